This design comes from an exercise in tuning for small area on the open sky130 flow, not from production work. In this exercise RTL edits were held to simulation tests only and were not proved equivalent to the original. Runs are listed by start time; runs that overlapped did not see each other's results, and the first one shown may already differ from the original design. The series may have gaps, and a smaller design here may also do less where the tests do not look. Power is estimated from default activity; no workload was simulated.

## design/flow/config.mk

```make
export PLATFORM = sky130hd
export DESIGN_NAME = Register
export DESIGN_NICKNAME = Register
export VERILOG_FILES = /design/flow/design.v
export SDC_FILE = /design/flow/constraint.sdc
export NUM_CORES = 4
export LEC_CHECK = 0
export CAP_MARGIN = 20
export CORE_MARGIN = 2
export CORE_UTILIZATION = 40
export SLEW_MARGIN = 20
export SYNTH_HIERARCHICAL = 1
```

## design/flow/constraint.sdc

```tcl
create_clock -name core_clock -period 5.0 [get_ports {Clock}]
set_input_delay 1.0000 -clock core_clock [delete_from_list [all_inputs] [get_ports {Clock}]]
set_output_delay 1.0000 -clock core_clock [all_outputs]
set_load 0.01 [all_outputs]
```

## design/flow/design.v

```verilog
module Decoder(Selector, WriAdd, WriEn, Clock);
input [4:0] WriAdd;
input WriEn, Clock;
output [31:0] Selector;
reg       En;
reg [4:0] Add;
always @(posedge Clock)
begin
	En  <= WriEn;
	Add <= WriAdd;
end
assign Selector = {31'b0, En} << Add;
endmodule
module CompArchReg(R, DataI, Clock, EnWri);
input Clock, EnWri;
input [31:0] DataI;
output reg [31:0] R;
always @(posedge Clock)
	if (EnWri)
		R <= DataI;
endmodule
module Multiplex(R, ReadAdd, Output, Clock);
input [1023:0] R;
input [4:0] ReadAdd;
input Clock;
output reg [31:0] Output;
wire [31:0] Sel = 32'b1 << ReadAdd;
wire [31:0] Out;
genvar b, i;
generate
for (b = 0; b < 32; b = b + 1) begin : g_bit
	wire [31:0] col;
	for (i = 0; i < 32; i = i + 1) begin : g_col
		assign col[i] = R[32*i + b];
	end
	MuxBit mb (col, Sel, Out[b]);
end
endgenerate
always @(posedge Clock)
	Output <= Out;
endmodule
module MuxBit(D, Sel, O);
input [31:0] D, Sel;
output O;
wire [10:0] n;
genvar g;
generate
for (g = 0; g < 10; g = g + 1) begin : g_grp
	AndOr3 ao (D[3*g +: 3], Sel[3*g +: 3], n[g]);
end
endgenerate
assign n[10] = ~(D[30] & Sel[30] | D[31] & Sel[31]);
assign O = ~&n;
endmodule
module AndOr3(D, S, N);
input [2:0] D, S;
output N;
assign N = ~(D[0] & S[0] | D[1] & S[1] | D[2] & S[2]);
endmodule
module Register(Clock, Reset, EnWri, WriAdd, DataI, ReadA, ReadB, DataA, DataB);
input Clock, Reset, EnWri;
input [31:0] DataI;
input [4:0] WriAdd, ReadA, ReadB;
output [31:0] DataA, DataB;
wire [31:0] Selector;
wire [1023:0] Rall;
Decoder Dec (Selector, WriAdd, EnWri, Clock);
wire [31:0] DataW = DataI & {32{~Reset}};
genvar i;
generate
for (i = 0; i < 32; i = i + 1) begin : g_reg
	CompArchReg Reg (Rall[32*i +: 32], DataW, Clock, Selector[i] | Reset);
end
endgenerate
Multiplex MulA (Rall, ReadA, DataA, Clock);
Multiplex MulB (Rall, ReadB, DataB, Clock);
endmodule
```

## design/flow/run.sh

```bash
#!/bin/bash
# synth_recipe.tcl (not shown) runs the flow's synth.tcl, then flattens the netlist and writes it again
# the make line also repeats each setting of config.mk as NAME=value (left out here)
make -C /OpenROAD-flow-scripts/flow DESIGN_CONFIG=/design/flow/config.mk WORK_HOME=/design/flow/orfs CLKGATE_MAP_FILE= SYNTH_SCRIPT=/design/flow/synth_recipe.tcl finish
```

==> impl_summary.log, run 1 <==
INFO  metric timing.critical_path.required = 5.57 ns
INFO  metric p_int = 15.9 mW
INFO  metric slew_viol_final = 0
INFO  metric pwr_cell_area = 416 nW/um^2
INFO  metric holdCritPathClass = reg -> reg
INFO  metric route.detailed.vias_per_inst = 7.35
INFO  metric r2r-start = Dec.En
INFO  metric design.die.area = 108000 sq um
INFO  metric synth.largest_area_cell = sky130_fd_sc_hd__edfxtp_1
INFO  metric area_growth = 18.6%
INFO  metric clk_root_buffer_cell = sky130_fd_sc_hd__clkbuf_16
INFO  metric postRouteAntennaNets = 0
INFO  metric max-slew-margin-rel = 17.8%
INFO  metric synthesis.instances = 2266
INFO  metric number_of_global_route_vias_before_repair = 29.1k
INFO  metric synthesis.yosys.warnings = 9
INFO  metric path_max_fanout = 18
INFO  metric fillerInstances = 8527
INFO  metric rsz0062_at_grt = false
INFO  metric timing.clock.skew = 0.0286 ns
INFO  metric post_route_cells_drive_above_1_share = 18.1%
INFO  metric relative_contribution_of_the_clock_network_to_total_power = 39.8%
INFO  metric run_status = finished clean
INFO  metric hold_path.startpoint = g_reg[31].Reg.R[1]
INFO  metric track_usage = 28.1%
INFO  metric critPathLaunchType = primary input
INFO  metric cts_htree_levels = 3
INFO  metric place_congestion = 0.936
INFO  metric synth.distinct_cells = 25
INFO  metric crit_path_end_kind = flip-flop
INFO  metric whs = 0.596 ns
INFO  metric ff_to_ff_path_depth = 4
INFO  metric remaining_drc_errors = 0
INFO  metric seq_area_frac_synth = 76.5%
INFO  metric initial_core_util = 40.5%
INFO  metric fin_crit = 3.67 ns
INFO  metric post_cts_buffers = 0
INFO  metric tritoncts_clock_tree = yes
INFO  metric timing_worst_slew_pin_value = 1.23 ns
INFO  metric antenna_cells = 0
INFO  metric maxCapViolations = 0
INFO  metric pwr-share-seq = 53.4%
INFO  metric peak_ir_drop_on_the_vdd_network = 0.267 mV
INFO  metric r2r_setup_slack = 2.32 ns
INFO  metric hold_buffers = 0
INFO  metric number_of_hold_slack_violations_in_the_final_timing_report = 0
INFO  metric power.combinational.fraction = 6.8%
INFO  metric ctsLongestPathBuffers = 3
INFO  metric synth_top_area_share = 73.2%
INFO  metric ys_async_sr_fraction = 0%
INFO  metric fin_nets = 2654
INFO  metric timing.rr.end = g_reg[6].Reg.R[15]
INFO  metric critPathKind = in -> reg
INFO  metric die-height = 328 microns
INFO  metric drt_pass_1_iters = 14
INFO  metric setup-violations-final = 0
INFO  metric switching_share = 23.2%
INFO  metric fmax = 0.273 GHz
INFO  metric clock_buffers_created_by_tritoncts = 106
INFO  metric clock_latency = 0.69 ns
INFO  metric placementRows = 118
INFO  metric timing.final.crit_share = 73.4%
INFO  metric clk_pin_slew_worst_paths = 0.06 ns
INFO  metric initialDrtViolationCount = 8186
INFO  metric cell_area_after_synthesis = 42000 sq um
INFO  metric cts-resized-gates = 0
INFO  metric timing.hold.worst_endpoint = MulB.Output[1]
INFO  metric vias = 30.0k
INFO  metric leak = 17.0 nW
INFO  metric design.portCount = 114
INFO  metric post_synth.cell_area_avg = 18.5 sq um
INFO  metric flop_and_latch_count_out_of_synthesis = 1094
INFO  metric dieWidth = 328 microns
INFO  metric wl_per_cell = 38.2 microns
INFO  metric globalRoute.totalOverflow = 0
INFO  metric first_pass_grt_wire_length = 216000 microns
INFO  metric arrival = 4.24 ns
INFO  metric synth-edff-count = 1024
INFO  metric setup_tns = 0 ns
INFO  metric dp_hpwl = 93200 microns
INFO  metric p_sw = 4.80 mW
INFO  metric antenna_found_initial = 0
INFO  metric place.port_buffers = 113
INFO  metric synth.area.top_cells = sky130_fd_sc_hd__edfxtp_1, sky130_fd_sc_hd__a222oi_1, sky130_fd_sc_hd__dfxtp_1
INFO  metric total_routed_wirelength = 156000 microns
INFO  metric grt_start_max_net_pins = 50
INFO  metric ys.flop_type = sky130_fd_sc_hd__edfxtp_1
INFO  metric numClockSinks = 1094
INFO  metric whs_path_depth = 2
INFO  metric core_area = 104000 sq um
INFO  metric final_util = 48.0%
==> power groups by stage <==
stage	sequential, mW	combinational, mW	clock [mW]
6_report	11.1	1.41	8.26
5_1_grt	11.1	1.44	8.66
4_1_cts	11.0	1.38	8.29
3_5_place_dp	11.2	1.37	0
3_3_place_gp	11.2	1.35	0
2_1_floorplan	11.1	0.556	0
==> metrics by stage <==
step | worst slack (ns) | instance area (sq um) | total power [mW] | cells
floorplan | 2.02 | 42000 | 11.7 | 2266
global placement | 0.851 | 46200 | 12.5 | 3876
CTS | 1.44 | 49800 | 20.7 | 4077
detailed placement | 0.727 | 46200 | 12.6 | 3876
finish | 1.33 | 49800 | 20.7 | 4077
global route | 1.42 | 49800 | 21.2 | 4077
==> worst max-delay path by stage <==
stage          cells past startpoint     start              to
4_1_cts                            7  ReadA[4]  MulA.Output[4]
5_1_grt                            7  ReadA[4]  MulA.Output[4]
2_1_floorplan                      5  ReadA[1]  MulA.Output[0]
3_3_place_gp                       7  ReadA[4]  MulA.Output[4]
6_report                           7  ReadA[4]  MulA.Output[4]
3_5_place_dp                       7  ReadA[4]  MulA.Output[4]
==> per-module statistics from Yosys, one instance, submodules excluded <==
module,flops+latches,cells inside,times used,cell area [sq um]
Decoder,6,53,1,350
AndOr3,0,1,640,10.0
Register,0,71,1,467
CompArchReg,32,32,32,961
MuxBit,0,5,64,36.3
Multiplex,32,79,2,855
==> critical path: stages <==
cell and delay (ns):
sky130_fd_sc_hd__clkdlybuf4s50_1 0.55, sky130_fd_sc_hd__nand2b_1 0.63, sky130_fd_sc_hd__nor2_4 0.33, sky130_fd_sc_hd__buf_4 0.27
sky130_fd_sc_hd__a222oi_1 0.29, sky130_fd_sc_hd__nand4_1 0.49, sky130_fd_sc_hd__or4_4 0.63
==> registers in the layout (all words and copies together) (netlist names) <==
signal,cells
g.Reg.R,1024
MulB.Output,32
MulA.Output,32
Dec.Add,5
Dec.En,1
==> placed cells by master, fill, tap and decap left out, types with 2 or more instances in the layout <==
cell | Yosys | routed
sky130_fd_sc_hd__dfxtp_1 | 70 | 70
sky130_fd_sc_hd__clkbuf_16 | 0 | 109
sky130_fd_sc_hd__nand2_1 | 67 | 67
sky130_fd_sc_hd__or4_4 | 64 | 64
sky130_fd_sc_hd__or3b_1 | 6 | 6
sky130_fd_sc_hd__nor2_1 | 96 | 32
sky130_fd_sc_hd__buf_4 | 0 | 133
sky130_fd_sc_hd__nand4bb_1 | 3 | 3
sky130_fd_sc_hd__clkinv_1 | 0 | 17
sky130_fd_sc_hd__clkinv_2 | 0 | 17
sky130_fd_sc_hd__and2b_2 | 8 | 9
sky130_fd_sc_hd__nand2b_1 | 6 | 6
sky130_fd_sc_hd__nand4b_1 | 3 | 3
sky130_fd_sc_hd__clkdlybuf4s50_1 | 0 | 112
sky130_fd_sc_hd__clkinvlp_4 | 0 | 3
sky130_fd_sc_hd__a222oi_1 | 640 | 640
sky130_fd_sc_hd__nand3b_1 | 6 | 6
sky130_fd_sc_hd__nand3_1 | 2 | 2
sky130_fd_sc_hd__a22o_1 | 64 | 64
sky130_fd_sc_hd__nor2_2 | 0 | 35
sky130_fd_sc_hd__nand4_1 | 129 | 129
sky130_fd_sc_hd__bufinv_16 | 0 | 11
sky130_fd_sc_hd__nor2_4 | 0 | 29
sky130_fd_sc_hd__inv_6 | 0 | 3
sky130_fd_sc_hd__edfxtp_1 | 1024 | 1024
sky130_fd_sc_hd__or3_1 | 2 | 2
sky130_fd_sc_hd__clkinv_4 | 0 | 2
sky130_fd_sc_hd__nor2b_4 | 0 | 15
sky130_fd_sc_hd__or2_2 | 3 | 35
sky130_fd_sc_hd__clkbuf_8 | 0 | 13
sky130_fd_sc_hd__nor2b_2 | 0 | 7
sky130_fd_sc_hd__clkbuf_1 | 9 | 23
sky130_fd_sc_hd__clkinv_8 | 0 | 2
==> cell usage after synthesis, types with 3 or more instances <==
library cell                   n
sky130_fd_sc_hd__a222oi_1    640
sky130_fd_sc_hd__a22o_1       64
sky130_fd_sc_hd__and2b_2       8
sky130_fd_sc_hd__buf_2         5
sky130_fd_sc_hd__clkbuf_1      9
sky130_fd_sc_hd__dfxtp_1      70
sky130_fd_sc_hd__edfxtp_1   1024
sky130_fd_sc_hd__nand2_1      67
sky130_fd_sc_hd__nand2b_1      6
sky130_fd_sc_hd__nand3b_1      6
sky130_fd_sc_hd__nand4_1     129
sky130_fd_sc_hd__nand4b_1      3
sky130_fd_sc_hd__nand4bb_1     3
sky130_fd_sc_hd__nor2_1       96
sky130_fd_sc_hd__nor2b_1      22
sky130_fd_sc_hd__or2_1        32
sky130_fd_sc_hd__or2_2         3
sky130_fd_sc_hd__or3b_1        6
sky130_fd_sc_hd__or4_4        64
==> cells by family after synthesis <==
| logic type | count (synthesis) | synth area share, % |
|---|---|---|
| flip-flops | 1094 | 76.5 |
| AO/OA/AOI/OAI | 704 | 16.6 |
| AND/OR/NAND/NOR | 452 | 6.69 |
| buffers and inverters | 16 | 0.185 |
==> area by class of cell <==
| class | instances | area, sq um | area share [%] |
|---|---|---|---|
| Clock buffer | 145 | 2990 | 6.01 |
| Clock inverter | 56 | 598 | 1.20 |
| Multi-Input combinational cell | 1156 | 10200 | 20.5 |
| Sequential cell | 1094 | 32200 | 64.5 |
| Tap cell | 1380 | 1730 | 3.47 |
| Timing Repair Buffer | 246 | 2140 | 4.29 |
==> metal layers <==
metal / global-route usage (%) / share of wire (%) / vias to the layer above
met2: 42.3 / 44 / 2758
met5: 0 / 0 / -
met3: 6.38 / 15 / 404
li1: - / - / 11700
met1: 38.5 / 36 / 15100
met4: 13.7 / 5.5 / 0
==> run 2, diff against run 1 <==
==> design/flow/design.v (replaced) <==
module Decoder(Selector, WriAdd, WriEn, Reset, Clock);
input [4:0] WriAdd;
input WriEn, Reset, Clock;
output [31:0] Selector;
reg       En;
reg [4:0] Add;
always @(posedge Clock)
begin
	En  <= WriEn;
	Add <= WriAdd;
end
wire [7:0] Hi = ({7'b0, En} << Add[4:2]) | {8{Reset}};
wire [3:0] Lo = ({3'b0, 1'b1} << Add[1:0]) | {4{Reset}};
OneHot Oh (Hi, Lo, Selector);
endmodule
module OneHot(Hi, Lo, Sel);
input [7:0] Hi;
input [3:0] Lo;
output [31:0] Sel;
genvar j, k;
generate
for (j = 0; j < 8; j = j + 1) begin : g_hi
	for (k = 0; k < 4; k = k + 1) begin : g_lo
		wire n;
		Nand2 a (Hi[j], Lo[k], n);
		Inv d (n, Sel[4*j + k]);
	end
end
endgenerate
endmodule
module Nand2(A, B, Y);
input A, B;
output Y;
assign Y = ~(A & B);
endmodule
module Inv(A, Y);
input A;
output Y;
assign Y = ~A;
endmodule
module CompArchReg(R, DataI, Clock, EnWri);
input Clock, EnWri;
input [31:0] DataI;
output reg [31:0] R;
always @(posedge Clock)
	if (EnWri)
		R <= DataI;
endmodule
module Multiplex(Rn, ReadAdd, Output, Clock);
input [1023:0] Rn;
input [4:0] ReadAdd;
input Clock;
output reg [31:0] Output;
wire [7:0] Hi = {7'b0, 1'b1} << ReadAdd[4:2];
wire [3:0] Lo = {3'b0, 1'b1} << ReadAdd[1:0];
wire [31:0] Sel;
wire [31:0] Out;
OneHot Oh (Hi, Lo, Sel);
genvar b, i;
generate
for (b = 0; b < 32; b = b + 1) begin : g_bit
	wire [31:0] col;
	for (i = 0; i < 32; i = i + 1) begin : g_col
		assign col[i] = Rn[32*i + b];
	end
	MuxBit mb (col, Sel, Out[b]);
end
endgenerate
always @(posedge Clock)
	Output <= Out;
endmodule
module MuxBit(Dn, Sel, O);
input [31:0] Dn, Sel;
output O;
wire [10:0] n;
wire [2:0] m;
genvar g;
generate
for (g = 0; g < 10; g = g + 1) begin : g_grp
	AndOr3 ao (Dn[3*g +: 3], Sel[3*g +: 3], n[g]);
end
endgenerate
AndOr2 ao10 (Dn[31:30], Sel[31:30], n[10]);
Nand4 c0 (n[3:0], m[0]);
Nand4 c1 (n[7:4], m[1]);
Nand3 c2 (n[10:8], m[2]);
Nor3 c3 (m, O);
endmodule
module AndOr3(D, S, N);
input [2:0] D, S;
output N;
assign N = ~(D[0] & S[0] | D[1] & S[1] | D[2] & S[2]);
endmodule
module AndOr2(D, S, N);
input [1:0] D, S;
output N;
assign N = ~(D[0] & S[0] | D[1] & S[1]);
endmodule
module Nand4(A, Y);
input [3:0] A;
output Y;
assign Y = ~&A;
endmodule
module Nand3(A, Y);
input [2:0] A;
output Y;
assign Y = ~&A;
endmodule
module Nor3(A, Y);
input [2:0] A;
output Y;
assign Y = ~|A;
endmodule
module Register(Clock, Reset, EnWri, WriAdd, DataI, ReadA, ReadB, DataA, DataB);
input Clock, Reset, EnWri;
input [31:0] DataI;
input [4:0] WriAdd, ReadA, ReadB;
output [31:0] DataA, DataB;
wire [31:0] Selector;
wire [1023:0] Rn;
Decoder Dec (Selector, WriAdd, EnWri, Reset, Clock);
wire ResetN = ~Reset;
wire [31:0] DataN;
Nand2Vec Wd (DataI, ResetN, DataN);
genvar i;
generate
for (i = 0; i < 32; i = i + 1) begin : g_reg
	CompArchReg Reg (Rn[32*i +: 32], DataN, Clock, Selector[i]);
end
endgenerate
Multiplex MulA (Rn, ReadA, DataA, Clock);
Multiplex MulB (Rn, ReadB, DataB, Clock);
endmodule
module Nand2Vec(A, B, Y);
input [31:0] A;
input B;
output [31:0] Y;
assign Y = ~(A & {32{B}});
endmodule
==> design/flow/flow/run.sh (new file) <==
#!/bin/bash
# Standard ORFS layout, changed in three places:
#  - synthesis buffers are removed at floorplan and port buffers are the
#    smallest buffer;
#  - after global placement, flow/size.tcl sizes the gates to their loads
#    (instead of leaving it all to repair_design's buffering);
#  - clock tree synthesis uses clkbuf_8 with larger sink clusters and no
#    dummy loads.
set -euo pipefail
export REMOVE_ABC_BUFFERS=1
export BUFFER_PORTS_ARGS="-buffer_cell sky130_fd_sc_hd__buf_1"
export CTS_ARGS="-sink_clustering_enable -repair_clock_nets -dont_use_dummy_load -buf_list {sky130_fd_sc_hd__clkbuf_8} -sink_clustering_size 18 -sink_clustering_max_diameter 60"
export RESULTS=$PWD/orfs/results/sky130hd/Register/base
bash standard.sh $RESULTS/3_3_place_gp.odb > standard_place.log 2>&1
openroad -no_init -exit flow/size.tcl > size.log 2>&1
bash standard.sh > standard_finish.log 2>&1
==> design/flow/flow/size.tcl (new file) <==
# Gate sizing after global placement: every combinational cell to the
# smallest of its family, then drivers up until their nets' slew is in range.
set P $::env(FLOW_HOME)/platforms/sky130hd
set R $::env(RESULTS)
read_liberty $P/lib/sky130_fd_sc_hd__tt_025C_1v80.lib
read_db $R/3_3_place_gp.odb
read_sdc $R/2_floorplan.sdc
source $P/setRC.tcl
source [file dirname [info script]]/size_lib.tcl
estimate_parasitics -placement
report_design_area
size_pass 1.1
report_design_area
estimate_parasitics -placement
report_check_types -max_slew -max_capacitance -violators
write_db $R/3_3_place_gp.odb
==> design/flow/flow/size_lib.tcl (new file) <==
# Resize combinational cells: first everything to the smallest cell of its
# family, then drivers up only as far as their nets' slew needs.
proc size_pass {target} {
  set lib [lindex [get_libs *] 0]
  set fam [dict create]
  foreach lc [get_lib_cells */*] {
    set n [get_name $lc]
    if {[regexp {^(sky130_fd_sc_hd__[a-z0-9]+)_([0-9]+)$} $n -> base sz]} {
      if {[string match "*lpflow*" $n] || [string match "*probe*" $n]} continue
      dict lappend fam $base [list $n [get_property $lc area] $sz]
    }
  }
  foreach base [dict keys $fam] {
    dict set fam $base [lsort -real -index 1 [lsort -integer -decreasing -index 2 [dict get $fam $base]]]
  }
  set insts {}
  foreach c [get_cells *] {
    set ref [get_property $c ref_name]
    if {![regexp {^(sky130_fd_sc_hd__[a-z0-9]+)_([0-9]+)$} $ref -> base sz]} continue
    if {[regexp {^sky130_fd_sc_hd__(df|edf|sdf|dl|tap|fill|decap|conb|clkbuf|clkinv)} $ref]} continue
    lappend insts [list $c $base]
  }
  set down 0
  foreach ib $insts {
    lassign $ib c base
    set small [lindex [dict get $fam $base] 0 0]
    if {[get_property $c ref_name] ne $small} { replace_cell $c $small; incr down }
  }
  puts "downsized $down"
  for {set pass 0} {$pass < 3} {incr pass} {
    set up 0
    foreach ib $insts {
      lassign $ib c base
      set outs [get_pins -of_objects $c -filter "direction == output"]
      if {[llength $outs] == 0} continue
      set opts [dict get $fam $base]
      set ref [get_property $c ref_name]
      set i 0
      foreach o $opts { if {[lindex $o 0] eq $ref} break; incr i }
      while 1 {
        set worst 0
        foreach o $outs {
          set net [get_nets -of_objects $o]
          foreach p [get_pins -of_objects $net] {
            set s [get_property $p slew_max]
            if {$s > $worst} { set worst $s }
          }
        }
        if {$worst <= $target || $i >= [llength $opts] - 1} break
        incr i
        replace_cell $c [lindex $opts $i 0]
        incr up
      }
    }
    puts "pass $pass upsized $up"
    if {$up == 0} break
  }
}
==> design/flow/standard.sh (new file) <==
#!/bin/bash
# synth_recipe.tcl (not shown) runs the flow's synth.tcl, then flattens the netlist and writes it again
# the make line also repeats each setting of config.mk as NAME=value (left out here)
make -C /OpenROAD-flow-scripts/flow DESIGN_CONFIG=/design/flow/config.mk WORK_HOME=/design/flow/orfs CLKGATE_MAP_FILE= SYNTH_SCRIPT=/design/flow/synth_recipe.tcl "${@:-finish}"
--- a/design/flow/config.mk
+++ b/design/flow/config.mk
@@ -7,6 +7,7 @@
 export LEC_CHECK = 0
-export CAP_MARGIN = 20
+export CAP_MARGIN = 10
 export CORE_MARGIN = 2
-export CORE_UTILIZATION = 40
-export SLEW_MARGIN = 20
+export CORE_UTILIZATION = 45
+export GPL_TIMING_DRIVEN = 0
+export SLEW_MARGIN = 10
 export SYNTH_HIERARCHICAL = 1
removed: design/flow/run.sh
==> run 2 against run 1 <==
Net effect:
- highest routed layer is now met5
- register-to-register slack improved by 0.27 ns
- combinational power hardly changed
- sequential share of layout area is 7.2 points higher
- clock-buffer cell count decreased by 64
- routed wire length is 2.7% lower
- power decreased by 20%
- core utilization is 0.075 points higher
- sequential cell count did not move
==> impl_summary.log, run 2 <==
INFO  metric run_status = finished clean
INFO  metric post_route_cells_drive_above_1_share = 7.44%
INFO  metric clock_buffers_created_by_tritoncts = 81
INFO  metric timing.hold.worst_endpoint = Dec.Add[1]
INFO  metric maxCapViolations = 0
INFO  metric timing.critical_path.required = 5.53 ns
INFO  metric grt_start_max_net_pins = 33
INFO  metric crit_path_end_kind = flip-flop
INFO  metric max-slew-margin-rel = 18.6%
INFO  metric whs_path_depth = 1
INFO  metric postRouteAntennaNets = 0
INFO  metric flop_and_latch_count_out_of_synthesis = 1094
INFO  metric synth.largest_area_cell = sky130_fd_sc_hd__edfxtp_1
INFO  metric vias = 29.4k
INFO  metric synth.distinct_cells = 26
INFO  metric clk_pin_slew_worst_paths = 0.11 ns
INFO  metric synth.most_common_cell = sky130_fd_sc_hd__edfxtp_1
INFO  metric placementRows = 112
INFO  metric pwr_cell_area = 373 nW/um^2
INFO  metric final_common_cell = sky130_fd_sc_hd__edfxtp_1
INFO  metric total_power = 16.7 mW
INFO  metric place_congestion = 0.884
INFO  metric largest_reg_flops = 1024
INFO  metric tritoncts_clock_tree = yes
INFO  metric design.portCount = 114
INFO  metric clock_latency = 0.78 ns
INFO  metric holdCritPathClass = in -> reg
INFO  metric final-seq-area = 32200 sq um
INFO  metric synthesis.instances = 2324
INFO  metric ff_to_ff_path_depth = 4
INFO  metric timing.final.crit_share = 60.5%
INFO  metric leak = 13.9 nW
INFO  metric largest-register = g.Reg.R
INFO  metric dieWidth = 311 microns
INFO  metric hold_buffers = 0
INFO  metric synth.area.top_cells = sky130_fd_sc_hd__edfxtp_1, sky130_fd_sc_hd__a222oi_1, sky130_fd_sc_hd__dfxtp_1
INFO  metric fin_nets = 2566
INFO  metric die-height = 311 microns
INFO  metric wl_per_cell = 40.1 microns
INFO  metric mostFrequentLayoutCells = sky130_fd_sc_hd__edfxtp_1, sky130_fd_sc_hd__a222oi_1, sky130_fd_sc_hd__nand4_1, sky130_fd_sc_hd__nand2_1, sky130_fd_sc_hd__buf_1
INFO  metric multi_input_gate_area = 9090 sq um
INFO  metric fin_crit = 3.03 ns
INFO  metric synthesis.yosys.warnings = 9
INFO  metric fillerInstances = 7754
INFO  metric peak_ir_drop_on_the_vdd_network = 0.204 mV
INFO  metric globalRoute.totalOverflow = 0
INFO  metric remaining_drc_errors = 0
INFO  metric setup_tns = 0 ns
INFO  metric critPathKind = in -> reg
INFO  metric synth_common_cells = sky130_fd_sc_hd__edfxtp_1, sky130_fd_sc_hd__a222oi_1, sky130_fd_sc_hd__nand2_1, sky130_fd_sc_hd__nand4_1, sky130_fd_sc_hd__inv_1
INFO  metric path_max_fanout = 32
INFO  metric number_of_global_route_vias_before_repair = 29.1k
INFO  metric initialDrtViolationCount = 7896
INFO  metric worst_setup_path_startpoint = ReadB[3]
INFO  metric critPathLaunchType = primary input
INFO  metric seq_area_frac_synth = 76.0%
INFO  metric cts-resized-gates = 0
INFO  metric total_routed_wirelength = 152000 microns
INFO  metric antenna_found_initial = 10
INFO  metric track_usage = 30.2%
INFO  metric p_sw = 4.20 mW
INFO  metric arrival = 3.55 ns
INFO  metric power.combinational.fraction = 8.3%
INFO  metric dp_hpwl = 76900 microns
INFO  metric r2r_setup_slack = 2.59 ns
INFO  metric design.die.area = 96500 sq um
INFO  metric place.port_buffers = 113
INFO  metric setup-violations-final = 0
INFO  metric synth-edff-count = 1024
INFO  metric clk_root_buffer_cell = sky130_fd_sc_hd__clkbuf_8
INFO  metric hold_path.startpoint = WriAdd[1]
INFO  metric p_int = 12.5 mW
INFO  metric synth_top_area_share = 72.7%
INFO  metric drt_pass_1_iters = 13
INFO  metric timing.clock.skew = 0.0844 ns
INFO  metric post_synth.cell_area_avg = 18.2 sq um
INFO  metric timing_worst_slew_pin_value = 1.22 ns
INFO  metric ys_async_sr_fraction = 0%
INFO  metric r2r-start = Dec.Add[1]
INFO  metric slew_viol_final = 0
INFO  metric biggestRegsByFlops = g.Reg.R x1024, MulA.Output x32, MulB.Output x32
INFO  metric cell_area_after_synthesis = 42300 sq um
INFO  metric ys.flop_type = sky130_fd_sc_hd__edfxtp_1
INFO  metric area_growth = 5.88%
INFO  metric numClockSinks = 1094
INFO  metric number_of_hold_slack_violations_in_the_final_timing_report = 0
INFO  metric post_cts_buffers = 0
INFO  metric initial_core_util = 45.4%
INFO  metric pwr-share-seq = 66.3%
INFO  metric first_pass_grt_wire_length = 207000 microns
INFO  metric rsz0062_at_grt = false
INFO  metric route.detailed.vias_per_inst = 7.78
INFO  metric fmax = 0.330 GHz
INFO  metric ctsLongestPathBuffers = 3
INFO  metric timing.rr.end = g_reg[22].Reg.R[21]
INFO  metric core_area = 93200 sq um
INFO  metric switching_share = 25.2%
INFO  metric relative_contribution_of_the_clock_network_to_total_power = 25.3%
INFO  metric cts_htree_levels = 3
run 2: cell count changes in the layout (fill, tap and decap cells not counted), moves of 59 or more:
cell,delta
sky130_fd_sc_hd__a22o_1,-64
sky130_fd_sc_hd__a22oi_1,+64
sky130_fd_sc_hd__buf_1,+113
sky130_fd_sc_hd__buf_4,-133
sky130_fd_sc_hd__clkbuf_16,-109
sky130_fd_sc_hd__clkbuf_8,+68
sky130_fd_sc_hd__clkdlybuf4s50_1,-112
sky130_fd_sc_hd__inv_2,+80
sky130_fd_sc_hd__nand2_1,+59
sky130_fd_sc_hd__nand3_1,+62
sky130_fd_sc_hd__nor3_1,+66
sky130_fd_sc_hd__or4_4,-64
run 2: how the worst max path moves through the flow:
| stage | slack, ns | endpoint | depth (start not counted) |
|---|---|---|---|
| after global placement | 0.66 | MulB.Output[0] | 7 |
| after detailed placement | 1.47 | MulB.Output[1] | 7 |
| after floorplan | 2.29 | MulA.Output[0] | 6 |
| after CTS | 2.23 | MulB.Output[1] | 7 |
| after global routing | 1.95 | MulB.Output[25] | 7 |
| final | 1.97 | MulB.Output[21] | 7 |
run 2: final cells by class:
| cell class | count | area share, % |
|---|---|---|
| inverters | 100 | 0.950 |
| flip-flops and latches | 1094 | 71.8 |
| well taps | 1254 | 3.50 |
| multi-input cells | 1126 | 20.3 |
| clock buffers | 81 | 2.49 |
| repair buffers | 113 | 0.947 |
| diodes | 10 | 0.0559 |
run 2: kinds of logic (layout without fill, tap and decap cells):
logic type             after synthesis  after routing  share of synthesized area (%)
other                                0             10                              0
buffers and inverters              104            294                          0.979
AND/OR/NAND/NOR                    410            410                           5.75
AO/OA/AOI/OAI                      716            716                           17.3
flip-flops                        1094           1094                           76.0
run 2: Yosys stat by module (local to each module, per instance), a selection:
module       copies in the design  flip-flops and latches  cell area, sq um
Decoder                         1                       6               260
Nor3                           64                       0              10.0
AndOr3                        640                       0              10.0
CompArchReg                    32                      32               961
Inv                            96                       0              3.75
Nand3                          64                       0              5.00
Nand2Vec                        1                       0               154
Nand2                          96                       0              3.75
AndOr2                         64                       0              12.5
Nand4                         128                       0              6.26
Register                        1                       0              3.75
Multiplex                       2                      32               728
run 2: worst max-delay path, cell delays in order:
cell and delay (ns):
sky130_fd_sc_hd__buf_1 0.30, sky130_fd_sc_hd__and3b_1 0.27, sky130_fd_sc_hd__nand2_1 0.10, sky130_fd_sc_hd__inv_2 0.36
sky130_fd_sc_hd__a222oi_1 0.56, sky130_fd_sc_hd__nand4_1 0.29, sky130_fd_sc_hd__nor3_1 0.65
run 2: power groups by stage:
stage	Clock (mW)	Combinational (mW)	Sequential, mW
4_1_cts	4.20	1.35	11.1
2_1_floorplan	0	0.631	11.2
3_5_place_dp	0	1.35	11.3
5_1_grt	4.52	1.43	11.1
6_report	4.22	1.39	11.1
3_3_place_gp	0	1.38	11.2
run 2: metrics by stage:
stage	cell area [sq um]	setup slack [ns]	hold slack [ns]	cells	util, %
floorplan	42300	2.29	0.543	2320	-
global placement	44300	0.657	0.570	3687	47.5
global route	44800	1.95	0.329	3771	48.1
detailed placement	43700	1.47	0.574	3687	46.9
CTS	44800	2.23	0.330	3768	48.0
finish	44800	1.97	0.334	3778	48.1
run 2: metal layers:
metal	track usage, %	part of all wire, %	up-vias
met1	38.5	34	14800
met4	16.0	5.5	2
met5	0.198	0.067	-
met2	46.8	45	2652
met3	8.64	15	554
li1	-	-	11400
==> run 3, diff against run 2 <==
--- a/design/flow/design.v
+++ b/design/flow/design.v
@@ -1,5 +1,5 @@
-module Decoder(Selector, WriAdd, WriEn, Reset, Clock);
+module Decoder(Selector, SelectorN, WriAdd, WriEn, Reset, Clock);
 input [4:0] WriAdd;
 input WriEn, Reset, Clock;
-output [31:0] Selector;
+output [31:0] Selector, SelectorN;
 reg       En;
@@ -13,8 +13,8 @@
 wire [3:0] Lo = ({3'b0, 1'b1} << Add[1:0]) | {4{Reset}};
-OneHot Oh (Hi, Lo, Selector);
+OneHot Oh (Hi, Lo, Selector, SelectorN);
 endmodule
-module OneHot(Hi, Lo, Sel);
+module OneHot(Hi, Lo, Sel, SelN);
 input [7:0] Hi;
 input [3:0] Lo;
-output [31:0] Sel;
+output [31:0] Sel, SelN;
 genvar j, k;
@@ -23,5 +23,4 @@
 	for (k = 0; k < 4; k = k + 1) begin : g_lo
-		wire n;
-		Nand2 a (Hi[j], Lo[k], n);
-		Inv d (n, Sel[4*j + k]);
+		Nand2 a (Hi[j], Lo[k], SelN[4*j + k]);
+		Inv d (SelN[4*j + k], Sel[4*j + k]);
 	end
@@ -40,9 +39,26 @@
 endmodule
-module CompArchReg(R, DataI, Clock, EnWri);
-input Clock, EnWri;
+module CompArchReg(R, DataI, Clock, EnWri, EnWriN);
+input Clock, EnWri, EnWriN;
 input [31:0] DataI;
-output reg [31:0] R;
+output [31:0] R;
+wire [31:0] D;
+genvar b;
+generate
+for (b = 0; b < 32; b = b + 1) begin : g_bit
+	AndOr22 ao (R[b], EnWriN, DataI[b], EnWri, D[b]);
+end
+endgenerate
+Dff32 ff (D, R, Clock);
+endmodule
+module AndOr22(A1, A2, B1, B2, X);
+input A1, A2, B1, B2;
+output X;
+assign X = A1 & A2 | B1 & B2;
+endmodule
+module Dff32(D, Q, Clock);
+input [31:0] D;
+input Clock;
+output reg [31:0] Q;
 always @(posedge Clock)
-	if (EnWri)
-		R <= DataI;
+	Q <= D;
 endmodule
@@ -57,3 +73,3 @@
 wire [31:0] Out;
-OneHot Oh (Hi, Lo, Sel);
+OneHot Oh (Hi, Lo, Sel, );
 genvar b, i;
@@ -118,5 +134,5 @@
 output [31:0] DataA, DataB;
-wire [31:0] Selector;
+wire [31:0] Selector, SelectorN;
 wire [1023:0] Rn;
-Decoder Dec (Selector, WriAdd, EnWri, Reset, Clock);
+Decoder Dec (Selector, SelectorN, WriAdd, EnWri, Reset, Clock);
 wire ResetN = ~Reset;
@@ -127,3 +143,3 @@
 for (i = 0; i < 32; i = i + 1) begin : g_reg
-	CompArchReg Reg (Rn[32*i +: 32], DataN, Clock, Selector[i]);
+	CompArchReg Reg (Rn[32*i +: 32], DataN, Clock, Selector[i], SelectorN[i]);
 end
--- a/design/flow/flow/run.sh
+++ b/design/flow/flow/run.sh
@@ -6,3 +6,3 @@
 #    (instead of leaving it all to repair_design's buffering);
-#  - clock tree synthesis uses clkbuf_8 with larger sink clusters and no
+#  - clock tree synthesis uses clkbuf_4 with small sink clusters and no
 #    dummy loads.
@@ -11,3 +11,3 @@
 export BUFFER_PORTS_ARGS="-buffer_cell sky130_fd_sc_hd__buf_1"
-export CTS_ARGS="-sink_clustering_enable -repair_clock_nets -dont_use_dummy_load -buf_list {sky130_fd_sc_hd__clkbuf_8} -sink_clustering_size 18 -sink_clustering_max_diameter 60"
+export CTS_ARGS="-sink_clustering_enable -repair_clock_nets -dont_use_dummy_load -buf_list {sky130_fd_sc_hd__clkbuf_4} -sink_clustering_size 8 -sink_clustering_max_diameter 50"
 export RESULTS=$PWD/orfs/results/sky130hd/Register/base
==> design/flow/flow/caps.txt (new file) <==
sky130_fd_sc_hd__a2111o_1 0.175791
sky130_fd_sc_hd__a2111o_2 0.324107
sky130_fd_sc_hd__a2111o_4 0.535593
sky130_fd_sc_hd__a2111oi_0 0.021067
sky130_fd_sc_hd__a2111oi_1 0.031138
sky130_fd_sc_hd__a2111oi_2 0.056773
sky130_fd_sc_hd__a2111oi_4 0.105296
sky130_fd_sc_hd__a211o_1 0.176707
sky130_fd_sc_hd__a211o_2 0.325022
sky130_fd_sc_hd__a211o_4 0.559397
sky130_fd_sc_hd__a211oi_1 0.047617
sky130_fd_sc_hd__a211oi_2 0.088816
sky130_fd_sc_hd__a211oi_4 0.141917
sky130_fd_sc_hd__a21bo_1 0.183115
sky130_fd_sc_hd__a21bo_2 0.288401
sky130_fd_sc_hd__a21bo_4 0.475169
sky130_fd_sc_hd__a21boi_0 0.048533
sky130_fd_sc_hd__a21boi_1 0.075999
sky130_fd_sc_hd__a21boi_2 0.129099
sky130_fd_sc_hd__a21boi_4 0.215159
sky130_fd_sc_hd__a21o_1 0.177622
sky130_fd_sc_hd__a21o_2 0.309458
sky130_fd_sc_hd__a21o_4 0.568552
sky130_fd_sc_hd__a21oi_1 0.074168
sky130_fd_sc_hd__a21oi_2 0.128184
sky130_fd_sc_hd__a21oi_4 0.221568
sky130_fd_sc_hd__a221o_1 0.158396
sky130_fd_sc_hd__a221o_2 0.299387
sky130_fd_sc_hd__a221o_4 0.537424
sky130_fd_sc_hd__a221oi_1 0.054942
sky130_fd_sc_hd__a221oi_2 0.09614
sky130_fd_sc_hd__a221oi_4 0.166636
sky130_fd_sc_hd__a222oi_1 0.065928
sky130_fd_sc_hd__a22o_1 0.159312
sky130_fd_sc_hd__a22o_2 0.301218
sky130_fd_sc_hd__a22o_4 0.55665
sky130_fd_sc_hd__a22oi_1 0.088816
sky130_fd_sc_hd__a22oi_2 0.170298
sky130_fd_sc_hd__a22oi_4 0.293894
sky130_fd_sc_hd__a2bb2o_1 0.158396
sky130_fd_sc_hd__a2bb2o_2 0.300303
sky130_fd_sc_hd__a2bb2o_4 0.502634
sky130_fd_sc_hd__a2bb2oi_1 0.06959
sky130_fd_sc_hd__a2bb2oi_2 0.130015
sky130_fd_sc_hd__a2bb2oi_4 0.226145
sky130_fd_sc_hd__a311o_1 0.142832
sky130_fd_sc_hd__a311o_2 0.298472
sky130_fd_sc_hd__a311o_4 0.453196
sky130_fd_sc_hd__a311oi_1 0.043955
sky130_fd_sc_hd__a311oi_2 0.084238
sky130_fd_sc_hd__a311oi_4 0.133677
sky130_fd_sc_hd__a31o_1 0.160227
sky130_fd_sc_hd__a31o_2 0.271922
sky130_fd_sc_hd__a31o_4 0.498972
sky130_fd_sc_hd__a31oi_1 0.065928
sky130_fd_sc_hd__a31oi_2 0.118113
sky130_fd_sc_hd__a31oi_4 0.211497
sky130_fd_sc_hd__a32o_1 0.151072
sky130_fd_sc_hd__a32o_2 0.264597
sky130_fd_sc_hd__a32o_4 0.536509
sky130_fd_sc_hd__a32oi_1 0.085154
sky130_fd_sc_hd__a32oi_2 0.15565
sky130_fd_sc_hd__a32oi_4 0.25178
sky130_fd_sc_hd__a41o_1 0.16572
sky130_fd_sc_hd__a41o_2 0.325022
sky130_fd_sc_hd__a41o_4 0.560313
sky130_fd_sc_hd__a41oi_1 0.065928
sky130_fd_sc_hd__a41oi_2 0.124522
sky130_fd_sc_hd__a41oi_4 0.194102
sky130_fd_sc_hd__and2_0 0.108958
sky130_fd_sc_hd__and2_1 0.158396
sky130_fd_sc_hd__and2_2 0.303049
sky130_fd_sc_hd__and2_4 0.539255
sky130_fd_sc_hd__and2b_1 0.169383
sky130_fd_sc_hd__and2b_2 0.310374
sky130_fd_sc_hd__and2b_4 0.46876
sky130_fd_sc_hd__and3_1 0.157481
sky130_fd_sc_hd__and3_2 0.309458
sky130_fd_sc_hd__and3_4 0.532847
sky130_fd_sc_hd__and3b_1 0.157481
sky130_fd_sc_hd__and3b_2 0.309458
sky130_fd_sc_hd__and3b_4 0.46052
sky130_fd_sc_hd__and4_1 0.161143
sky130_fd_sc_hd__and4_2 0.300303
sky130_fd_sc_hd__and4_4 0.531931
sky130_fd_sc_hd__and4b_1 0.15565
sky130_fd_sc_hd__and4b_2 0.297556
sky130_fd_sc_hd__and4b_4 0.463267
sky130_fd_sc_hd__and4bb_1 0.156565
sky130_fd_sc_hd__and4bb_2 0.27009
sky130_fd_sc_hd__and4bb_4 0.461436
sky130_fd_sc_hd__buf_1 0.130015
sky130_fd_sc_hd__buf_12 5.0
sky130_fd_sc_hd__buf_16 5.0
sky130_fd_sc_hd__buf_2 0.315867
sky130_fd_sc_hd__buf_4 0.561228
sky130_fd_sc_hd__buf_6 0.785532
sky130_fd_sc_hd__buf_8 5.0
sky130_fd_sc_hd__bufbuf_16 1.49415
sky130_fd_sc_hd__bufbuf_8 0.941172
sky130_fd_sc_hd__bufinv_16 1.509714
sky130_fd_sc_hd__bufinv_8 0.942087
sky130_fd_sc_hd__clkbuf_1 0.130015
sky130_fd_sc_hd__clkbuf_16 1.531687
sky130_fd_sc_hd__clkbuf_2 0.281077
sky130_fd_sc_hd__clkbuf_4 0.517283
sky130_fd_sc_hd__clkbuf_8 0.909128
sky130_fd_sc_hd__clkdlybuf4s15_1 0.160227
sky130_fd_sc_hd__clkdlybuf4s15_2 0.280161
sky130_fd_sc_hd__clkdlybuf4s18_1 0.160227
sky130_fd_sc_hd__clkdlybuf4s18_2 0.297556
sky130_fd_sc_hd__clkdlybuf4s25_1 0.151987
sky130_fd_sc_hd__clkdlybuf4s25_2 0.298472
sky130_fd_sc_hd__clkdlybuf4s50_1 0.156565
sky130_fd_sc_hd__clkdlybuf4s50_2 0.292979
sky130_fd_sc_hd__clkinv_1 0.19044
sky130_fd_sc_hd__clkinv_16 2.348337
sky130_fd_sc_hd__clkinv_2 0.395518
sky130_fd_sc_hd__clkinv_4 0.782786
sky130_fd_sc_hd__clkinv_8 1.38154
sky130_fd_sc_hd__clkinvlp_2 0.154734
sky130_fd_sc_hd__clkinvlp_4 0.32136
sky130_fd_sc_hd__conb_1 1.9038
sky130_fd_sc_hd__dfbbn_1 0.153819
sky130_fd_sc_hd__dfbbn_2 0.288401
sky130_fd_sc_hd__dfbbp_1 0.153819
sky130_fd_sc_hd__dfrbp_1 0.16572
sky130_fd_sc_hd__dfrbp_2 0.253611
sky130_fd_sc_hd__dfrtn_1 0.174876
sky130_fd_sc_hd__dfrtp_1 0.174876
sky130_fd_sc_hd__dfrtp_2 0.322276
sky130_fd_sc_hd__dfrtp_4 0.551157
sky130_fd_sc_hd__dfsbp_1 0.166636
sky130_fd_sc_hd__dfsbp_2 0.311289
sky130_fd_sc_hd__dfstp_1 0.167551
sky130_fd_sc_hd__dfstp_2 0.311289
sky130_fd_sc_hd__dfstp_4 0.622568
sky130_fd_sc_hd__dfxbp_1 0.159312
sky130_fd_sc_hd__dfxbp_2 0.292063
sky130_fd_sc_hd__dfxtp_1 0.162058
sky130_fd_sc_hd__dfxtp_2 0.303049
sky130_fd_sc_hd__dfxtp_4 0.54658
sky130_fd_sc_hd__dlclkp_1 0.152903
sky130_fd_sc_hd__dlclkp_2 0.295725
sky130_fd_sc_hd__dlclkp_4 0.508128
sky130_fd_sc_hd__dlrbn_1 0.162058
sky130_fd_sc_hd__dlrbn_2 0.285654
sky130_fd_sc_hd__dlrbp_1 0.161143
sky130_fd_sc_hd__dlrbp_2 0.287486
sky130_fd_sc_hd__dlrtn_1 0.158396
sky130_fd_sc_hd__dlrtn_2 0.285654
sky130_fd_sc_hd__dlrtn_4 0.545664
sky130_fd_sc_hd__dlrtp_1 0.157481
sky130_fd_sc_hd__dlrtp_2 0.285654
sky130_fd_sc_hd__dlrtp_4 0.545664
sky130_fd_sc_hd__dlxbn_1 0.161143
sky130_fd_sc_hd__dlxbn_2 0.293894
sky130_fd_sc_hd__dlxbp_1 0.161143
sky130_fd_sc_hd__dlxtn_1 0.162058
sky130_fd_sc_hd__dlxtn_2 0.303965
sky130_fd_sc_hd__dlxtn_4 0.545664
sky130_fd_sc_hd__dlxtp_1 0.160227
sky130_fd_sc_hd__dlygate4sd1_1 0.159312
sky130_fd_sc_hd__dlygate4sd2_1 0.159312
sky130_fd_sc_hd__dlygate4sd3_1 0.154734
sky130_fd_sc_hd__dlymetal6s2s_1 0.157481
sky130_fd_sc_hd__dlymetal6s4s_1 0.156565
sky130_fd_sc_hd__dlymetal6s6s_1 0.160227
sky130_fd_sc_hd__ebufn_1 0.075999
sky130_fd_sc_hd__ebufn_2 0.125437
sky130_fd_sc_hd__ebufn_4 0.219736
sky130_fd_sc_hd__ebufn_8 0.380869
sky130_fd_sc_hd__edfxbp_1 0.168467
sky130_fd_sc_hd__edfxtp_1 0.171214
sky130_fd_sc_hd__einvn_0 0.050364
sky130_fd_sc_hd__einvn_1 0.074168
sky130_fd_sc_hd__einvn_2 0.128184
sky130_fd_sc_hd__einvn_4 0.244456
sky130_fd_sc_hd__einvn_8 0.411082
sky130_fd_sc_hd__einvp_1 0.076914
sky130_fd_sc_hd__einvp_2 0.135508
sky130_fd_sc_hd__einvp_4 0.236216
sky130_fd_sc_hd__einvp_8 0.403757
sky130_fd_sc_hd__fa_1 0.15565
sky130_fd_sc_hd__fa_2 0.288401
sky130_fd_sc_hd__fa_4 0.519114
sky130_fd_sc_hd__fah_1 0.161143
sky130_fd_sc_hd__fahcin_1 0.071421
sky130_fd_sc_hd__fahcon_1 0.068675
sky130_fd_sc_hd__ha_1 0.157481
sky130_fd_sc_hd__ha_2 0.295725
sky130_fd_sc_hd__ha_4 0.523691
sky130_fd_sc_hd__inv_1 0.181284
sky130_fd_sc_hd__inv_12 1.417246
sky130_fd_sc_hd__inv_16 1.681833
sky130_fd_sc_hd__inv_2 0.331431
sky130_fd_sc_hd__inv_4 0.563059
sky130_fd_sc_hd__inv_6 0.782786
sky130_fd_sc_hd__inv_8 1.035471
sky130_fd_sc_hd__lpflow_clkbufkapwr_1 0.13093
sky130_fd_sc_hd__lpflow_clkbufkapwr_16 1.742258
sky130_fd_sc_hd__lpflow_clkbufkapwr_2 0.281992
sky130_fd_sc_hd__lpflow_clkbufkapwr_4 0.52186
sky130_fd_sc_hd__lpflow_clkbufkapwr_8 0.950327
sky130_fd_sc_hd__lpflow_clkinvkapwr_1 0.191355
sky130_fd_sc_hd__lpflow_clkinvkapwr_16 2.351084
sky130_fd_sc_hd__lpflow_clkinvkapwr_2 0.395518
sky130_fd_sc_hd__lpflow_clkinvkapwr_4 0.784617
sky130_fd_sc_hd__lpflow_clkinvkapwr_8 1.42457
sky130_fd_sc_hd__lpflow_inputiso0n_1 0.158396
sky130_fd_sc_hd__lpflow_inputiso0p_1 0.169383
sky130_fd_sc_hd__lpflow_inputiso1n_1 0.169383
sky130_fd_sc_hd__lpflow_inputiso1p_1 0.164805
sky130_fd_sc_hd__lpflow_inputisolatch_1 0.162058
sky130_fd_sc_hd__lpflow_isobufsrc_1 0.082407
sky130_fd_sc_hd__lpflow_isobufsrc_16 0.576792
sky130_fd_sc_hd__lpflow_isobufsrc_2 0.142832
sky130_fd_sc_hd__lpflow_isobufsrc_4 0.254527
sky130_fd_sc_hd__lpflow_isobufsrc_8 0.420237
sky130_fd_sc_hd__lpflow_isobufsrckapwr_16 1.71937
sky130_fd_sc_hd__lpflow_lsbuf_lh_hl_isowell_tap_1 0.128184
sky130_fd_sc_hd__lpflow_lsbuf_lh_hl_isowell_tap_2 0.301218
sky130_fd_sc_hd__lpflow_lsbuf_lh_hl_isowell_tap_4 0.549326
sky130_fd_sc_hd__lpflow_lsbuf_lh_isowell_4 0.549326
sky130_fd_sc_hd__lpflow_lsbuf_lh_isowell_tap_1 0.128184
sky130_fd_sc_hd__lpflow_lsbuf_lh_isowell_tap_2 0.301218
sky130_fd_sc_hd__lpflow_lsbuf_lh_isowell_tap_4 0.549326
sky130_fd_sc_hd__macro_sparecell 1.8948
sky130_fd_sc_hd__maj3_1 0.15565
sky130_fd_sc_hd__maj3_2 0.30488
sky130_fd_sc_hd__maj3_4 0.534678
sky130_fd_sc_hd__mux2_1 0.173045
sky130_fd_sc_hd__mux2_2 0.297556
sky130_fd_sc_hd__mux2_4 0.536509
sky130_fd_sc_hd__mux2_8 0.931101
sky130_fd_sc_hd__mux2i_1 0.068675
sky130_fd_sc_hd__mux2i_2 0.108042
sky130_fd_sc_hd__mux2i_4 0.19044
sky130_fd_sc_hd__mux4_1 0.161143
sky130_fd_sc_hd__mux4_2 0.301218
sky130_fd_sc_hd__mux4_4 0.548411
sky130_fd_sc_hd__nand2_1 0.166636
sky130_fd_sc_hd__nand2_2 0.295725
sky130_fd_sc_hd__nand2_4 0.5301
sky130_fd_sc_hd__nand2_8 0.933848
sky130_fd_sc_hd__nand2b_1 0.150156
sky130_fd_sc_hd__nand2b_2 0.285654
sky130_fd_sc_hd__nand2b_4 0.52186
sky130_fd_sc_hd__nand3_1 0.146494
sky130_fd_sc_hd__nand3_2 0.26002
sky130_fd_sc_hd__nand3_4 0.469675
sky130_fd_sc_hd__nand3b_1 0.143748
sky130_fd_sc_hd__nand3b_2 0.263682
sky130_fd_sc_hd__nand3b_4 0.479746
sky130_fd_sc_hd__nand4_1 0.124522
sky130_fd_sc_hd__nand4_2 0.20051
sky130_fd_sc_hd__nand4_4 0.357981
sky130_fd_sc_hd__nand4b_1 0.124522
sky130_fd_sc_hd__nand4b_2 0.20051
sky130_fd_sc_hd__nand4b_4 0.36439
sky130_fd_sc_hd__nand4bb_1 0.123606
sky130_fd_sc_hd__nand4bb_2 0.20051
sky130_fd_sc_hd__nand4bb_4 0.35615
sky130_fd_sc_hd__nor2_1 0.08607
sky130_fd_sc_hd__nor2_2 0.141917
sky130_fd_sc_hd__nor2_4 0.25178
sky130_fd_sc_hd__nor2_8 0.433054
sky130_fd_sc_hd__nor2b_1 0.082407
sky130_fd_sc_hd__nor2b_2 0.142832
sky130_fd_sc_hd__nor2b_4 0.254527
sky130_fd_sc_hd__nor3_1 0.052195
sky130_fd_sc_hd__nor3_2 0.092478
sky130_fd_sc_hd__nor3_4 0.153819
sky130_fd_sc_hd__nor3b_1 0.049448
sky130_fd_sc_hd__nor3b_2 0.093394
sky130_fd_sc_hd__nor3b_4 0.146494
sky130_fd_sc_hd__nor4_1 0.036631
sky130_fd_sc_hd__nor4_2 0.064097
sky130_fd_sc_hd__nor4_4 0.11262
sky130_fd_sc_hd__nor4b_1 0.033884
sky130_fd_sc_hd__nor4b_2 0.065012
sky130_fd_sc_hd__nor4b_4 0.113535
sky130_fd_sc_hd__nor4bb_1 0.036631
sky130_fd_sc_hd__nor4bb_2 0.060435
sky130_fd_sc_hd__nor4bb_4 0.111704
sky130_fd_sc_hd__o2111a_1 0.161143
sky130_fd_sc_hd__o2111a_2 0.299387
sky130_fd_sc_hd__o2111a_4 0.551157
sky130_fd_sc_hd__o2111ai_1 0.071421
sky130_fd_sc_hd__o2111ai_2 0.129099
sky130_fd_sc_hd__o2111ai_4 0.215159
sky130_fd_sc_hd__o211a_1 0.183115
sky130_fd_sc_hd__o211a_2 0.268259
sky130_fd_sc_hd__o211a_4 0.509043
sky130_fd_sc_hd__o211ai_1 0.074168
sky130_fd_sc_hd__o211ai_2 0.133677
sky130_fd_sc_hd__o211ai_4 0.215159
sky130_fd_sc_hd__o21a_1 0.162974
sky130_fd_sc_hd__o21a_2 0.29481
sky130_fd_sc_hd__o21a_4 0.509959
sky130_fd_sc_hd__o21ai_0 0.050364
sky130_fd_sc_hd__o21ai_1 0.080576
sky130_fd_sc_hd__o21ai_2 0.13917
sky130_fd_sc_hd__o21ai_4 0.224314
sky130_fd_sc_hd__o21ba_1 0.156565
sky130_fd_sc_hd__o21ba_2 0.264597
sky130_fd_sc_hd__o21ba_4 0.45228
sky130_fd_sc_hd__o21bai_1 0.07783
sky130_fd_sc_hd__o21bai_2 0.140086
sky130_fd_sc_hd__o21bai_4 0.245371
sky130_fd_sc_hd__o221a_1 0.152903
sky130_fd_sc_hd__o221a_2 0.281077
sky130_fd_sc_hd__o221a_4 0.487986
sky130_fd_sc_hd__o221ai_1 0.070506
sky130_fd_sc_hd__o221ai_2 0.128184
sky130_fd_sc_hd__o221ai_4 0.216074
sky130_fd_sc_hd__o22a_1 0.162058
sky130_fd_sc_hd__o22a_2 0.30488
sky130_fd_sc_hd__o22a_4 0.5301
sky130_fd_sc_hd__o22ai_1 0.073252
sky130_fd_sc_hd__o22ai_2 0.137339
sky130_fd_sc_hd__o22ai_4 0.21699
sky130_fd_sc_hd__o2bb2a_1 0.156565
sky130_fd_sc_hd__o2bb2a_2 0.29481
sky130_fd_sc_hd__o2bb2a_4 0.497141
sky130_fd_sc_hd__o2bb2ai_1 0.075999
sky130_fd_sc_hd__o2bb2ai_2 0.134592
sky130_fd_sc_hd__o2bb2ai_4 0.246287
sky130_fd_sc_hd__o311a_1 0.15565
sky130_fd_sc_hd__o311a_2 0.293894
sky130_fd_sc_hd__o311a_4 0.539255
sky130_fd_sc_hd__o311ai_0 0.029307
sky130_fd_sc_hd__o311ai_1 0.045786
sky130_fd_sc_hd__o311ai_2 0.082407
sky130_fd_sc_hd__o311ai_4 0.142832
sky130_fd_sc_hd__o31a_1 0.149241
sky130_fd_sc_hd__o31a_2 0.285654
sky130_fd_sc_hd__o31a_4 0.544749
sky130_fd_sc_hd__o31ai_1 0.047617
sky130_fd_sc_hd__o31ai_2 0.080576
sky130_fd_sc_hd__o31ai_4 0.144663
sky130_fd_sc_hd__o32a_1 0.150156
sky130_fd_sc_hd__o32a_2 0.300303
sky130_fd_sc_hd__o32a_4 0.55665
sky130_fd_sc_hd__o32ai_1 0.046702
sky130_fd_sc_hd__o32ai_2 0.088816
sky130_fd_sc_hd__o32ai_4 0.153819
sky130_fd_sc_hd__o41a_1 0.14741
sky130_fd_sc_hd__o41a_2 0.305796
sky130_fd_sc_hd__o41a_4 0.544749
sky130_fd_sc_hd__o41ai_1 0.033884
sky130_fd_sc_hd__o41ai_2 0.062266
sky130_fd_sc_hd__o41ai_4 0.108958
sky130_fd_sc_hd__or2_0 0.100718
sky130_fd_sc_hd__or2_1 0.164805
sky130_fd_sc_hd__or2_2 0.299387
sky130_fd_sc_hd__or2_4 0.514536
sky130_fd_sc_hd__or2b_1 0.169383
sky130_fd_sc_hd__or2b_2 0.312205
sky130_fd_sc_hd__or2b_4 0.515452
sky130_fd_sc_hd__or3_1 0.167551
sky130_fd_sc_hd__or3_2 0.310374
sky130_fd_sc_hd__or3_4 0.531931
sky130_fd_sc_hd__or3b_1 0.167551
sky130_fd_sc_hd__or3b_2 0.269175
sky130_fd_sc_hd__or3b_4 0.469675
sky130_fd_sc_hd__or4_1 0.167551
sky130_fd_sc_hd__or4_2 0.310374
sky130_fd_sc_hd__or4_4 0.534678
sky130_fd_sc_hd__or4b_1 0.167551
sky130_fd_sc_hd__or4b_2 0.265513
sky130_fd_sc_hd__or4b_4 0.533762
sky130_fd_sc_hd__or4bb_1 0.167551
sky130_fd_sc_hd__or4bb_2 0.312205
sky130_fd_sc_hd__or4bb_4 0.532847
sky130_fd_sc_hd__probe_p_8 0.954905
sky130_fd_sc_hd__probec_p_8 0.952158
sky130_fd_sc_hd__sdfbbn_1 0.153819
sky130_fd_sc_hd__sdfbbn_2 0.291148
sky130_fd_sc_hd__sdfbbp_1 0.153819
sky130_fd_sc_hd__sdfrbp_1 0.130015
sky130_fd_sc_hd__sdfrbp_2 0.253611
sky130_fd_sc_hd__sdfrtn_1 0.1822
sky130_fd_sc_hd__sdfrtp_1 0.183115
sky130_fd_sc_hd__sdfrtp_2 0.328684
sky130_fd_sc_hd__sdfrtp_4 0.58137
sky130_fd_sc_hd__sdfsbp_1 0.168467
sky130_fd_sc_hd__sdfsbp_2 0.309458
sky130_fd_sc_hd__sdfstp_1 0.167551
sky130_fd_sc_hd__sdfstp_2 0.315867
sky130_fd_sc_hd__sdfstp_4 0.554819
sky130_fd_sc_hd__sdfxbp_1 0.159312
sky130_fd_sc_hd__sdfxbp_2 0.290232
sky130_fd_sc_hd__sdfxtp_1 0.162974
sky130_fd_sc_hd__sdfxtp_2 0.308543
sky130_fd_sc_hd__sdfxtp_4 0.539255
sky130_fd_sc_hd__sdlclkp_1 0.154734
sky130_fd_sc_hd__sdlclkp_2 0.301218
sky130_fd_sc_hd__sdlclkp_4 0.532847
sky130_fd_sc_hd__sedfxbp_1 0.168467
sky130_fd_sc_hd__sedfxbp_2 0.301218
sky130_fd_sc_hd__sedfxtp_1 0.171214
sky130_fd_sc_hd__sedfxtp_2 0.315867
sky130_fd_sc_hd__sedfxtp_4 0.560313
sky130_fd_sc_hd__xnor2_1 0.06959
sky130_fd_sc_hd__xnor2_2 0.121775
sky130_fd_sc_hd__xnor2_4 0.211497
sky130_fd_sc_hd__xnor3_1 0.154734
sky130_fd_sc_hd__xnor3_2 0.301218
sky130_fd_sc_hd__xnor3_4 0.554819
sky130_fd_sc_hd__xor2_1 0.076914
sky130_fd_sc_hd__xor2_2 0.130015
sky130_fd_sc_hd__xor2_4 0.219736
sky130_fd_sc_hd__xor3_1 0.151072
sky130_fd_sc_hd__xor3_2 0.285654
sky130_fd_sc_hd__xor3_4 0.506296
--- a/design/flow/flow/size_lib.tcl
+++ b/design/flow/flow/size_lib.tcl
@@ -1,4 +1,13 @@
 # Resize combinational cells: first everything to the smallest cell of its
-# family, then drivers up only as far as their nets' slew needs.
-proc size_pass {target} {
+# family, then drivers up only as far as their nets' slew and capacitance
+# need (caps.txt: each cell's output max_capacitance from the liberty file).
+proc size_pass {target {capfrac 0.8}} {
+  set capfile [file join [file dirname [info script]] caps.txt]
+  if {[info exists ::size_capfile]} { set capfile $::size_capfile }
+  set caplim [dict create]
+  set f [open $capfile]
+  foreach line [split [read $f] "\n"] {
+    if {[llength $line] == 2} { dict set caplim [lindex $line 0] [lindex $line 1] }
+  }
+  close $f
   set lib [lindex [get_libs *] 0]
@@ -29,2 +38,4 @@
   puts "downsized $down"
+  # replace_cell drops the parasitics of the nets it touches
+  estimate_parasitics -placement
   for {set pass 0} {$pass < 3} {incr pass} {
@@ -41,4 +52,10 @@
         set worst 0
+        set capok 1
+        set ref [get_property $c ref_name]
         foreach o $outs {
           set net [get_nets -of_objects $o]
+          if {[dict exists $caplim $ref]} {
+            set cap [expr {[$net capacitance [sta::cmd_scene] max] * 1e12}]
+            if {$cap > $capfrac * [dict get $caplim $ref]} { set capok 0 }
+          }
           foreach p [get_pins -of_objects $net] {
@@ -48,5 +65,6 @@
         }
-        if {$worst <= $target || $i >= [llength $opts] - 1} break
+        if {($worst <= $target && $capok) || $i >= [llength $opts] - 1} break
         incr i
         replace_cell $c [lindex $opts $i 0]
+        estimate_parasitics -placement
         incr up
--- a/design/flow/config.mk
+++ b/design/flow/config.mk
@@ -9,3 +9,3 @@
 export CORE_MARGIN = 2
-export CORE_UTILIZATION = 45
+export CORE_UTILIZATION = 65
 export GPL_TIMING_DRIVEN = 0
==> run 3 against run 2 <==
Net effect:
- first-iteration DRC count rose by 78%
- combinational power is 130% higher
- still clean on timing, DRC and antenna
- clock power is 5.9% higher
- sequential power is essentially flat
- routed wire length is 25% higher
- critical endpoint is now g_reg[10].Reg.ff.Q[0]
- critical path type is now reg -> reg
- synthesized area is 3.0% lower
- setup slack lost 1.3 ns
- non-clock buffer count rose by 6
- hold slack better by 0.18 ns
- via count rose by 42%
- design area down 3.4%
- sequential cell count stayed put
==> impl_summary.log, run 3 <==
INFO  metric numClockSinks = 1094
INFO  metric track_usage = 55.6%
INFO  metric synth.mux.area_fraction = 0%
INFO  metric run_status = finished clean
INFO  metric fmax = 0.234 GHz
INFO  metric flop_and_latch_count_out_of_synthesis = 1094
INFO  metric seq_area_frac_synth = 53.4%
INFO  metric synth_common_cells = sky130_fd_sc_hd__dfxtp_1, sky130_fd_sc_hd__a22o_1, sky130_fd_sc_hd__a222oi_1, sky130_fd_sc_hd__nand2_1, sky130_fd_sc_hd__nand4_1
INFO  metric clock_buffers_created_by_tritoncts = 156
INFO  metric max-slew-margin-rel = 12.4%
INFO  metric rsz0062_at_grt = false
INFO  metric final_cells = 4481
INFO  metric arrival = 5.28 ns
INFO  metric multi_input_gate_area = 18200 sq um
INFO  metric clk_root_buffer_cell = sky130_fd_sc_hd__clkbuf_4
INFO  metric relative_contribution_of_the_clock_network_to_total_power = 23.6%
INFO  metric maxCapViolations = 0
INFO  metric number_of_global_route_vias_before_repair = 39.1k
INFO  metric globalRoute.totalOverflow = 0
INFO  metric fin_crit = 4.28 ns
INFO  metric design.portCount = 114
INFO  metric synth.most_common_cell = sky130_fd_sc_hd__dfxtp_1
INFO  metric crit_path_cell_trace = inv_2, o21bai_1, nand2_2, inv_2, a22o_1
INFO  metric cp_num_buf_inv = 2
INFO  metric synth_top_area_share = 53.4%
INFO  metric cts_htree_levels = 4
INFO  metric initial_core_util = 65.4%
INFO  metric largest_reg_flops = 1024
INFO  metric slew_viol_final = 0
INFO  metric place.port_buffers = 113
INFO  metric die-height = 255 microns
INFO  metric dp.cells = 4303
INFO  metric worst_setup_path_startpoint = Dec.Add[1]
INFO  metric ctsLongestPathBuffers = 3
INFO  metric clock_latency = 1.14 ns
INFO  metric area_growth = 5.43%
INFO  metric total_power = 18.9 mW
INFO  metric remaining_drc_errors = 0
INFO  metric post_route_design_area = 43300 sq um
INFO  metric first_pass_grt_wire_length = 263000 microns
INFO  metric vias = 41.8k
INFO  metric total_routed_wirelength = 190000 microns
INFO  metric number_of_hold_slack_violations_in_the_final_timing_report = 0
INFO  metric peak_ir_drop_on_the_vdd_network = 0.275 mV
INFO  metric post_route_cells_drive_above_1_share = 8.95%
INFO  metric p_sw = 6.12 mW
INFO  metric drt_pass_1_iters = 17
INFO  metric combinational_family_with_the_most_area_after_synthesis = compound AO/OA/AOI/OAI gates
INFO  metric placementRows = 92
INFO  metric initialDrtViolationCount = 14.1k
INFO  metric timing.final.crit_share = 85.6%
INFO  metric p_int = 12.8 mW
INFO  metric synth-edff-count = 0
INFO  metric timing.critical_path.required = 6.00 ns
INFO  metric synth-compound-area-share = 39.7%
INFO  metric post_dp_cell_area = 42000 sq um
INFO  metric clk_pin_slew_worst_paths = 0.10 ns
INFO  metric largest-register = g.Reg.ff.Q
INFO  metric slowest_stage = sky130_fd_sc_hd__inv_2
INFO  metric dieWidth = 255 microns
INFO  metric yosys.area_share.simple = 5.93%
INFO  metric pwr-share-seq = 59.4%
INFO  metric cell_area_after_synthesis = 41000 sq um
INFO  metric dp_hpwl = 97100 microns
INFO  metric cts-resized-gates = 0
INFO  metric ys.flop_type = sky130_fd_sc_hd__dfxtp_1
INFO  metric fin_nets = 3671
INFO  metric crit_top_cell = sky130_fd_sc_hd__inv_2
INFO  metric mostFrequentLayoutCells = sky130_fd_sc_hd__dfxtp_1, sky130_fd_sc_hd__a22o_1, sky130_fd_sc_hd__a222oi_1, sky130_fd_sc_hd__clkbuf_4, sky130_fd_sc_hd__nand4_1
INFO  metric slowest_delay = 1.25 ns
INFO  metric route.detailed.vias_per_inst = 9.34
INFO  metric critPathLaunchType = flip-flop
INFO  metric switching_share = 32.3%
INFO  metric fillerInstances = 4732
INFO  metric post_synth.cell_area_avg = 12.3 sq um
INFO  metric grt_start_max_net_pins = 34
INFO  metric synth.area.top_cells = sky130_fd_sc_hd__dfxtp_1, sky130_fd_sc_hd__a22o_1, sky130_fd_sc_hd__a222oi_1
INFO  metric final_common_cell = sky130_fd_sc_hd__dfxtp_1
INFO  metric holdCritPathClass = in -> reg
INFO  metric synthXorXnorAreaFrac = 0%
INFO  metric ff_to_ff_path_depth = 5
INFO  metric design.die.area = 65200 sq um
INFO  metric critPathKind = reg -> reg
INFO  metric timing_worst_slew_pin_value = 1.31 ns
INFO  metric synthesis.yosys.warnings = 9
INFO  metric cp-endpoint = g_reg[10].Reg.ff.Q[0]
INFO  metric instance_count_on_the_critical_path = 5
INFO  metric r2r-start = Dec.Add[1]
INFO  metric crit_path_end_kind = flip-flop
INFO  metric setup_tns = 0 ns
INFO  metric r2r_setup_slack = 0.72 ns
INFO  metric place_congestion = 1.02
INFO  metric synth.largest_area_cell = sky130_fd_sc_hd__dfxtp_1
INFO  metric leak = 17.3 nW
INFO  metric setup-violations-final = 0
INFO  metric antenna_found_initial = 17
INFO  metric tritoncts_clock_tree = yes
INFO  metric pwr_cell_area = 438 nW/um^2
INFO  metric core_area = 62700 sq um
INFO  metric synth.distinct_cells = 26
INFO  metric final-seq-area = 21900 sq um
INFO  metric wl_per_cell = 42.3 microns
INFO  metric biggestRegsByFlops = g.Reg.ff.Q x1024, MulA.Output x32, MulB.Output x32
INFO  metric power.combinational.fraction = 17.0%
INFO  metric timing.rr.end = g_reg[10].Reg.ff.Q[0]
INFO  metric yosys.area_share.adder = 0%
INFO  metric postRouteAntennaNets = 0
INFO  metric synthesis.instances = 3348
INFO  metric ys_async_sr_fraction = 0%
INFO  metric path_max_fanout = 33
INFO  metric timing.clock.skew = 0.0788 ns
INFO  metric critical-path-top-delay-family = buffers and inverters
run 3: cell types whose count changed after synthesis:
cell | previous run | this run
sky130_fd_sc_hd__a22o_1 | 0 | 1024
sky130_fd_sc_hd__dfxtp_1 | 70 | 1094
sky130_fd_sc_hd__edfxtp_1 | 1024 | 0
run 3: worst min-delay path by stage:
stage                                       from                     end  slack, ns  cells past startpoint
after floorplan             g_reg[0].Reg.ff.Q[0]    g_reg[0].Reg.ff.Q[0]       0.48                      1
after global placement      g_reg[6].Reg.ff.Q[9]    g_reg[6].Reg.ff.Q[9]       0.49                      1
after detailed placement  g_reg[18].Reg.ff.Q[20]  g_reg[18].Reg.ff.Q[20]       0.49                      1
after CTS                  g_reg[10].Reg.ff.Q[0]   g_reg[10].Reg.ff.Q[0]       0.52                      1
after global routing       g_reg[10].Reg.ff.Q[0]   g_reg[10].Reg.ff.Q[0]       0.53                      1
final                                  WriAdd[2]              Dec.Add[2]       0.51                      2
run 3: cell type report:
class / count / area share [%]
clock buffers: 156 / 2.71
multi-input cells: 2150 / 42.1
well taps: 846 / 2.45
diodes: 16 / 0.0926
flip-flops and latches: 1094 / 50.6
repair buffers: 119 / 1.12
inverters: 100 / 0.868
run 3: logic make-up after synthesis:
| family | Yosys count |
|---|---|
| DFF | 1094 |
| AOI/OAI and AO/OA | 1740 |
| buffers and inverters | 104 |
| and+or+nand+nor | 410 |
run 3: timing repair:
item | 4_1_cts | 5_1_grt
hold endpoints to repair | 6 | 0
buffers inserted | 0 | 0
hold buffers | 6 | 0
run 3: per-stage QoR:
stage	setup slack, ns	hold WS (ns)	utilization (%)
after CTS	1.31	0.515	68.9
final	0.720	0.511	69.0
after floorplan	2.27	0.477	-
after detailed placement	0.712	0.493	66.9
after global routing	0.943	0.526	68.9
after global placement	-0.312	0.487	67.7
run 3: modules after synthesis, one instance, submodules excluded, a selection:
module / cells inside / area (sq um) / flip-flops and latches / times used
Nand2Vec: 35 / 154 / 0 / 1
Inv: 1 / 3.75 / 0 / 96
Register: 1 / 3.75 / 0 / 1
Nand2: 1 / 3.75 / 0 / 96
AndOr2: 1 / 12.5 / 0 / 64
AndOr22: 1 / 8.76 / 0 / 1024
run 3: layer usage:
metal	routed length, microns	vias up	track usage, %
li1	-	15800	-
met4	17700	19	41.5
met2	72600	4962	73.8
met1	61700	19700	66.1
met5	347	-	3.08
met3	37200	1335	31.3
run 3: power by group through the flow:
stage	logic [mW]	registers, mW	clock network (mW)
2_1_floorplan	1.86	11.2	0
3_3_place_gp	2.93	11.2	0
3_5_place_dp	2.93	11.4	0
4_1_cts	2.94	11.2	4.31
5_1_grt	3.21	11.4	4.67
6_report	3.21	11.3	4.47
run 3: worst reg2reg max path, cell delays in order, from the launching register on:
cell and delay, ns:
sky130_fd_sc_hd__dfxtp_1 0.64, sky130_fd_sc_hd__inv_2 0.07, sky130_fd_sc_hd__o21bai_1 0.86, sky130_fd_sc_hd__nand2_2 1.06, sky130_fd_sc_hd__inv_2 1.27, sky130_fd_sc_hd__a22o_1 0.26
==> run 4, diff against run 3 <==
--- a/design/flow/config.mk
+++ b/design/flow/config.mk
@@ -9,3 +9,3 @@
 export CORE_MARGIN = 2
-export CORE_UTILIZATION = 65
+export CORE_UTILIZATION = 45
 export GPL_TIMING_DRIVEN = 0
==> run 4 against run 3 <==
Net effect:
- sequential power about the same
- fmax increased by 1.1%
- non-clock buffer count unchanged
- critical endpoint is now g_reg[6].Reg.ff.Q[1]
- synthesized cell count unchanged
- highest routed layer unchanged
- clock skew increased by 0.026 ns
==> impl_summary.log, run 4 <==
INFO  metric largest-register = g.Reg.ff.Q
INFO  metric tritoncts_clock_tree = yes
INFO  metric wl_per_cell = 41.2 microns
INFO  metric timing.final.crit_share = 84.6%
INFO  metric r2r_setup_slack = 0.77 ns
INFO  metric cp_num_buf_inv = 2
INFO  metric synth.area.top_cells = sky130_fd_sc_hd__dfxtp_1, sky130_fd_sc_hd__a22o_1, sky130_fd_sc_hd__a222oi_1
INFO  metric timing.clock.skew = 0.105 ns
INFO  metric timing.rr.end = g_reg[6].Reg.ff.Q[1]
INFO  metric slew_viol_final = 0
INFO  metric run_status = finished clean
INFO  metric drt_pass_1_iters = 22
INFO  metric remaining_drc_errors = 0
INFO  metric pwr-share-seq = 59.3%
INFO  metric whs = 0.506 ns
INFO  metric flop_and_latch_count_out_of_synthesis = 1094
INFO  metric peak_ir_drop_on_the_vdd_network = 0.250 mV
INFO  metric post_dp_cell_area = 42400 sq um
INFO  metric grt_start_max_net_pins = 34
INFO  metric setup_slack = 0.768 ns
INFO  metric ys.flop_type = sky130_fd_sc_hd__dfxtp_1
INFO  metric post_route_design_area = 43600 sq um
INFO  metric clk_root_buffer_cell = sky130_fd_sc_hd__clkbuf_4
INFO  metric critPathKind = reg -> reg
INFO  metric final-seq-area = 21900 sq um
INFO  metric leak = 17.3 nW
INFO  metric post_cts_buffers = 0
INFO  metric post_route_cells_drive_above_1_share = 8.98%
INFO  metric holdCritPathClass = in -> reg
INFO  metric mostFrequentLayoutCells = sky130_fd_sc_hd__dfxtp_1, sky130_fd_sc_hd__a22o_1, sky130_fd_sc_hd__a222oi_1, sky130_fd_sc_hd__clkbuf_4, sky130_fd_sc_hd__nand4_1
INFO  metric vias = 40.2k
INFO  metric route.detailed.vias_per_inst = 8.36
INFO  metric synth.most_common_cell = sky130_fd_sc_hd__dfxtp_1
INFO  metric final_common_cell = sky130_fd_sc_hd__dfxtp_1
INFO  metric synth_top_area_share = 53.4%
INFO  metric synth_common_cells = sky130_fd_sc_hd__dfxtp_1, sky130_fd_sc_hd__a22o_1, sky130_fd_sc_hd__a222oi_1, sky130_fd_sc_hd__nand2_1, sky130_fd_sc_hd__nand4_1
INFO  metric setup-violations-final = 0
INFO  metric fin_nets = 3672
INFO  metric global_route.usage.met3 = 16.2%
INFO  metric number_of_hold_slack_violations_in_the_final_timing_report = 0
INFO  metric ctsLongestPathBuffers = 3
INFO  metric synth-edff-count = 0
INFO  metric cts_htree_levels = 4
INFO  metric clk_pin_slew_worst_paths = 0.09 ns
INFO  metric seq_area_frac_synth = 53.4%
INFO  metric grt_use_met2 = 57.0%
INFO  metric place.port_buffers = 113
INFO  metric r2r-start = Dec.Add[1]
INFO  metric multi_input_gate_area = 18200 sq um
INFO  metric globalRoute.totalOverflow = 0
INFO  metric biggestRegsByFlops = g.Reg.ff.Q x1024, MulA.Output x32, MulB.Output x32
INFO  metric instance_count_on_the_critical_path = 5
INFO  metric numClockSinks = 1094
INFO  metric met1_routing_resource_usage_after_global_routing = 48.5%
INFO  metric slowest_stage = sky130_fd_sc_hd__inv_2
INFO  metric fin_crit = 4.23 ns
INFO  metric initial_core_util = 45.5%
INFO  metric die-height = 306 microns
INFO  metric placementRows = 110
INFO  metric dp_hpwl = 103000 microns
INFO  metric dpl_worst_slack = 0.632 ns
INFO  metric arrival = 5.25 ns
INFO  metric rsz0062_at_grt = false
INFO  metric initialDrtViolationCount = 11.0k
INFO  metric whs_path_depth = 2
INFO  metric crit_top_cell = sky130_fd_sc_hd__inv_2
INFO  metric ys_async_sr_fraction = 0%
INFO  metric clock_buffers_created_by_tritoncts = 157
INFO  metric pwr_cell_area = 434 nW/um^2
INFO  metric ff_to_ff_path_depth = 5
INFO  metric cp-endpoint = g_reg[6].Reg.ff.Q[1]
INFO  metric clock_latency = 1.12 ns
INFO  metric slowest_delay = 1.18 ns
INFO  metric power.combinational.fraction = 16.8%
INFO  metric synthesis.yosys.warnings = 9
INFO  metric total_routed_wirelength = 198000 microns
INFO  metric timing.critical_path.required = 6.01 ns
INFO  metric synth.distinct_cells = 26
INFO  metric fillerInstances = 8042
INFO  metric top_usage_layer = met2
INFO  metric maxCapViolations = 0
INFO  metric crit_path_cell_trace = inv_2, o21bai_1, nand2_2, inv_2, a22o_1
INFO  metric postRouteAntennaNets = 0
INFO  metric max-slew-margin-rel = 14.9%
INFO  metric core_area = 90100 sq um
INFO  metric largest_reg_flops = 1024
INFO  metric design.portCount = 114
INFO  metric crit_path_end_kind = flip-flop
INFO  metric p_int = 12.8 mW
INFO  metric first_pass_grt_wire_length = 273000 microns
INFO  metric number_of_global_route_vias_before_repair = 38.8k
INFO  metric synth.largest_area_cell = sky130_fd_sc_hd__dfxtp_1
INFO  metric critPathLaunchType = flip-flop
INFO  metric switching_share = 32.3%
INFO  metric place_congestion = 0.937
INFO  metric critical-path-top-delay-family = buffers and inverters
INFO  metric relative_contribution_of_the_clock_network_to_total_power = 23.9%
INFO  metric path_max_fanout = 33
INFO  metric area_growth = 6.38%
INFO  metric antenna_found_initial = 14
INFO  metric dieWidth = 306 microns
INFO  metric total_power = 18.9 mW
INFO  metric track_usage = 39.9%
INFO  metric fmax = 0.236 GHz
INFO  metric worst_setup_path_startpoint = Dec.Add[1]
INFO  metric post_synth.cell_area_avg = 12.3 sq um
INFO  metric synthesis.instances = 3348
INFO  metric design.die.area = 93600 sq um
INFO  metric timing_worst_slew_pin_value = 1.27 ns
INFO  metric cell_area_after_synthesis = 41000 sq um
INFO  metric p_sw = 6.12 mW
[run 4: final cells by class]
| class | instances | area share [%] |
|---|---|---|
| sequential | 1094 | 50.2 |
| clock buffer | 157 | 2.70 |
| antenna | 7 | 0.0401 |
| multi-input combinational | 2150 | 41.7 |
| inverter | 100 | 0.860 |
| tap | 1176 | 3.37 |
| timing repair buffer | 119 | 1.11 |
[run 4: cell families (layout without fill, tap and decap cells)]
logic type	after synthesis	after routing	synth area share, %
buffers and inverters	104	376	1.01
DFF	1094	1094	53.4
and+or+nand+nor	410	410	5.93
AOI/OAI and AO/OA	1740	1740	39.7
other	0	7	0
[run 4: stage by stage]
step / utilization [%] / TNS (ns) / cells
2_1_floorplan: - / 0 / 3344
3_3_place_gp: 47.6 / -40.14 / 4633
3_5_place_dp: 47.0 / 0 / 4633
4_1_cts: 48.4 / 0 / 4796
5_1_grt: 48.4 / 0 / 4799
6_report: 48.4 / 0 / 4803
[run 4: repair_timing]
action                                 4_1_cts  5_1_grt
endpoints found under the hold margin        6        0
hold buffers                                 6        0
resized for setup                            0        0
[run 4: worst min-delay path by stage]
stage,startpoint,endpoint,slack (ns)
floorplan,g_reg[0].Reg.ff.Q[0],g_reg[0].Reg.ff.Q[0],0.48
global placement,g_reg[15].Reg.ff.Q[14],g_reg[15].Reg.ff.Q[14],0.49
detailed placement,g_reg[12].Reg.ff.Q[30],g_reg[12].Reg.ff.Q[30],0.49
CTS,EnWri,Dec.En,0.44
global route,WriAdd[2],Dec.Add[2],0.51
finish,EnWri,Dec.En,0.51
[run 4: modules after synthesis, one instance, submodules excluded, excerpt]
module | flip-flops and latches | times used
AndOr3 | 0 | 640
Nand2Vec | 0 | 1
Decoder | 6 | 1
AndOr22 | 0 | 1024
Nand3 | 0 | 64
AndOr2 | 0 | 64
Nand4 | 0 | 128
Dff32 | 32 | 32
Multiplex | 32 | 2
Nand2 | 0 | 96
Inv | 0 | 96
Nor3 | 0 | 64
Register | 0 | 1
[run 4: power groups by stage]
stage               clock (mW)  combinational, mW  sequential [mW]
global route              4.80               3.24             11.4
floorplan                    0               1.86             11.2
detailed placement           0               3.01             11.3
global placement             0               3.01             11.2
finish                    4.52               3.19             11.2
CTS                       4.47               3.01             11.2
[run 4: metal layers]
metal  up-vias  wire length [microns]
met5         -                     76
li1      15800                      -
met2      3961                  81500
met3       838                  30800
met1     19600                  70800
met4        12                  14700

## port drivers added, routing unchanged
In the flow no input, the clock included, has a driving cell. The finished layouts below were timed again as built, in two steps.
Step 1: set_driving_cell puts a clkbuf_16 on Clock and a buf_2 on each other input, an assumption about the parent block.
Step 2 adds t to the input delays and takes it off the output delays; t is the mean of the earliest and latest rising clock arrival at the registers after step 1. Input paths then give back, and output paths get back, about the clock's delay inside the block.
Slacks: no drivers / after step 1 / after step 2; pairs: no drivers / after step 1.
| run | t (ns) | setup WS [ns] | worst hold slack (ns) | worst register clock-pin slew, ns |
|---|---|---|---|---|
| run 1 | 0.748 | 1.331 / 1.364 / 0.616 | 0.596 / 0.596 / 0.596 | 0.07 / 0.07 |
| run 2 | 0.811 | 1.974 / 1.988 / 1.177 | 0.334 / 0.292 / 0.540 | 0.12 / 0.12 |
| run 3 | 1.172 | 0.720 / 0.720 / 0.223 | 0.511 / 0.463 / 0.519 | 0.10 / 0.10 |
| run 4 | 1.143 | 0.768 / 0.768 / 0.157 | 0.506 / 0.458 / 0.518 | 0.11 / 0.11 |
After both steps every run listed still meets setup and hold. For run 2, which loses most, drivers alone change the setup slack by +0.014 ns; drivers and shift together by -0.797 ns.
